From an optimization exercise on the open Yosys and OpenROAD flow, aimed at small area; shortcuts taken in it are not production practice. Where RTL was checked, it was by simulation tests only, not by an equivalence proof against the original. The runs stand in the order in which they began. Some may have run side by side, so a run need not build on the results above it, and the first need not be the original design. Some runs may be left out. An edit can pass the tests and still lose a function that they never use. Only the layout flow was run in run 11; the RTL was not checked for function there. In runs 7 to 14 the design's own scripts or RTL, not TritonCTS, make the clock network. The clock input has no modelled driver; a real chip could not lean on it and would need a root buffer or a full tree.

==> design/flow/design.v <==
module  debounce (   
    input    wire    clk          ,
        input    wire    rst_n        ,
        input    wire    key_i        ,
    output   wire    key_o     
);
parameter CLK_MAX = 6'd49;  
reg [5:0] cnt;
reg clk_en;
reg key_o_r;
always @(posedge clk or negedge rst_n) begin  
    if (~rst_n) begin
        cnt <= 0;
    end  
    else begin
        cnt <= (cnt == CLK_MAX) ? 6'd0 : cnt + 1'b1;    
    end  
end  
always @(posedge clk or negedge rst_n) begin  
    if (~rst_n) begin
        clk_en <= 1'b0;
    end  
    else begin
        clk_en <= (cnt == CLK_MAX) ? 1'b1 : 1'b0;    
    end  
end  
reg [7:0] shift_val;
always @(posedge clk or negedge rst_n) begin  
    if (~rst_n) begin
        shift_val <= 8'hff;
    end  
    else begin
        shift_val <= (clk_en) ? {shift_val[6:0],key_i} : shift_val;    
    end  
end  
always @(posedge clk or negedge rst_n) begin
    if (~rst_n) begin
        key_o_r <= 1'b0;
    end  
    else begin
        if (shift_val == 8'b1000_0000 && clk_en) begin   
        	key_o_r <= 1'b1;
        end    
        else begin
        	key_o_r <= 1'b0;
        end
    end  
end  
assign key_o = key_o_r;
endmodule
module  sco (
    input    wire              clk                 ,
        input    wire              rst_n               ,
        input    wire              key_bs              ,  
        input    wire              key_rec             ,  
        input    wire              key_dis             ,  
    output   wire    [23:0]    dout        
);
parameter CNT_10MS = 6'd49;  
reg en_bs; 
reg en_rec;  
reg en_dis;  
always @(posedge clk or negedge rst_n) begin  
    if (~rst_n) begin
        en_bs <= 0;
    end  
    else begin
        en_bs <= (key_bs) ? ~en_bs : en_bs;    
    end  
end  
always @(posedge clk or negedge rst_n) begin  
    if (~rst_n) begin
        en_rec <= 0;
    end  
    else begin
        en_rec <= (en_bs && key_rec) ? 1'b1 : 1'b0;    
    end  
end  
always @(posedge clk or negedge rst_n) begin  
    if (~rst_n) begin
        en_dis <= 0;
    end  
    else begin
        en_dis <= (~en_bs && key_dis) ? 1'b1 : 1'b0;    
    end  
end  
reg [5:0] cnt_10ms;
reg flag_10ms;  
always @(posedge clk or negedge rst_n) begin   
    if (~rst_n) begin
        cnt_10ms <= 0;
    end  
    else begin
        cnt_10ms <= (cnt_10ms == CNT_10MS) ? 6'd0 : cnt_10ms + 1'b1;    
    end  
end  
always @(posedge clk or negedge rst_n) begin  
    if (~rst_n) begin
        flag_10ms <= 1'b0;
    end  
    else begin
        flag_10ms <= (cnt_10ms == CNT_10MS) ? 1'b1 : 1'b0;    
    end  
end  
reg [3:0] cnt_0;  
reg [3:0] cnt_1;
reg [3:0] cnt_2;
reg [3:0] cnt_3;
reg [3:0] cnt_4;
reg [3:0] cnt_5;
always @(posedge clk or negedge rst_n) begin
    if (~rst_n) begin
        cnt_0 <= 0;
    end  
    else begin
        cnt_0 <= (cnt_0 == 4'd9 && flag_10ms) ? 4'd0 : (en_bs && flag_10ms) ? cnt_0 + 1'b1 : cnt_0;    
    end  
end  
always @(posedge clk or negedge rst_n) begin
    if (~rst_n) begin
        cnt_1 <= 0;
    end  
    else begin
        cnt_1 <= (cnt_1 == 4'd9 && cnt_0 == 4'd9 && flag_10ms) ? 4'd0 : (cnt_0 == 4'd9 && flag_10ms) ? cnt_1 + 1'b1 : cnt_1;    
    end  
end  
always @(posedge clk or negedge rst_n) begin
    if (~rst_n) begin
        cnt_2 <= 0;
    end  
    else begin
        cnt_2 <= (cnt_2 == 4'd9 && cnt_1 == 4'd9 && cnt_0 == 4'd9 && flag_10ms) ? 4'd0 : (cnt_1 == 4'd9 && cnt_0 == 4'd9 && flag_10ms) ? cnt_2 + 1'b1 : cnt_2;    
    end  
end  
always @(posedge clk or negedge rst_n) begin
    if (~rst_n) begin
        cnt_3 <= 0;
    end  
    else begin
        cnt_3 <= (cnt_3 == 4'd5 && cnt_2 == 4'd9 && cnt_1 == 4'd9 && cnt_0 == 4'd9 && flag_10ms) ? 4'd0 : (cnt_2 == 4'd9 && cnt_1 == 4'd9 && cnt_0 == 4'd9 && flag_10ms) ? cnt_3 + 1'b1 : cnt_3;    
    end  
end  
always @(posedge clk or negedge rst_n) begin
    if (~rst_n) begin
        cnt_4 <= 0;
    end  
    else begin
        cnt_4 <= (cnt_4 == 4'd9 && cnt_3 == 4'd5 && cnt_2 == 4'd9 && cnt_1 == 4'd9 && cnt_0 == 4'd9 && flag_10ms) ? 4'd0 : (cnt_3 == 4'd5 && cnt_2 == 4'd9 && cnt_1 == 4'd9 && cnt_0 == 4'd9 && flag_10ms) ? cnt_4 + 1'b1 : cnt_4;    
    end  
end  
always @(posedge clk or negedge rst_n) begin
    if (~rst_n) begin
        cnt_5 <= 0;
    end  
    else begin
        cnt_5 <= (cnt_5 == 4'd5 && cnt_4 == 4'd9 && cnt_3 == 4'd5 && cnt_2 == 4'd9 && cnt_1 == 4'd9 && cnt_0 == 4'd9 && flag_10ms) ? 4'd0 : (cnt_4 == 4'd9 && cnt_3 == 4'd5 && cnt_2 == 4'd9 && cnt_1 == 4'd9 && cnt_0 == 4'd9 && flag_10ms) ? cnt_5 + 1'b1 : cnt_5;    
    end  
end  
reg [23:0] data_rec0;  
reg [23:0] data_rec1;
reg [23:0] data_rec2;
reg [1:0]  cnt_rec;
always @(posedge clk or negedge rst_n) begin
    if (~rst_n) begin
        cnt_rec <= 0;
    end  
    else begin
        cnt_rec <= (cnt_rec == 2'd2 && en_rec ) ? 2'd0 : (en_rec) ? cnt_rec + 1'b1 : cnt_rec;      
    end  
end  
always @(posedge clk or negedge rst_n) begin
    if (~rst_n) begin
        data_rec0 <= 24'hffffff;
        data_rec1 <= 24'hffffff;
        data_rec2 <= 24'hffffff;
    end  
    else begin
        case (cnt_rec)
                2'd0: begin data_rec0 <= (en_rec) ? {cnt_5,cnt_4,cnt_3,cnt_2,cnt_1,cnt_0} : data_rec0; end
                2'd1: begin data_rec1 <= (en_rec) ? {cnt_5,cnt_4,cnt_3,cnt_2,cnt_1,cnt_0} : data_rec1; end
                2'd2: begin data_rec2 <= (en_rec) ? {cnt_5,cnt_4,cnt_3,cnt_2,cnt_1,cnt_0} : data_rec2; end
                default: ;
            endcase  
    end  
end  
reg [23:0] data_r;
reg [1:0]  cnt_dis;
always @(posedge clk or negedge rst_n) begin
    if (~rst_n) begin
        cnt_dis <= 0;
    end  
    else begin
        cnt_dis <= (en_bs) ? 2'd0 : (en_dis) ? cnt_dis + 1'b1 : cnt_dis;    
    end  
end  
always @(posedge clk or negedge rst_n) begin
    if (~rst_n) begin
        data_r <= 24'hffffff;
    end  
    else begin
        if (en_bs) begin
           data_r <= {cnt_5,cnt_4,cnt_3,cnt_2,cnt_1,cnt_0};  
        end 
        else begin
           case (cnt_dis)
                   2'd0: begin data_r <= {cnt_5,cnt_4,cnt_3,cnt_2,cnt_1,cnt_0}; end
                   2'd1: begin data_r <= data_rec0; end     
                   2'd2: begin data_r <= data_rec1; end     
                   2'd3: begin data_r <= data_rec2; end     
                   default:;
               endcase  
        end   
    end  
end  
assign dout = data_r;
endmodule
module  led_display (
    input    wire              clk              ,
        input    wire              rst_n            ,
        input    wire    [23:0]    din              ,   
    output   wire    [2:0]     sel              ,   
        output   wire    [7:0]     seg                  
);
parameter MS_MAX = 3'd4;  
reg          flag_1ms;
reg  [2:0]   cnt_1ms;
reg  [2:0]   sel_r;
reg  [6:0]   seg_r;
reg  [3:0]   seg_sel;
reg  [2:0]   cnt_sel;
wire         dp;  
always @(posedge clk or negedge rst_n) begin    
    if (~rst_n) begin
        cnt_1ms <= 0;
    end  
    else begin
        cnt_1ms <= (cnt_1ms == MS_MAX) ? 3'd0 : cnt_1ms + 1'b1;    
    end  
end  
always @(posedge clk or negedge rst_n) begin  
    if (~rst_n) begin
        flag_1ms <= 1'b0;
    end  
    else begin
        flag_1ms <= (cnt_1ms == MS_MAX) ? 1'b1 : 1'b0;    
    end  
end  
always @(posedge clk or negedge rst_n) begin  
    if (~rst_n) begin
        cnt_sel <= 0;
    end  
    else begin
        cnt_sel <= (cnt_sel == 3'd5 && flag_1ms) ? 3'd0 : (flag_1ms) ? cnt_sel + 1'b1 : cnt_sel;   
    end  
end  
always @(*) begin           
        case (cnt_sel)
            3'd0: begin sel_r = 3'b101;seg_sel = din[3:0];   end
            3'd1: begin sel_r = 3'b100;seg_sel = din[7:4];   end
            3'd2: begin sel_r = 3'b011;seg_sel = din[11:8];  end
            3'd3: begin sel_r = 3'b010;seg_sel = din[15:12]; end
            3'd4: begin sel_r = 3'b001;seg_sel = din[19:16]; end
            3'd5: begin sel_r = 3'b000;seg_sel = din[23:20]; end
            default: begin sel_r = 3'b111;seg_sel = 4'd10;   end 
        endcase  
end  
always @(*) begin          
        case (seg_sel)
            4'd0: begin seg_r = 7'b100_0000;    end  
            4'd1: begin seg_r = 7'b111_1001;    end  
            4'd2: begin seg_r = 7'b010_0100;    end  
            4'd3: begin seg_r = 7'b011_0000;    end  
            4'd4: begin seg_r = 7'b001_1001;    end  
            4'd5: begin seg_r = 7'b001_0010;    end  
            4'd6: begin seg_r = 7'b000_0010;    end  
            4'd7: begin seg_r = 7'b111_1000;    end  
            4'd8: begin seg_r = 7'b000_0000;    end  
            4'd9: begin seg_r = 7'b001_0000;    end  
            default: begin seg_r = 7'b100_0000; end  
            endcase  
end  
assign dp = !(cnt_sel == 3'd2 || cnt_sel == 3'd4);   
assign seg = {dp,seg_r};
assign sel = sel_r;
endmodule
module  second_counter_top (
    input    wire             clk                 ,
        input    wire             rst_n               ,
        input    wire             key_bs              ,  
        input    wire             key_rec             ,  
        input    wire             key_dis             ,  
    output   wire    [2:0]    sel                 ,                   
    output   wire    [7:0]    seg                  
);
wire        key_bs_o;
wire        key_rec_o;
wire        key_dis_o;
wire [23:0] dout;
debounce  debounce_u1( 
    .clk                 (clk),
    .rst_n               (rst_n),
    .key_i               (key_bs),
    .key_o               (key_bs_o)
);
debounce  debounce_u2( 
    .clk                 (clk),
    .rst_n               (rst_n),
    .key_i               (key_rec),
    .key_o               (key_rec_o)
); 
debounce  debounce_u3( 
    .clk                 (clk),
    .rst_n               (rst_n),
    .key_i               (key_dis),
    .key_o               (key_dis_o)
);
sco  sco_u1( 
    .clk                 (clk),
    .rst_n               (rst_n),
    .key_bs              (key_bs_o),
    .key_rec             (key_rec_o),
    .key_dis             (key_dis_o),
    .dout                (dout)
);
led_display  led_display_u1( 
    .clk                 (clk),
    .rst_n               (rst_n),
    .din                 (dout),
    .sel                 (sel),
    .seg                 (seg)
);
endmodule
==> design/flow/run.sh <==
#!/bin/bash
# synth_recipe.tcl (not shown) runs the flow's synth.tcl, then flattens the netlist and writes it again
# the make line also repeats each setting of config.mk as NAME=value (left out here)
make -C /OpenROAD-flow-scripts/flow DESIGN_CONFIG=/design/flow/config.mk WORK_HOME=/design/flow/orfs CLKGATE_MAP_FILE= SYNTH_SCRIPT=/design/flow/synth_recipe.tcl finish
==> design/flow/config.mk <==
export PLATFORM = sky130hd
export DESIGN_NAME = second_counter_top
export DESIGN_NICKNAME = second_counter_top
export VERILOG_FILES = /design/flow/design.v
export SDC_FILE = /design/flow/constraint.sdc
export NUM_CORES = 4
export LEC_CHECK = 0
export CAP_MARGIN = 20
export CORE_MARGIN = 2
export CORE_UTILIZATION = 40
export SLEW_MARGIN = 20
==> design/flow/constraint.sdc <==
create_clock -name core_clock -period 10.0 [get_ports {clk}]
set_input_delay 2.0000 -clock core_clock [delete_from_list [all_inputs] [get_ports {clk}]]
set_output_delay 2.0000 -clock core_clock [all_outputs]
set_load 0.01 [all_outputs]
==> qor.txt, run 1 <==
status -> timing/DRC/antenna clean
wire length per cell -> 16.4 µm
clock sinks -> 189
CTS root buf -> clkbuf_16
setup total negative slack -> 0 ps
via count -> 5295
Final Util -> 45.3%
initial antenna violation count -> 0
synthesized instance count -> 697
MaxCap Viol Count -> 0
Worst-Margin Slew -> 879 ps
startpoint types -> flop
Min-Delay Path Class -> flop to flop
largest net degree at the start of global routing -> 100
Max-slew headroom -> 41.3%
CTS tree -> done
port bufs -> 15
mapped cell area -> 0.00853 mm²
CP delay by family, top -> simple AND/OR/NAND/NOR gates
xor/xnor cell area share of the yosys netlist -> 2.05%
GPL Wtd Cong -> 0.817
cts hold-fix bufs -> 0
# Post-CTS Setup Buffers -> 0
Worst-path clk slew -> 70 ps
Starting DRT DRC Count -> 411
CP Max Fanout -> 16
cell mode on critical path -> ha_1
initial core utilization -> 40.7%
nets -> 741
Post-Synthesis Net Count -> 737
Yosys cell types -> 53
area grow syn2layout -> 11.2%
largest family of logic cells by synthesized area -> multiplexers
mux share of post-synthesis cell area -> 12.2%
skew final -> 11.6 ps
Worst Setup End Kind -> primary output
final wirelength -> 16.2 mm
core box area -> 0.0210 mm²
Max clock buf depth -> 2
Synth warnings -> 3
post-CTS sizing -> 0
register area share after synthesis -> 57.2%
vias per cell -> 5.35
TritonCTS buffer count -> 17
Compound-Gate Fraction of Synth Area -> 9.66%
final setup fails -> 0
fin crit share -> 55.1%
DIE HEIGHT -> 150 µm
Max stage delay cell, worst path -> dfrtp_1
GRT overflow -> 0
GRT Total Usage -> 15.4%
RSZ-0062 raised after global routing -> no
htree depth -> 4
first-pass GRT wire length -> 27.3 mm
HPWL Detailed -> 10.4 mm
Initial DRT Pass Iterations -> 5
crit-path max cell delay -> 660 ps
Async SR Flop Fraction -> 100%
CP Cell Sequence -> inv_1 -> ha_1 -> or3_1 -> or2_2 -> and3_1 -> ha_1 -> nand2_1 -> nor3b_1 -> clkdlybuf4s50_1
type of the worst setup path -> flop to primary output
IO Pins -> 16
layout cells sized above 1 -> 36.0%
Mean Syn Cell Area -> 12.2 µm²
min cycle time layout -> 5510 ps
num rows -> 53
CP arrival -> 3510 ps
ANT cells -> 0
Routed Antenna Nets -> 0
vias in the first global route -> 5457
die area -> 0.0225 mm²
WP buf/inv -> 2
fillers -> 1924
Crit path required time -> 8000 ps
Highest Clock Rate -> 181 MHz
synthesized flop and latch total -> 189
Synth Area in Simple Gates -> 10.6%
hold_ws -> 435 ps
most used flip-flop cell after synthesis -> dfstp_2
adder-cell area share of the yosys netlist -> 5.13%
latest clock arrival within the worst-skew pair -> 420 ps
Fin. Hold Viols -> 0
EDFF count, synth -> 0
DRC -> 0
Die Width -> 150 µm
max-slew violation count -> 0
[metrics by stage]
stage	instances	area, µm²	setup WS, ps
CTS	989	9490	4450
global placement	957	8900	5020
detailed placement	957	8910	4910
floorplan	697	8530	5570
finish	989	9490	4490
global route	989	9490	4250
[worst register-to-register path: cells and delay by family, from the launching register on]
kind | cells | cell delay [ps]
adders and majority gates | 1 | 180
and+or+nand+nor | 4 | 1250
buffers and inverters | 1 | 140
DFF | 1 | 440
[layout by cell type, fill, tap and decap left out, drive strengths merged, types with 4 or more instances in the layout]
cell type | Yosys | routed
nor3 | 6 | 6
xor2 | 9 | 9
mux2 | 89 | 89
xnor2 | 11 | 11
clkbuf | 22 | 22
inv | 26 | 27
dfrtp | 69 | 69
a22o | 4 | 4
nor2b | 5 | 5
nor4 | 7 | 7
nand4 | 4 | 4
clkdlybuf4s50 | 0 | 14
ha | 35 | 35
o31ai | 4 | 4
clkinv | 0 | 4
a21oi | 11 | 11
or3 | 5 | 5
and3b | 4 | 4
dfstp | 120 | 120
a222oi | 25 | 25
a21o | 4 | 4
nor2 | 41 | 41
a22oi | 5 | 5
o21ai | 58 | 58
nand3 | 25 | 25
mux2i | 4 | 4
or2 | 4 | 4
nand2 | 56 | 56
buf | 13 | 6
nand2b | 4 | 4
[Yosys cell counts, types with 2 or more instances]
| library cell | instances | area (µm²) |
|---|---|---|
| xnor2_1 | 11 | 96.3 |
| nand3_1 | 24 | 120 |
| nand2b_1 | 4 | 25.0 |
| mux2_2 | 89 | 1000 |
| and2_1 | 2 | 12.5 |
| buf_4 | 3 | 22.5 |
| a22oi_1 | 5 | 37.5 |
| xor2_1 | 9 | 78.8 |
| nand2_1 | 56 | 210 |
| and3_1 | 2 | 12.5 |
| and3b_1 | 3 | 26.3 |
| ha_1 | 35 | 438 |
| a32oi_1 | 2 | 17.5 |
| mux2i_1 | 4 | 40.0 |
| a21o_1 | 4 | 30.0 |
| nand4b_1 | 3 | 26.3 |
| buf_6 | 3 | 33.8 |
| o22ai_1 | 2 | 12.5 |
| buf_2 | 7 | 35.0 |
| or3_1 | 5 | 31.3 |
| nor3_1 | 5 | 25.0 |
| nor2_1 | 41 | 154 |
| dfrtp_1 | 69 | 1730 |
| nor2b_1 | 5 | 31.3 |
| nor4_1 | 7 | 43.8 |
| inv_1 | 26 | 97.6 |
| clkbuf_1 | 22 | 82.6 |
| a21oi_1 | 11 | 55.1 |
| o21ai_0 | 58 | 290 |
| o31ai_1 | 4 | 30.0 |
| a211oi_1 | 2 | 15.0 |
| or2_2 | 3 | 18.8 |
| a22o_1 | 4 | 35.0 |
| dfstp_2 | 120 | 3150 |
| nand3b_1 | 3 | 22.5 |
| a222oi_1 | 25 | 250 |
| nand4_1 | 3 | 18.8 |
[final cells by class]
| class | count | area [µm²] | share of cell area (%) |
|---|---|---|---|
| Sequential cell | 189 | 4880 | 51.4 |
| Multi-Input combinational cell | 447 | 3400 | 35.8 |
| Clock buffer | 22 | 464 | 4.89 |
| Tap cell | 275 | 344 | 3.63 |
| Timing Repair Buffer | 20 | 193 | 2.03 |
| Clock inverter | 10 | 115 | 1.21 |
| Inverter | 26 | 97.6 | 1.03 |
[metal layers]
metal	GRT usage [%]	vias to the layer above	part of all wire [%]
li1	-	2501	-
met3	3.57	13	3.9
met4	3.63	0	0.77
met1	20.3	2692	46
met2	25.8	89	49
met5	0	-	0
[kinds of logic after synthesis]
logic type / count (synthesis)
flops: 189
simple gates: 177
xor+xnor: 20
compound gates: 122
mux: 93
fa+ha+maj: 35
buf+inv: 61
[final timing paths]
kind / to / slack [ps] / from / depth (start not counted)
max: seg[3] / 4490 / led_display_u1.cnt_sel[2]$_DFFE_PN0P_ / 9
min: sco_u1.en_bs$_DFFE_PN0P_ / 440 / debounce_u1.key_o_r$_DFF_PN0_ / 1
max reg2reg: sco_u1.cnt_4[3]$_DFFE_PN0P_ / 7940 / sco_u1.cnt_1[1]$_DFFE_PN0P_ / 6
min reg2reg: sco_u1.en_bs$_DFFE_PN0P_ / 440 / debounce_u1.key_o_r$_DFF_PN0_ / 1
max in group asynchronous: sco_u1.cnt_0[0]$_DFFE_PN0P_ / 7040 / rst_n / 2
min in group asynchronous: debounce_u2.cnt[0]$_DFF_PN0_ / 1680 / rst_n / 1
[flip-flops by register name, summed over array words and instances (netlist names), 6 cells and up]
register	cells
sco_u1.data_rec0	24
debounce_u3.shift_val	8
sco_u1.data_rec1	24
sco_u1.data_r	24
debounce_u1.shift_val	8
debounce_u1.cnt	6
sco_u1.cnt_10ms	6
debounce_u3.cnt	6
debounce_u2.cnt	6
debounce_u2.shift_val	8
sco_u1.data_rec2	24
Power of run 1 is not shown: the default activity estimate is doubtful for this run.
==> run 2: changes to the inputs <==
==> design/flow/design.v (replaced) <==
module  debounce (
        input    wire    clk          ,
        input    wire    rst_n        ,
        input    wire    smp          ,
        input    wire    key_i        ,
        output   wire    fire
);
reg [3:0] st;
always @(posedge clk or negedge rst_n) begin
    if (~rst_n)
        st <= 4'b0000;
    else if (smp) begin
        if (key_i)
            st <= (st == 4'b0111) ? 4'b1000 : 4'b0000;
        else if (st[3])
            st <= (st[1] | st[0]) ? 4'b1111 : 4'b0001;
        else
            st <= (st[2:0] == 3'd7) ? 4'b1001 : {1'b0, st[2:0] + 3'd1};
    end
end
assign fire = st[3] & ~st[1];
endmodule
module  sco (
        input    wire              clk                 ,
        input    wire              rst_n               ,
        input    wire              p1                  ,
        input    wire              p2                  ,
        input    wire              p3                  ,
        input    wire              fire_bs             ,
        input    wire              fire_rec            ,
        input    wire              fire_dis            ,
        input    wire    [2:0]     sel                 ,
        output   wire    [3:0]     dig
);
reg        en;         
reg [1:0]  cd;         
reg [1:0]  cr;         
reg [3:0]  d0, d1, d2, d4;
reg [2:0]  d3, d5;
wire d0_9 = d0[3] & d0[0];
wire d1_9 = d1[3] & d1[0];
wire d2_9 = d2[3] & d2[0];
wire d3_5 = d3[2] & d3[0];
wire d4_9 = d4[3] & d4[0];
wire d5_5 = d5[2] & d5[0];
wire c1 = p1 & d0_9;
wire c2 = c1 & d1_9;
wire c3 = c2 & d2_9;
wire c4 = c3 & d3_5;
wire c5 = c4 & d4_9;
function [3:0] inc10;
    input [3:0] d;
    inc10 = (d[3] & d[0]) ? 4'd0 : d + 4'd1;
endfunction
function [2:0] inc6;
    input [2:0] d;
    inc6 = (d[2] & d[0]) ? 3'd0 : d + 3'd1;
endfunction
always @(posedge clk or negedge rst_n) begin
    if (~rst_n) begin
        d0 <= 4'd0; d1 <= 4'd0; d2 <= 4'd0; d3 <= 3'd0; d4 <= 4'd0; d5 <= 3'd0;
    end
    else begin
        if (p1 & (en | d0_9)) d0 <= inc10(d0);
        if (c1) d1 <= inc10(d1);
        if (c2) d2 <= inc10(d2);
        if (c3) d3 <= inc6(d3);
        if (c4) d4 <= inc10(d4);
        if (c5) d5 <= inc6(d5);
    end
end
always @(posedge clk or negedge rst_n) begin
    if (~rst_n) begin
        en <= 1'b0;
        cd <= 2'd0;
    end
    else begin
        if (p2 & fire_bs) begin
            en <= ~en;
            cd <= 2'd0;
        end
        else if (p3 & fire_dis & ~fire_bs & ~en)
            cd <= cd + 2'd1;
    end
end
wire [21:0] now = {d5, d4, d3, d2, d1, d0};
wire wr = p2 & fire_rec & en;
reg        full;       
always @(posedge clk or negedge rst_n) begin
    if (~rst_n) begin
        cr <= 2'd0;
        full <= 1'b0;
    end
    else if (wr) begin
        cr <= cr[1] ? 2'd0 : cr + 2'd1;
        if (cr[1]) full <= 1'b1;
    end
end
reg [21:0] lap0, lap1, lap2;
always @(posedge clk) begin
    if (wr & (cr == 2'd0)) lap0 <= now;
    if (wr & (cr == 2'd1)) lap1 <= now;
    if (wr & cr[1])        lap2 <= now;
end
wire blank = ~full & ((cd == 2'd3) | (cd == 2'd2 & ~cr[1]) | (cd == 2'd1 & cr == 2'd0));
reg [21:0] v;
always @(*) begin
    case (cd)
        2'd0: v = now;
        2'd1: v = lap0;
        2'd2: v = lap1;
        default: v = lap2;
    endcase
end
reg [3:0] dv;
always @(*) begin
    case (sel)
        3'd5: dv = v[3:0];
        3'd4: dv = v[7:4];
        3'd3: dv = v[11:8];
        3'd2: dv = {1'b0, v[14:12]};
        3'd1: dv = v[18:15];
        default: dv = {1'b0, v[21:19]};
    endcase
end
assign dig = blank ? 4'd0 : dv;
endmodule
module  led_display (
        input    wire              clk              ,
        input    wire              rst_n            ,
        input    wire    [3:0]     dig              ,   
        output   wire              p0               ,
        output   wire              p1               ,
        output   wire              p2               ,
        output   wire              p3               ,
        output   wire    [2:0]     sel              ,
        output   wire    [7:0]     seg
);
reg [2:0] b;
reg [2:0] c;
reg [2:0] sel_q;
wire f1 = b[2] & b[0];
always @(posedge clk or negedge rst_n) begin
    if (~rst_n) begin
        b     <= 3'd0;
        c     <= 3'd0;
        sel_q <= 3'd5;
    end
    else begin
        b <= f1 ? 3'd1 : b + 3'd1;
        if (f1) begin
            c     <= c[2] ? 3'd0 : c + 3'd1;
            sel_q <= (sel_q == 3'd0) ? 3'd5 : sel_q - 3'd1;
        end
    end
end
wire after = (c == 3'd0) & sel_q[0];
assign p0 = f1 & c[2] & ~sel_q[0];
assign p1 = after & b[0] & ~b[1] & ~b[2];
assign p2 = after & b[1] & ~b[0];
assign p3 = after & b[1] & b[0];
assign sel = sel_q;
reg [6:0] seg_r;
always @(*) begin
    case (dig)
        4'd0: seg_r = 7'b100_0000;
        4'd1: seg_r = 7'b111_1001;
        4'd2: seg_r = 7'b010_0100;
        4'd3: seg_r = 7'b011_0000;
        4'd4: seg_r = 7'b001_1001;
        4'd5: seg_r = 7'b001_0010;
        4'd6: seg_r = 7'b000_0010;
        4'd7: seg_r = 7'b111_1000;
        4'd8: seg_r = 7'b000_0000;
        4'd9: seg_r = 7'b001_0000;
        default: seg_r = 7'b100_0000;
    endcase
end
assign seg = {~(sel_q[0] & ~sel_q[2]), seg_r};
endmodule
module  second_counter_top (
        input    wire             clk                 ,
        input    wire             rst_n               ,
        input    wire             key_bs              ,
        input    wire             key_rec             ,
        input    wire             key_dis             ,
        output   wire    [2:0]    sel                 ,
        output   wire    [7:0]    seg
);
wire p0, p1, p2, p3;
wire fire_bs, fire_rec, fire_dis;
wire [3:0] dig;
debounce debounce_u1 (.clk(clk), .rst_n(rst_n), .smp(p0), .key_i(key_bs),  .fire(fire_bs));
debounce debounce_u2 (.clk(clk), .rst_n(rst_n), .smp(p0), .key_i(key_rec), .fire(fire_rec));
debounce debounce_u3 (.clk(clk), .rst_n(rst_n), .smp(p0), .key_i(key_dis), .fire(fire_dis));
sco sco_u1 (
    .clk(clk), .rst_n(rst_n), .p1(p1), .p2(p2), .p3(p3),
    .fire_bs(fire_bs), .fire_rec(fire_rec), .fire_dis(fire_dis),
    .sel(sel), .dig(dig));
led_display led_display_u1 (
    .clk(clk), .rst_n(rst_n), .dig(dig),
    .p0(p0), .p1(p1), .p2(p2), .p3(p3), .sel(sel), .seg(seg));
endmodule
==> qor.txt, run 2 <==
IO Pins -> 16
EDFF count, synth -> 66
post-CTS sizing -> 0
mapped cell area -> 0.00555 mm²
wire length per cell -> 16.3 µm
final setup fails -> 0
HPWL Detailed -> 7.49 mm
CP Max Fanout -> 23
CP Cell Sequence -> inv_1 -> ha_1 -> nor2b_1 -> o21ai_0 -> a21oi_1 -> a311o_1 -> inv_2 -> ha_1 -> nor3b_2 -> a221o_1 -> clkdlybuf4s50_1
vias per cell -> 5.45
fin crit share -> 61.0%
Starting DRT DRC Count -> 254
most common cell in the netlist -> edfxtp_1
initial antenna violation count -> 0
setup total negative slack -> 0 ps
max-slew violation count -> 0
latest clock arrival within the worst-skew pair -> 410 ps
synthesized instance count -> 474
r2r startpoint -> led_display_u1.sel_q[0]$_DFFE_PN1P_
clock sinks -> 115
CTS tree -> done
register area share after synthesis -> 57.9%
startpoint types -> flop
Worst Hold Path EP -> sco_u1.full$_DFFE_PN0P_
Die Width -> 122 µm
Post-Synthesis Net Count -> 506
most area-consuming cells after synthesis -> edfxtp_1, dfrtp_1, ha_1
die area -> 0.0148 mm²
Crit path required time -> 8000 ps
Worst-path clk slew -> 50 ps
Min-Delay Path Class -> flop to flop
CTS root buf -> clkbuf_16
num rows -> 43
GRT Total Usage -> 16.8%
min cycle time layout -> 6100 ps
status -> timing/DRC/antenna clean
Fin. Hold Viols -> 0
# Post-CTS Setup Buffers -> 0
synth cell count leaders -> edfxtp_1, dfrtp_1, nand2_1, inv_1, nor2_1
Initial DRT Pass Iterations -> 5
Max stage delay cell, worst path -> ha_1
DIE HEIGHT -> 122 µm
GRT overflow -> 0
Yosys top cell by area -> edfxtp_1
Reg2Reg Depth -> 6
min-delay src -> sco_u1.full$_DFFE_PN0P_
Synth warnings -> 3
ANT cells -> 0
skew final -> 10.3 ps
first-pass GRT wire length -> 18.8 mm
crit-path max cell delay -> 750 ps
area grow syn2layout -> 15.1%
core box area -> 0.0137 mm²
nets -> 527
CP arrival -> 4100 ps
GPL Wtd Cong -> 0.821
Mean Syn Cell Area -> 11.7 µm²
synthesized flop and latch total -> 115
RSZ-0062 raised after global routing -> no
Yosys cell types -> 55
hold path depth -> 1
Max-slew headroom -> 39.0%
layout cells sized above 1 -> 10.0%
most used flip-flop cell after synthesis -> edfxtp_1
Highest Clock Rate -> 164 MHz
vias in the first global route -> 3606
Regs by FF count -> sco_u1.lap0 x22, sco_u1.lap1 x22, sco_u1.lap2 x22
cts hold-fix bufs -> 0
TritonCTS buffer count -> 17
commonest cells after routing, fill and taps aside -> edfxtp_1, dfrtp_1, nand2_1
type of the worst setup path -> flop to primary output
port bufs -> 15
Worst Setup End Kind -> primary output
via count -> 3750
reg2reg setup slack -> 7550 ps
Worst-Margin Slew -> 915 ps
cell mode on critical path -> ha_1
Worst R2R End -> sco_u1.d5[2]$_DFFE_PN0P_
Max clock buf depth -> 2
MaxCap Viol Count -> 0
htree depth -> 4
largest net degree at the start of global routing -> 50
commonest non-fill, non-tap cell in the layout -> edfxtp_1
initial core utilization -> 40.4%
Routed Antenna Nets -> 0
area fraction of the dominant cell type after synthesis -> 35.7%
final wirelength -> 11.2 mm
Async SR Flop Fraction -> 42.6%
DRC -> 0
## run 2: cell count changes in the layout (fill, tap and decap cells not counted), sizes merged, moves of 9 or more
cell    delta
xnor2      -9
dfstp    -118
nand2     -12
o21ai     -38
a221oi    +14
a21oi     +20
a222oi    -21
inv       +12
edfxtp    +66
mux2      -85
dfrtp     -22
a22oi     +13
nand3     -17
## run 2: layer usage
layer | share of wire [%] | routed length [µm] | global-route usage [%]
met5 | 0 | 0 | 0
met1 | 46 | 5160 | 22.1
met3 | 5.2 | 587 | 4.68
met4 | 2.3 | 260 | 7.83
met2 | 46 | 5200 | 25.9
## run 2: worst max path at each step
stage | from | slack, ps | endpoint | cells past startpoint
floorplan | sco_u1.cd[0]$_DFFE_PN0P_ | 5570 | seg[6] | 12
global placement | sco_u1.cd[1]$_DFFE_PN0P_ | 4480 | seg[4] | 11
detailed placement | sco_u1.cd[1]$_DFFE_PN0P_ | 4340 | seg[4] | 11
CTS | sco_u1.cd[1]$_DFFE_PN0P_ | 3870 | seg[4] | 11
global route | sco_u1.cd[1]$_DFFE_PN0P_ | 3620 | seg[4] | 11
finish | sco_u1.cd[1]$_DFFE_PN0P_ | 3900 | seg[4] | 11
## run 2: final cells by class
cell class	instances	area [µm²]
multi-input cells	302	2100
clock buffers	25	485
flip-flops and latches	115	3210
inverters	39	146
fillers	1245	7330
well taps	180	225
clock inverters	7	31.3
repair buffers	20	183
## run 2: through the flow
step	worst slack, ps	instance area (µm²)	hold slack, ps	util (%)	instances
2_1_floorplan	5570	5550	440	-	474
3_3_place_gp	4480	5870	481	42.8	656
3_5_place_dp	4340	5870	480	42.8	656
4_1_cts	3870	6380	502	46.5	688
5_1_grt	3620	6380	525	46.5	688
6_report	3900	6380	502	46.5	688
## run 2: critical path, delay by kind of cell, from the launching register on
| kind | cells | cell delay (ps) |
|---|---|---|
| compound gates | 4 | 1180 |
| buf+inv | 3 | 710 |
| fa+ha+maj | 2 | 970 |
| simple gates | 2 | 390 |
| flops | 1 | 420 |
## run 2: cell families (layout without fill, tap and decap cells)
group | after synthesis | in the layout | synth area share (%)
mux | 12 | 12 | 2.25
flops | 115 | 115 | 57.9
fa+ha+maj | 27 | 27 | 6.09
buf+inv | 57 | 91 | 4.46
xor+xnor | 10 | 10 | 1.58
simple gates | 134 | 134 | 12.4
compound gates | 119 | 119 | 15.3
Power of run 2 is not shown: the default activity estimate is doubtful for this run.
==> run 3: changes to the inputs <==
--- a/design/flow/config.mk
+++ b/design/flow/config.mk
@@ -9,3 +9,6 @@
 export CORE_MARGIN = 2
-export CORE_UTILIZATION = 40
+export CORE_UTILIZATION = 70
+export CTS_BUF_LIST = sky130_fd_sc_hd__clkbuf_4
+export CTS_CLUSTER_SIZE = 20
+export PLACE_DENSITY = 0.8
 export SLEW_MARGIN = 20
==> qor.txt, run 3 <==
status -> timing/DRC/antenna clean
post-CTS sizing -> 0
mux share of post-synthesis cell area -> 2.25%
skew final -> 15.5 ps
htree depth -> 4
final setup fails -> 0
CP Max Fanout -> 23
mapped cell area -> 0.00555 mm²
Yosys cell types -> 55
layout cells sized above 1 -> 11.0%
synthesized instance count -> 474
TritonCTS buffer count -> 17
clock sinks -> 115
Max clock buf depth -> 2
final cell count without fillers -> 609
final wirelength -> 11.6 mm
Crit path required time -> 8000 ps
Yosys top cell by area -> edfxtp_1
Die Width -> 93.0 µm
GR Util met1 -> 34.8%
commonest non-fill, non-tap cell in the layout -> edfxtp_1
setup total negative slack -> 0 ps
HPWL Detailed -> 7.41 mm
Synth warnings -> 3
Min-Delay Path Class -> flop to flop
synthesized flop and latch total -> 115
MaxCap Viol Count -> 0
CTS root buf -> clkbuf_4
Async SR Flop Fraction -> 42.6%
Mean Syn Cell Area -> 11.7 µm²
die area -> 0.00866 mm²
ANT cells -> 0
DIE HEIGHT -> 93.0 µm
Fin. Hold Viols -> 0
# Post-CTS Setup Buffers -> 0
DRC -> 0
IO Pins -> 16
Final Util -> 78.9%
EDFF count, synth -> 66
Max-slew headroom -> 38.2%
most used flip-flop cell after synthesis -> edfxtp_1
Initial DRT Pass Iterations -> 6
Synth Area in Simple Gates -> 12.4%
Starting DRT DRC Count -> 349
grt peak-use layer -> met2
Compound-Gate Fraction of Synth Area -> 15.3%
area grow syn2layout -> 9.24%
CP arrival -> 4250 ps
CTS tree -> done
routing usage on met2 -> 49.6%
nets -> 526
xor/xnor cell area share of the yosys netlist -> 1.58%
via count -> 3910
largest family of logic cells by synthesized area -> compound AO/OA/AOI/OAI gates
M3 GR Usage -> 6.37%
vias per cell -> 6.42
area fraction of the dominant cell type after synthesis -> 35.7%
initial antenna violation count -> 0
commonest cells after routing, fill and taps aside -> edfxtp_1, dfrtp_1, nand2_1
Regs by FF count -> sco_u1.lap0 x22, sco_u1.lap1 x22, sco_u1.lap2 x22
Highest Clock Rate -> 160 MHz
post-layout instance area -> 0.00606 mm²
Worst Setup End Kind -> primary output
most area-consuming cells after synthesis -> edfxtp_1, dfrtp_1, ha_1
cts hold-fix bufs -> 0
latest clock arrival within the worst-skew pair -> 510 ps
GRT Total Usage -> 28.4%
GPL Wtd Cong -> 0.867
Worst-Margin Slew -> 927 ps
fin crit share -> 62.5%
largest net degree at the start of global routing -> 50
initial core utilization -> 72.2%
register area share after synthesis -> 57.9%
RSZ-0062 raised after global routing -> no
wire length per cell -> 19.0 µm
type of the worst setup path -> flop to primary output
adder-cell area share of the yosys netlist -> 6.09%
max-slew violation count -> 0
fillers -> 482
num rows -> 32
port bufs -> 15
startpoint types -> flop
most common cell in the netlist -> edfxtp_1
core box area -> 0.00769 mm²
min cycle time layout -> 6250 ps
vias in the first global route -> 3740
Post-Synthesis Net Count -> 506
Cell Count Post-Placement -> 577
first-pass GRT wire length -> 18.5 mm
placed inst area -> 0.00576 mm²
Worst-path clk slew -> 100 ps
synth cell count leaders -> edfxtp_1, dfrtp_1, nand2_1, inv_1, nor2_1
GRT overflow -> 0
Routed Antenna Nets -> 0
==> run 3: cell types whose count changed in the layout (fill, tap and decap cells not counted), sizes merged <==
| cell | change |
|---|---|
| inv | +2 |
| clkinv | -1 |
| bufinv | +3 |
| clkinvlp | +3 |
| clkbuf | -7 |
| buf | -1 |
==> run 3: through the flow <==
stage | hold slack, ps | setup slack, ps
3_3_place_gp | 452 | 4560
3_5_place_dp | 454 | 4410
6_report | 477 | 3750
5_1_grt | 497 | 3550
2_1_floorplan | 440 | 5570
4_1_cts | 478 | 3740
==> run 3: routing by layer <==
metal	routed length, µm	vias to the layer above
met5	0	-
met4	261	0
met3	740	34
met2	6000	189
met1	4590	1895
li1	-	1792
==> run 3: worst max-delay path, stage by stage, from the launching register on <==
cell             delay [ps]
dfrtp_1                 440
inv_1                   100
ha_1                    770
a22oi_1                 230
a221oi_1                500
nor4_1                  120
a311o_1                 360
inv_2                   110
ha_1                    170
inv_1                    70
a311oi_1                290
clkdlybuf4s50_1         610
==> run 3: cells by family after synthesis <==
| kind of cell | after synthesis |
|---|---|
| AND/OR/NAND/NOR | 134 |
| AO/OA/AOI/OAI | 119 |
| flip-flops | 115 |
| buffers and inverters | 57 |
| adder cells (fa/ha/maj) | 27 |
| multiplexers | 12 |
| XOR/XNOR | 10 |
==> run 3: layout make-up <==
class / instances / area (µm²) / area share, %
inverters: 39 / 146 / 2.41
clock inverters: 14 / 161 / 2.66
clock buffers: 18 / 135 / 2.23
flip-flops and latches: 115 / 3210 / 53.0
multi-input cells: 302 / 2100 / 34.7
repair buffers: 19 / 178 / 2.93
well taps: 102 / 128 / 2.11
==> run 3: final timing paths <==
kind / startpoint / endpoint / slack [ps] / depth (start not counted)
min in group asynchronous: rst_n / debounce_u2.st[2]$_DFFE_PN0P_ / 1500 / 1
worst max register to register: led_display_u1.sel_q[0]$_DFFE_PN1P_ / sco_u1.d5[2]$_DFFE_PN0P_ / 7540 / 6
worst min register to register: sco_u1.full$_DFFE_PN0P_ / sco_u1.full$_DFFE_PN0P_ / 480 / 1
worst min-delay path: sco_u1.full$_DFFE_PN0P_ / sco_u1.full$_DFFE_PN0P_ / 480 / 1
worst max-delay path: sco_u1.cd[1]$_DFFE_PN0P_ / seg[6] / 3750 / 11
max in group asynchronous: rst_n / led_display_u1.b[1]$_DFF_PN0_ / 8040 / 1
Power of run 3 is not shown: the default activity estimate is doubtful for this run.
==> run 4: changes to the inputs <==
--- a/design/flow/design.v
+++ b/design/flow/design.v
@@ -1,22 +1,45 @@
-module  debounce (
-        input    wire    clk          ,
-        input    wire    rst_n        ,
-        input    wire    smp          ,
-        input    wire    key_i        ,
-        output   wire    fire
-);
-reg [3:0] st;
-always @(posedge clk or negedge rst_n) begin
-    if (~rst_n)
-        st <= 4'b0000;
-    else if (smp) begin
-        if (key_i)
-            st <= (st == 4'b0111) ? 4'b1000 : 4'b0000;
-        else if (st[3])
-            st <= (st[1] | st[0]) ? 4'b1111 : 4'b0001;
-        else
-            st <= (st[2:0] == 3'd7) ? 4'b1001 : {1'b0, st[2:0] + 3'd1};
-    end
-end
-assign fire = st[3] & ~st[1];
+module debounce(input wire clk, input wire rst_n, input wire smp, input wire key_i, output reg fire);
+reg [3:0] st; reg [3:0] nx;
+always @(*) begin
+  case ({st, key_i})
+    5'd0: nx = 4'd9;
+    5'd1: nx = 4'd0;
+    5'd2: nx = 4'd7;
+    5'd3: nx = 4'd0;
+    5'd4: nx = 4'd9;
+    5'd5: nx = 4'd0;
+    5'd6: nx = 4'd5;
+    5'd7: nx = 4'd0;
+    5'd10: nx = 4'd5;
+    5'd11: nx = 4'd0;
+    5'd14: nx = 4'd3;
+    5'd15: nx = 4'd2;
+    5'd18: nx = 4'd10;
+    5'd19: nx = 4'd0;
+    5'd20: nx = 4'd11;
+    5'd21: nx = 4'd0;
+    5'd22: nx = 4'd13;
+    5'd23: nx = 4'd0;
+    5'd26: nx = 4'd14;
+    5'd27: nx = 4'd0;
+    5'd28: nx = 4'd1;
+    5'd29: nx = 4'd0;
+    default: nx = 4'bxxxx;
+  endcase
+  case (st)
+    4'd0: fire = 1'b0;
+    4'd1: fire = 1'b0;
+    4'd2: fire = 1'b1;
+    4'd3: fire = 1'b1;
+    4'd5: fire = 1'b0;
+    4'd7: fire = 1'b0;
+    4'd9: fire = 1'b0;
+    4'd10: fire = 1'b0;
+    4'd11: fire = 1'b0;
+    4'd13: fire = 1'b0;
+    4'd14: fire = 1'b0;
+    default: fire = 1'bx;
+  endcase
+end
+always @(posedge clk or negedge rst_n) if (~rst_n) st <= 4'd0; else if (smp) st <= nx;
 endmodule
@@ -52,3 +75,7 @@
     input [3:0] d;
-    inc10 = (d[3] & d[0]) ? 4'd0 : d + 4'd1;
+    input       e;
+    inc10 = {d[3] ^ (e & d[0] & (d[3] | (d[2] & d[1]))),
+             d[2] ^ (e & d[0] & d[1]),
+             d[1] ^ (e & d[0] & ~d[3]),
+             d[0] ^ e};
 endfunction
@@ -56,3 +83,6 @@
     input [2:0] d;
-    inc6 = (d[2] & d[0]) ? 3'd0 : d + 3'd1;
+    input       e;
+    inc6 = {d[2] ^ (e & d[0] & (d[2] | d[1])),
+            d[1] ^ (e & d[0] & ~d[2]),
+            d[0] ^ e};
 endfunction
@@ -63,8 +93,8 @@
     else begin
-        if (p1 & (en | d0_9)) d0 <= inc10(d0);
-        if (c1) d1 <= inc10(d1);
-        if (c2) d2 <= inc10(d2);
-        if (c3) d3 <= inc6(d3);
-        if (c4) d4 <= inc10(d4);
-        if (c5) d5 <= inc6(d5);
+        d0 <= inc10(d0, p1 & (en | d0_9));
+        d1 <= inc10(d1, c1);
+        d2 <= inc10(d2, c2);
+        d3 <= inc6(d3, c3);
+        d4 <= inc10(d4, c4);
+        d5 <= inc6(d5, c5);
     end
@@ -82,3 +112,3 @@
         else if (p3 & fire_dis & ~fire_bs & ~en)
-            cd <= cd + 2'd1;
+            cd <= {cd[1] ^ cd[0], ~cd[0]};
     end
@@ -94,3 +124,3 @@
     else if (wr) begin
-        cr <= cr[1] ? 2'd0 : cr + 2'd1;
+        cr <= {cr[0], ~(cr[1] | cr[0])};
         if (cr[1]) full <= 1'b1;
@@ -114,13 +144,6 @@
 end
-reg [3:0] dv;
-always @(*) begin
-    case (sel)
-        3'd5: dv = v[3:0];
-        3'd4: dv = v[7:4];
-        3'd3: dv = v[11:8];
-        3'd2: dv = {1'b0, v[14:12]};
-        3'd1: dv = v[18:15];
-        default: dv = {1'b0, v[21:19]};
-    endcase
-end
+wire [3:0] hi = sel[0] ? v[3:0]   : v[7:4];
+wire [3:0] mi = sel[0] ? v[11:8]  : {1'b0, v[14:12]};
+wire [3:0] lo = sel[0] ? v[18:15] : {1'b0, v[21:19]};
+wire [3:0] dv = sel[2] ? hi : sel[1] ? mi : lo;
 assign dig = blank ? 4'd0 : dv;
@@ -140,24 +163,24 @@
 reg [2:0] c;
-reg [2:0] sel_q;
-wire f1 = b[2] & b[0];
-always @(posedge clk or negedge rst_n) begin
-    if (~rst_n) begin
-        b     <= 3'd0;
-        c     <= 3'd0;
-        sel_q <= 3'd5;
+reg [2:0] s;
+wire f1 = b[2] & ~b[1];
+always @(posedge clk or negedge rst_n) begin
+    if (~rst_n) begin
+        b <= 3'b000;
+        c <= 3'b000;
+        s <= 3'd5;
     end
     else begin
-        b <= f1 ? 3'd1 : b + 3'd1;
-        if (f1) begin
-            c     <= c[2] ? 3'd0 : c + 3'd1;
-            sel_q <= (sel_q == 3'd0) ? 3'd5 : sel_q - 3'd1;
-        end
-    end
-end
-wire after = (c == 3'd0) & sel_q[0];
-assign p0 = f1 & c[2] & ~sel_q[0];
-assign p1 = after & b[0] & ~b[1] & ~b[2];
-assign p2 = after & b[1] & ~b[0];
-assign p3 = after & b[1] & b[0];
-assign sel = sel_q;
+        b <= {b[1], b[0], ~(b[2] & b[1])};
+        if (f1) c <= {c[1], c[0], ~(c[2] | c[1])};
+        s <= {s[2] ^ (f1 & ~s[0] & ~s[1]),
+              s[1] ^ (f1 & ~s[0] & (s[2] | s[1])),
+              s[0] ^ f1};
+    end
+end
+wire after = (c == 3'b000) & s[0];
+assign p0 = f1 & c[2] & ~c[1] & ~s[0];
+assign p1 = after & b[0] & ~b[1];
+assign p2 = after & b[1] & ~b[2];
+assign p3 = after & b[2] & b[0];
+assign sel = s;
 reg [6:0] seg_r;
@@ -175,6 +198,6 @@
         4'd9: seg_r = 7'b001_0000;
-        default: seg_r = 7'b100_0000;
+        default: seg_r = 7'bxxx_xxxx;
     endcase
 end
-assign seg = {~(sel_q[0] & ~sel_q[2]), seg_r};
+assign seg = {~(s[0] & ~s[2]), seg_r};
 endmodule
==> qor.txt, run 4 <==
status -> timing/DRC/antenna clean
Setup crit start -> sco_u1.cd[0]$_DFFE_PN0P_
r2r startpoint -> led_display_u1.s[0]$_DFF_PN1_
commonest non-fill, non-tap cell in the layout -> edfxtp_1
ANT cells -> 0
Worst R2R End -> sco_u1.lap2[21]$_DFFE_PP_
synth cell count leaders -> edfxtp_1, dfrtp_1, nand2_1, o21ai_0, inv_1
initial core utilization -> 71.2%
Initial DRT Pass Iterations -> 5
area fraction of the dominant cell type after synthesis -> 38.8%
via count -> 3371
Mean Syn Cell Area -> 12.7 µm²
Worst-path clk slew -> 100 ps
largest net degree at the start of global routing -> 50
CTS root buf -> clkbuf_4
placed inst area -> 0.00535 mm²
final wirelength -> 10.4 mm
GRT Total Usage -> 28.1%
post-CTS sizing -> 0
CP Max Fanout -> 22
MaxCap Viol Count -> 0
# Post-CTS Setup Buffers -> 0
cts hold-fix bufs -> 0
fin crit share -> 64.3%
Yosys cell types -> 50
die area -> 0.00799 mm²
mapped cell area -> 0.00511 mm²
Yosys top cell by area -> edfxtp_1
CTS tree -> done
nets -> 449
IO Pins -> 16
type of the worst setup path -> flop to primary output
Async SR Flop Fraction -> 42.6%
setup total negative slack -> 0 ps
Starting DRT DRC Count -> 338
GPL Wtd Cong -> 0.834
num rows -> 31
Crit path required time -> 8000 ps
Synth warnings -> 3
commonest cells after routing, fill and taps aside -> edfxtp_1, dfrtp_1, nand2_1
Max clock buf depth -> 2
Post-Synthesis Net Count -> 424
HPWL Detailed -> 6.75 mm
most common cell in the netlist -> edfxtp_1
most area-consuming cells after synthesis -> edfxtp_1, dfrtp_1, ha_1
startpoint types -> flop
Min-Delay Path Class -> flop to flop
Die Width -> 89.4 µm
port bufs -> 15
GRT overflow -> 0
first-pass GRT wire length -> 16.2 mm
Regs by FF count -> sco_u1.lap0 x22, sco_u1.lap1 x22, sco_u1.lap2 x22
core box area -> 0.00718 mm²
final setup fails -> 0
Fin. Hold Viols -> 0
vias per cell -> 6.25
min-delay src -> led_display_u1.b[0]$_DFF_PN0_
htree depth -> 4
Highest Clock Rate -> 155 MHz
vias in the first global route -> 3194
DRC -> 0
wire length per cell -> 19.3 µm
Setup crit end -> seg[3]
DIE HEIGHT -> 89.4 µm
latest clock arrival within the worst-skew pair -> 520 ps
area grow syn2layout -> 10.8%
initial antenna violation count -> 0
TritonCTS buffer count -> 17
skew final -> 13.8 ps
Worst Setup End Kind -> primary output
Reg2Reg Depth -> 5
layout cells sized above 1 -> 11.8%
Routed Antenna Nets -> 0
RSZ-0062 raised after global routing -> no
Worst-Margin Slew -> 907 ps
CP arrival -> 4430 ps
register area share after synthesis -> 62.9%
Max-slew headroom -> 39.6%
min cycle time layout -> 6430 ps
post-layout instance area -> 0.00566 mm²
reg2reg setup slack -> 6740 ps
synthesized flop and latch total -> 115
max-slew violation count -> 0
EDFF count, synth -> 66
clock sinks -> 115
most used flip-flop cell after synthesis -> edfxtp_1
synthesized instance count -> 402
-- run 4: cell count changes after synthesis, moves of 6 or more --
cell	delta
a21oi_1	-15
nand2b_1	+15
nand2_1	-13
inv_1	-12
a221oi_1	-10
ha_1	-10
nor2_1	-10
xnor2_1	+10
o21ai_0	+9
xor2_1	-8
o31ai_1	-6
-- run 4: area by class of cell --
cell class | instances | area [µm²]
inverter | 26 | 97.6
fill | 442 | 1520
multi-input combinational | 249 | 1750
clock inverter | 15 | 174
clock buffer | 17 | 128
timing repair buffer | 18 | 170
sequential | 115 | 3210
tap | 99 | 124
-- run 4: kinds of logic after synthesis --
family                   after synthesis  share of synthesized area [%]
XOR/XNOR                              12                           2.06
AND/OR/NAND/NOR                      102                           10.1
adder cells (fa/ha/maj)               17                           4.17
flip-flops                           115                           62.9
multiplexers                          19                           4.39
AO/OA/AOI/OAI                         99                           13.4
buffers and inverters                 38                           3.04
-- run 4: worst min-delay path by stage --
stage                                               end  slack [ps]  cells after the start
final                     led_display_u1.b[1]$_DFF_PN0_         410                      0
after global routing      led_display_u1.b[1]$_DFF_PN0_         440                      0
after CTS                 led_display_u1.b[1]$_DFF_PN0_         410                      0
after detailed placement  led_display_u1.b[1]$_DFF_PN0_         390                      0
after global placement    led_display_u1.b[1]$_DFF_PN0_         380                      0
after floorplan           led_display_u1.b[1]$_DFF_PN0_         370                      0
-- run 4: stage by stage --
step	util (%)	instances	setup WS [ps]	hold WS [ps]
finish	78.8	539	3570	413
global route	78.8	539	3280	444
CTS	78.8	539	3570	414
detailed placement	74.6	507	4160	390
global placement	74.6	507	4350	384
floorplan	-	402	5260	375
-- run 4: per-layer routing --
layer  up-vias  global-route usage [%]  share of wire (%)
met2       155                    44.6                 49
met5         -                       0                  0
met1      1636                    37.8                 42
met3        22                    7.66                6.3
met4         0                    10.2                1.9
li1       1558                       -                  -
-- run 4: worst max-delay path, stage by stage (launching register included) --
cell	delay, ps
dfrtp_1	450
inv_1	110
ha_1	760
a22oi_1	240
a32oi_1	270
o21ai_0	130
a221oi_1	610
inv_1	190
ha_1	360
inv_1	80
mux2i_1	70
nor2_1	110
clkdlybuf4s50_1	550
Power of run 4 is not shown: the default activity estimate is doubtful for this run.
==> run 5: changes to the inputs <==
==> design/flow/flow/run.sh (new file) <==
#!/bin/bash
# Own layout flow: the standard ORFS flow with three changes.
#  1. Synthesis is the standard synthesis script, except that ABC maps the
#     logic with an area-oriented script (flow/abc_area.script). Everything
#     before ABC (and so every register, its name and its cell) is unchanged.
#  2. Port buffers are the smallest buffer (buf_1) instead of a delay buffer.
#  3. CTS uses small clock buffers and no dummy loads.
# Each tool's output is in orfs/logs/...; make's own output in flow_make.log.
set -euo pipefail
W=$PWD
F=$W/flow

# synthesis script: synth_recipe.tcl sourcing a copy of ORFS's synth.tcl whose
# ABC call uses our script
sed "s|^source \$::env(SCRIPTS_DIR)/synth_preamble.tcl|source \$::env(SCRIPTS_DIR)/synth_preamble.tcl\nset abc_args [lreplace \$abc_args 1 1 $F/abc_area.script]|" \
    "$FLOW_HOME/scripts/synth.tcl" > "$W/synth_area.tcl"
grep -q "abc_area.script" "$W/synth_area.tcl"
sed "s|^source \$::env(SCRIPTS_DIR)/synth.tcl|source $W/synth_area.tcl|" synth_recipe.tcl > "$W/own_synth.tcl"
grep -q "synth_area.tcl" "$W/own_synth.tcl"
sed "s|SYNTH_SCRIPT=[^ ]*|SYNTH_SCRIPT=$W/own_synth.tcl|" standard.sh > "$W/own_standard.sh"
grep -q "own_synth.tcl" "$W/own_standard.sh"

CTS="-sink_clustering_enable -repair_clock_nets -dont_use_dummy_load"
CTS="$CTS -buf_list sky130_fd_sc_hd__clkbuf_4 -root_buf sky130_fd_sc_hd__clkbuf_8"
CTS="$CTS -sink_clustering_size 30 -sink_clustering_max_diameter 60"

bash "$W/own_standard.sh" \
    "BUFFER_PORTS_ARGS=-buffer_cell sky130_fd_sc_hd__buf_1" \
    "CTS_ARGS=$CTS" \
    finish > "$W/flow_make.log" 2>&1
test -s "$W/out/final.def"
==> design/flow/flow/abc_area.script (new file) <==
&get -n
&st
&syn3
&dch -f
&nf -R 1000 -p
&put
==> design/flow/standard.sh (new file) <==
#!/bin/bash
# synth_recipe.tcl (not shown) runs the flow's synth.tcl, then flattens the netlist and writes it again
# the make line also repeats each setting of config.mk as NAME=value (left out here)
make -C /OpenROAD-flow-scripts/flow DESIGN_CONFIG=/design/flow/config.mk WORK_HOME=/design/flow/orfs CLKGATE_MAP_FILE= SYNTH_SCRIPT=/design/flow/synth_recipe.tcl "${@:-finish}"
removed: design/flow/run.sh
==> qor.txt, run 5 <==
WP buf/inv -> 3
DRC -> 0
startpoint types -> flop
most used flip-flop cell after synthesis -> edfxtp_1
DIE HEIGHT -> 87.5 µm
r2r startpoint -> led_display_u1.s[0]$_DFF_PN1_
Cell Count Post-Placement -> 452
final cell count without fillers -> 469
hold path depth -> 0
layout cells sized above 1 -> 8.48%
Starting DRT DRC Count -> 426
first-pass GRT wire length -> 14.8 mm
HPWL Detailed -> 5.88 mm
Worst-path clk slew -> 80 ps
GPL Wtd Cong -> 0.779
fin crit share -> 57.8%
htree depth -> 4
most common cell in the netlist -> edfxtp_1
Max-slew headroom -> 40.2%
final setup fails -> 0
MaxCap Viol Count -> 0
CTS root buf -> clkbuf_8
type of the worst setup path -> flop to primary output
Reg2Reg Depth -> 7
area fraction of the dominant cell type after synthesis -> 40.6%
ANT cells -> 0
skew final -> 38.2 ps
port bufs -> 15
# Post-CTS Setup Buffers -> 0
area grow syn2layout -> 6.79%
Mean Syn Cell Area -> 13.8 µm²
Async SR Flop Fraction -> 42.6%
CTS tree -> done
Die Width -> 87.5 µm
Highest Clock Rate -> 173 MHz
post-CTS sizing -> 0
nets -> 413
mapped cell area -> 0.00488 mm²
num rows -> 30
Post-Synthesis Net Count -> 376
largest net degree at the start of global routing -> 50
most area-consuming cells after synthesis -> edfxtp_1, dfrtp_1, a222oi_1
setup total negative slack -> 0 ps
RSZ-0062 raised after global routing -> no
commonest non-fill, non-tap cell in the layout -> edfxtp_1
TritonCTS buffer count -> 17
Post-Place Worst Slack -> 4690 ps
min cycle time layout -> 5780 ps
Routed Antenna Nets -> 0
Max stage delay cell, worst path -> ha_1
Worst-Margin Slew -> 897 ps
IO Pins -> 16
latest clock arrival within the worst-skew pair -> 400 ps
GRT overflow -> 0
final worst slack -> 4220 ps
Fin. Hold Viols -> 0
clock sinks -> 115
wire length per cell -> 19.3 µm
initial core utilization -> 72.2%
vias per cell -> 6.45
Yosys top cell by area -> edfxtp_1
via count -> 3027
synth cell count leaders -> edfxtp_1, dfrtp_1, a21oi_1, nor2_1, nand2_1
register area share after synthesis -> 65.8%
min-delay src -> led_display_u1.b[0]$_DFF_PN0_
Worst R2R End -> sco_u1.lap1[8]$_DFFE_PP_
GRT Total Usage -> 26.5%
Regs by FF count -> sco_u1.lap0 x22, sco_u1.lap1 x22, sco_u1.lap2 x22
Crit path required time -> 8000 ps
crit-path max cell delay -> 530 ps
die area -> 0.00765 mm²
CP Max Fanout -> 23
CP delay by family, top -> compound AO/OA/AOI/OAI gates
synthesized flop and latch total -> 115
vias in the first global route -> 2933
Worst Setup End Kind -> primary output
reg2reg setup slack -> 6280 ps
cts hold-fix bufs -> 0
Synth warnings -> 3
Yosys cell types -> 34
EDFF count, synth -> 66
Max clock buf depth -> 2
max-slew violation count -> 0
CP arrival -> 3780 ps
synthesized instance count -> 354
core box area -> 0.00676 mm²
commonest cells after routing, fill and taps aside -> edfxtp_1, dfrtp_1, a21oi_1, nor2_1, nand2_1
Worst Hold Path EP -> led_display_u1.b[1]$_DFF_PN0_
status -> timing/DRC/antenna clean
final wirelength -> 9.08 mm
initial antenna violation count -> 0
Min-Delay Path Class -> flop to flop
CP Cell Sequence -> clkinv_1 -> ha_1 -> a222oi_1 -> mux4_2 -> a21oi_1 -> o21ai_0 -> clkinv_1 -> ha_1 -> o21ai_0 -> a21oi_1 -> buf_1
Initial DRT Pass Iterations -> 7
[run 5: how the worst max path moves through the flow]
stage / from / to / slack [ps] / depth (start not counted)
after floorplan: sco_u1.cd[0]$_DFFE_PN0P_ / seg[5] / 5300 / 9
after CTS: sco_u1.cd[0]$_DFFE_PN0P_ / seg[3] / 4280 / 11
after detailed placement: sco_u1.cd[0]$_DFFE_PN0P_ / seg[6] / 4690 / 10
after global routing: sco_u1.cd[0]$_DFFE_PN0P_ / seg[3] / 3870 / 11
after global placement: sco_u1.cd[0]$_DFFE_PN0P_ / seg[5] / 4890 / 10
final: sco_u1.cd[0]$_DFFE_PN0P_ / seg[3] / 4220 / 11
[run 5: kinds of logic (layout without fill, tap and decap cells)]
group | Yosys count | in the layout | synth area share [%]
DFF | 115 | 115 | 65.8
and+or+nand+nor | 90 | 90 | 8.92
AOI/OAI and AO/OA | 88 | 88 | 12.5
adders and majority gates | 17 | 17 | 4.36
buffers and inverters | 17 | 52 | 1.31
muxes | 15 | 15 | 4.95
xor gates and xnor gates | 12 | 12 | 2.15
[run 5: routing by layer]
metal,vias to the layer above,GRT usage (%),wire [µm]
li1,1425,-,-
met1,1457,39.5,4010
met2,129,38.0,4350
met3,16,7.77,594
met4,0,9.09,112
met5,-,0,0
[run 5: area by class of cell]
class / instances / area, µm²
flip-flops and latches: 115 / 3210
fillers: 428 / 1550
multi-input cells: 222 / 1620
repair buffers: 18 / 80.1
inverters: 17 / 63.8
well taps: 80 / 100
clock buffers: 17 / 134
[run 5: stage by stage]
step / util [%] / hold slack [ps] / cell area, µm²
3_5_place_dp: 75.1 / 369 / 5070
3_3_place_gp: 75.1 / 354 / 5070
4_1_cts: 77.1 / 407 / 5210
2_1_floorplan: - / 354 / 4880
5_1_grt: 77.1 / 430 / 5210
6_report: 77.1 / 409 / 5210
Power of run 5 is not shown: the default activity estimate is doubtful for this run.
==> run 6: changes to the inputs <==
--- a/design/flow/design.v
+++ b/design/flow/design.v
@@ -135,16 +135,9 @@
 wire blank = ~full & ((cd == 2'd3) | (cd == 2'd2 & ~cr[1]) | (cd == 2'd1 & cr == 2'd0));
-reg [21:0] v;
-always @(*) begin
-    case (cd)
-        2'd0: v = now;
-        2'd1: v = lap0;
-        2'd2: v = lap1;
-        default: v = lap2;
-    endcase
-end
-wire [3:0] hi = sel[0] ? v[3:0]   : v[7:4];
-wire [3:0] mi = sel[0] ? v[11:8]  : {1'b0, v[14:12]};
-wire [3:0] lo = sel[0] ? v[18:15] : {1'b0, v[21:19]};
-wire [3:0] dv = sel[2] ? hi : sel[1] ? mi : lo;
-assign dig = blank ? 4'd0 : dv;
+wire [3:0] src = blank ? 4'b0000 : {cd == 2'd3, cd == 2'd2, cd == 2'd1, cd == 2'd0};
+wire [21:0] v = ({22{src[0]}} & now)  | ({22{src[1]}} & lap0) |
+                ({22{src[2]}} & lap1) | ({22{src[3]}} & lap2);
+wire [5:0] pos = {sel == 3'd0, sel == 3'd1, sel == 3'd2, sel == 3'd3, sel == 3'd4, sel == 3'd5};
+assign dig = ({4{pos[0]}} & v[3:0])           | ({4{pos[1]}} & v[7:4])  |
+             ({4{pos[2]}} & v[11:8])          | ({4{pos[3]}} & {1'b0, v[14:12]}) |
+             ({4{pos[4]}} & v[18:15])         | ({4{pos[5]}} & {1'b0, v[21:19]});
 endmodule
--- a/design/flow/flow/run.sh
+++ b/design/flow/flow/run.sh
@@ -5,2 +5,4 @@
 #     before ABC (and so every register, its name and its cell) is unchanged.
+#     Yosys's full/half-adder extraction is skipped (ADDER_MAP_FILE empty), so
+#     ABC sees and optimises all of the logic.
 #  2. Port buffers are the smallest buffer (buf_1) instead of a delay buffer.
@@ -27,2 +29,3 @@
 bash "$W/own_standard.sh" \
+    "ADDER_MAP_FILE=" \
     "BUFFER_PORTS_ARGS=-buffer_cell sky130_fd_sc_hd__buf_1" \
--- a/design/flow/config.mk
+++ b/design/flow/config.mk
@@ -9,6 +9,3 @@
 export CORE_MARGIN = 2
-export CORE_UTILIZATION = 70
-export CTS_BUF_LIST = sky130_fd_sc_hd__clkbuf_4
-export CTS_CLUSTER_SIZE = 20
-export PLACE_DENSITY = 0.8
+export CORE_UTILIZATION = 45
 export SLEW_MARGIN = 20
==> qor.txt, run 6 <==
most area-consuming cells after synthesis -> edfxtp_1, dfrtp_1, a222oi_1
Worst-Margin Slew -> 965 ps
cts hold-fix bufs -> 0
status -> timing/DRC/antenna clean
CP Max Fanout -> 22
max-slew violation count -> 0
Worst-path clk slew -> 90 ps
area grow syn2layout -> 9.21%
DRC -> 0
multi-input logic area -> 0.00148 mm²
Mean Syn Cell Area -> 12.6 µm²
fin crit share -> 51.0%
initial antenna violation count -> 0
CP arrival -> 3100 ps
final cell count without fillers -> 548
Yosys top cell by area -> edfxtp_1
core box area -> 0.0102 mm²
Highest Clock Rate -> 196 MHz
GRT Total Usage -> 18.5%
commonest non-fill, non-tap cell in the layout -> edfxtp_1
via count -> 3152
GRT overflow -> 0
HPWL Detailed -> 5.96 mm
initial core utilization -> 45.8%
Yosys cell types -> 36
Initial DRT Pass Iterations -> 6
type of the worst setup path -> flop to primary output
ANT cells -> 0
Post-Synthesis Net Count -> 378
register area share after synthesis -> 68.5%
Regs by FF count -> sco_u1.lap0 x22, sco_u1.lap1 x22, sco_u1.lap2 x22
most common cell in the netlist -> edfxtp_1
fillers -> 907
synthesized instance count -> 373
Max-slew headroom -> 34.7%
final wirelength -> 9.53 mm
final setup fails -> 0
Die Width -> 106 µm
most used flip-flop cell after synthesis -> edfxtp_1
Fin. Hold Viols -> 0
startpoint types -> flop
min cycle time layout -> 5100 ps
vias per cell -> 5.75
Routed Antenna Nets -> 0
latest clock arrival within the worst-skew pair -> 390 ps
num rows -> 37
setup total negative slack -> 0 ps
skew final -> 30.2 ps
post-CTS sizing -> 0
Cell Count Post-Placement -> 531
Async SR Flop Fraction -> 42.6%
largest net degree at the start of global routing -> 50
Worst Setup End Kind -> primary output
Starting DRT DRC Count -> 261
register area -> 0.00321 mm²
mapped cell area -> 0.00468 mm²
TritonCTS buffer count -> 17
vias in the first global route -> 3016
# Post-CTS Setup Buffers -> 0
layout cells sized above 1 -> 7.52%
die area -> 0.0112 mm²
Min-Delay Path Class -> flop to flop
synthesized flop and latch total -> 115
MaxCap Viol Count -> 0
DIE HEIGHT -> 106 µm
commonest cells after routing, fill and taps aside -> edfxtp_1, nand2_1, dfrtp_1
CTS root buf -> clkbuf_8
clock sinks -> 115
RSZ-0062 raised after global routing -> no
nets -> 419
wire length per cell -> 17.4 µm
reg2reg setup slack -> 6360 ps
synth cell count leaders -> edfxtp_1, nand2_1, dfrtp_1, nor2_1, a21oi_1
Max clock buf depth -> 2
IO Pins -> 16
EDFF count, synth -> 66
Synth warnings -> 3
htree depth -> 4
GPL Wtd Cong -> 0.764
port bufs -> 15
first-pass GRT wire length -> 15.9 mm
Crit path required time -> 8000 ps
CTS tree -> done
area fraction of the dominant cell type after synthesis -> 42.3%
## run 6: metrics by stage
step | instance area, µm² | hold WS [ps] | worst slack, ps | utilization, %
2_1_floorplan | 4680 | 354 | 4880 | -
4_1_cts | 5120 | 388 | 4880 | 50.0
6_report | 5120 | 386 | 4900 | 50.0
3_5_place_dp | 4980 | 361 | 5310 | 48.7
3_3_place_gp | 4980 | 357 | 5430 | 48.7
5_1_grt | 5120 | 397 | 4590 | 50.0
## run 6: worst max-delay path: stages (launching register included)
cell      delay [ps]
dfrtp_1          430
and3_1           800
a222oi_1         190
nand3_1          130
o21ai_0           90
o21ai_0          560
nor2_1           140
nand3_1          130
o21ai_0           90
buf_1            160
## run 6: path summary, 6_finish.rpt
path	start	to	depth (start not counted)
setup reg to reg	led_display_u1.s[0]$_DFF_PN1_	sco_u1.d5[1]$_DFF_PN0_	11
max in group asynchronous	rst_n	sco_u1.d2[0]$_DFF_PN0_	2
hold / removal	led_display_u1.b[0]$_DFF_PN0_	led_display_u1.b[1]$_DFF_PN0_	0
hold reg to reg	led_display_u1.b[0]$_DFF_PN0_	led_display_u1.b[1]$_DFF_PN0_	0
setup / recovery	sco_u1.cd[0]$_DFFE_PN0P_	seg[3]	9
min in group asynchronous	rst_n	debounce_u3.st[0]$_DFFE_PN0P_	2
## run 6: layer usage
layer | wire length [µm] | vias up | part of all wire (%) | track usage (%)
met2 | 4360 | 77 | 46 | 27.2
met1 | 4670 | 1566 | 49 | 26.8
li1 | - | 1501 | - | -
met4 | 78 | 0 | 0.82 | 5.92
met3 | 417 | 8 | 4.4 | 5.33
met5 | 0 | - | 0 | 0
## run 6: area by class of cell
cell class / count / area share (%)
flip-flops and latches: 115 / 62.8
multi-input cells: 256 / 29.0
clock buffers: 17 / 2.62
inverters: 2 / 0.147
repair buffers: 22 / 2.15
well taps: 136 / 3.33
## run 6: logic make-up (layout without fill, tap and decap cells)
family / Yosys count / in the layout / synth area share (%)
AOI/OAI and AO/OA: 96 / 96 / 13.7
xor gates and xnor gates: 14 / 14 / 2.62
buffers and inverters: 2 / 41 / 0.160
DFF: 115 / 115 / 68.5
muxes: 3 / 3 / 0.721
and+or+nand+nor: 143 / 143 / 14.2
Power of run 6 is not shown: the default activity estimate is doubtful for this run.
==> run 7: changes to the inputs <==
--- a/design/flow/flow/run.sh
+++ b/design/flow/flow/run.sh
@@ -8,3 +8,4 @@
 #  2. Port buffers are the smallest buffer (buf_1) instead of a delay buffer.
-#  3. CTS uses small clock buffers and no dummy loads.
+#  3. The clock tree is built by flow/cts.tcl (a root buffer and 12 leaf
+#     buffers over position-based groups of registers) instead of TritonCTS.
 # Each tool's output is in orfs/logs/...; make's own output in flow_make.log.
@@ -24,6 +25,2 @@
 
-CTS="-sink_clustering_enable -repair_clock_nets -dont_use_dummy_load"
-CTS="$CTS -buf_list sky130_fd_sc_hd__clkbuf_4 -root_buf sky130_fd_sc_hd__clkbuf_8"
-CTS="$CTS -sink_clustering_size 30 -sink_clustering_max_diameter 60"
-
 bash "$W/own_standard.sh" \
@@ -31,3 +28,3 @@
     "BUFFER_PORTS_ARGS=-buffer_cell sky130_fd_sc_hd__buf_1" \
-    "CTS_ARGS=$CTS" \
+    "PRE_CTS_TCL=$F/cts.tcl" \
     finish > "$W/flow_make.log" 2>&1
==> design/flow/flow/cts.tcl (new file) <==
proc my_cts_build { nleaf ncol bufname {rootname sky130_fd_sc_hd__clkbuf_8} } {
  set db [ord::get_db]
  set block [ord::get_db_block]
  set clk [$block findNet clk]
  $clk setSigType CLOCK
  set sinks {}
  foreach it [$clk getITerms] {
    set bb [[$it getInst] getBBox]
    lappend sinks [list $it [expr {([$bb xMin] + [$bb xMax]) / 2}] [expr {([$bb yMin] + [$bb yMax]) / 2}]]
  }
  # split into ncol columns by x, each into nrow groups by y
  set nrow [expr {($nleaf + $ncol - 1) / $ncol}]
  set groups {}
  set s [lsort -integer -index 1 $sinks]
  set n [llength $s]
  for {set c 0} {$c < $ncol} {incr c} {
    set col [lsort -integer -index 2 [lrange $s [expr {$c * $n / $ncol}] [expr {($c + 1) * $n / $ncol - 1}]]]
    set m [llength $col]
    for {set r 0} {$r < $nrow} {incr r} {
      lappend groups [lrange $col [expr {$r * $m / $nrow}] [expr {($r + 1) * $m / $nrow - 1}]]
    }
  }
  set master [$db findMaster $bufname]
  set drv $clk
  if {$nleaf > 4} {
    set sx 0; set sy 0
    foreach e $sinks { incr sx [lindex $e 1]; incr sy [lindex $e 2] }
    set n [llength $sinks]
    set root [odb::dbInst_create $block [$db findMaster $rootname] "clkbuf_root"]
    set drv [odb::dbNet_create $block "clknet_root"]
    $drv setSigType CLOCK
    [$root findITerm A] connect $clk
    [$root findITerm X] connect $drv
    $root setLocation [expr {$sx / $n}] [expr {$sy / $n}]
    $root setPlacementStatus PLACED
  }
  set k 0
  foreach g $groups {
    set sx 0; set sy 0
    foreach e $g { incr sx [lindex $e 1]; incr sy [lindex $e 2] }
    set n [llength $g]
    set inst [odb::dbInst_create $block $master "clkbuf_leaf_$k"]
    set net [odb::dbNet_create $block "clknet_leaf_$k"]
    $net setSigType CLOCK
    [$inst findITerm A] connect $drv
    [$inst findITerm X] connect $net
    foreach e $g { set it [lindex $e 0]; $it disconnect; $it connect $net }
    $inst setLocation [expr {$sx / $n}] [expr {$sy / $n}]
    $inst setPlacementStatus PLACED
    incr k
  }
  puts "my_cts: [llength $sinks] sinks, $k buffers $bufname"
}

# Replace TritonCTS: the clock port drives one root clock buffer, which
# drives 12 leaf clock buffers, each driving about 10 registers.
rename clock_tree_synthesis triton_clock_tree_synthesis
proc clock_tree_synthesis { args } {
  my_cts_build 12 3 sky130_fd_sc_hd__clkbuf_4 sky130_fd_sc_hd__clkbuf_4
  set_propagated_clock [all_clocks]
}
--- a/design/flow/config.mk
+++ b/design/flow/config.mk
@@ -7,5 +7,6 @@
 export LEC_CHECK = 0
-export CAP_MARGIN = 20
+export CAP_MARGIN = 0
 export CORE_MARGIN = 2
 export CORE_UTILIZATION = 45
-export SLEW_MARGIN = 20
+export GPL_TIMING_DRIVEN = 0
+export SLEW_MARGIN = 0
==> qor.txt, run 7 <==
status -> timing/DRC/antenna clean
post-CTS sizing -> 0
Starting DRT DRC Count -> 347
GR Util met1 -> 27.1%
Max-slew headroom -> 29.7%
HPWL Detailed -> 6.47 mm
Max stage delay cell, worst path -> and3_1
die area -> 0.0112 mm²
Regs by FF count -> sco_u1.lap0 x22, sco_u1.lap1 x22, sco_u1.lap2 x22
type of the worst setup path -> flop to primary output
nets -> 417
vias in the first global route -> 3186
setup total negative slack -> 0 ps
wire length per cell -> 18.1 µm
CP arrival -> 3400 ps
vias per cell -> 5.78
Post-Synthesis Net Count -> 378
MaxCap Viol Count -> 0
skew final -> 11.7 ps
synth cell count leaders -> edfxtp_1, nand2_1, dfrtp_1, nor2_1, a21oi_1
port bufs -> 15
Async SR Flop Fraction -> 42.6%
num rows -> 37
crit-path max cell delay -> 900 ps
grt peak-use layer -> met2
routing usage on met2 -> 29.9%
layout cells sized above 1 -> 7.56%
Highest Clock Rate -> 185 MHz
Worst-Margin Slew -> 1050 ps
DRC -> 0
Mean Syn Cell Area -> 12.6 µm²
RSZ-0062 raised after global routing -> no
max-slew violation count -> 0
fillers -> 951
GRT overflow -> 0
# Post-CTS Setup Buffers -> 0
synthesized flop and latch total -> 115
Yosys top cell by area -> edfxtp_1
final wirelength -> 9.88 mm
Worst-path clk slew -> 100 ps
IO Pins -> 16
EDFF count, synth -> 66
final setup fails -> 0
most area-consuming cells after synthesis -> edfxtp_1, dfrtp_1, a222oi_1
CP Max Fanout -> 22
area fraction of the dominant cell type after synthesis -> 42.3%
DIE HEIGHT -> 106 µm
via count -> 3163
cell mode on critical path -> nand2_1
GRT Total Usage -> 18.3%
min cycle time layout -> 5400 ps
M3 GR Usage -> 2.15%
Synth warnings -> 3
largest net degree at the start of global routing -> 30
latest clock arrival within the worst-skew pair -> 490 ps
mapped cell area -> 0.00468 mm²
area grow syn2layout -> 10.4%
fin crit share -> 54.0%
Fin. Hold Viols -> 0
Min-Delay Path Class -> flop to flop
most used flip-flop cell after synthesis -> edfxtp_1
startpoint types -> flop
first-pass GRT wire length -> 16.7 mm
Crit path required time -> 8000 ps
commonest cells after routing, fill and taps aside -> edfxtp_1, nand2_1, dfrtp_1
Routed Antenna Nets -> 0
initial antenna violation count -> 0
Die Width -> 106 µm
core box area -> 0.0102 mm²
CP Cell Sequence -> and3_1 -> a221o_1 -> a221oi_1 -> a31oi_1 -> nand2_1 -> nand2_1 -> clkinv_1 -> nor2_1 -> nand3_1 -> o31ai_1 -> buf_1
register area share after synthesis -> 68.5%
Initial DRT Pass Iterations -> 8
synthesized instance count -> 373
Worst Setup End Kind -> primary output
GPL Wtd Cong -> 0.717
commonest non-fill, non-tap cell in the layout -> edfxtp_1
Yosys cell types -> 36
most common cell in the netlist -> edfxtp_1
cts hold-fix bufs -> 0
initial core utilization -> 45.8%
## run 7: cell counts after synthesis
No cell type changed its count.
## run 7: cell families after synthesis
family	count (synthesis)	share of synthesized area, %
AND/OR/NAND/NOR	143	14.2
flip-flops	115	68.5
AO/OA/AOI/OAI	96	13.7
XOR/XNOR	14	2.62
multiplexers	3	0.721
buffers and inverters	2	0.160
## run 7: area by class of cell
type	instances	area (µm²)	area share [%]
Buffer	13	97.6	1.89
Multi-Input combinational cell	256	1490	28.8
Tap cell	136	170	3.29
Sequential cell	115	3210	62.1
Antenna cell	1	2.50	0.0484
Inverter	2	7.51	0.145
Timing Repair Buffer	24	194	3.75
## run 7: metrics by stage
stage	hold WS, ps	cell area (µm²)	worst slack [ps]	util, %	cells
final	388	5170	4600	50.5	547
after global routing	398	5170	4270	50.5	546
after CTS	389	5170	4560	50.5	546
after detailed placement	368	5070	5140	49.6	533
after global placement	358	4910	3450	48.0	524
after floorplan	354	4680	4880	-	373
## run 7: worst max-delay path: cells and delay by family (launching register included)
| kind | cells | cell delay (ps) |
|---|---|---|
| AOI/OAI and AO/OA | 4 | 640 |
| buffers and inverters | 2 | 320 |
| and+or+nand+nor | 5 | 1460 |
| DFF | 1 | 480 |
## run 7: final timing paths
kind / from / endpoint / slack, ps / depth (start not counted)
setup / recovery: sco_u1.cd[0]$_DFFE_PN0P_ / seg[6] / 4600 / 11
setup reg to reg: led_display_u1.s[0]$_DFF_PN1_ / sco_u1.d5[1]$_DFF_PN0_ / 6450 / 11
min in group asynchronous: rst_n / debounce_u3.st[0]$_DFFE_PN0P_ / 1560 / 1
max in group asynchronous: rst_n / sco_u1.d2[0]$_DFF_PN0_ / 7870 / 2
hold / removal: led_display_u1.b[0]$_DFF_PN0_ / led_display_u1.b[1]$_DFF_PN0_ / 390 / 0
hold reg to reg: led_display_u1.b[0]$_DFF_PN0_ / led_display_u1.b[1]$_DFF_PN0_ / 390 / 0
## run 7: routing by layer
layer,up-vias,wire length (µm)
li1,1499,-
met1,1564,4480
met2,83,4650
met3,17,570
met4,0,186
met5,-,0
Power of run 7 is not shown: the default activity estimate is doubtful for this run.
==> run 8: changes to the inputs <==
--- a/design/flow/flow/cts.tcl
+++ b/design/flow/flow/cts.tcl
@@ -58,3 +58,3 @@
 proc clock_tree_synthesis { args } {
-  my_cts_build 12 3 sky130_fd_sc_hd__clkbuf_4 sky130_fd_sc_hd__clkbuf_4
+  my_cts_build 12 6 sky130_fd_sc_hd__clkbuf_4 sky130_fd_sc_hd__clkbuf_4
   set_propagated_clock [all_clocks]
--- a/design/flow/config.mk
+++ b/design/flow/config.mk
@@ -7,3 +7,3 @@
 export LEC_CHECK = 0
-export CAP_MARGIN = 0
+export CAP_MARGIN = 20
 export CORE_MARGIN = 2
@@ -11,2 +11,2 @@
 export GPL_TIMING_DRIVEN = 0
-export SLEW_MARGIN = 0
+export SLEW_MARGIN = 20
==> qor.txt, run 8 <==
status -> timing/DRC/antenna clean
Max stage delay cell, worst path -> and3_1
Worst-Margin Slew -> 1020 ps
setup total negative slack -> 0 ps
final setup fails -> 0
area grow syn2layout -> 10.4%
wire length per cell -> 17.9 µm
die area -> 0.0112 mm²
GRT Total Usage -> 18.1%
latest clock arrival within the worst-skew pair -> 470 ps
vias in the first global route -> 3148
nets -> 419
Worst-path clk slew -> 90 ps
commonest cells after routing, fill and taps aside -> edfxtp_1, nand2_1, dfrtp_1
Setup crit start -> sco_u1.cd[0]$_DFFE_PN0P_
initial core utilization -> 45.8%
post-CTS sizing -> 0
Initial DRT Pass Iterations -> 5
Starting DRT DRC Count -> 307
WP buf/inv -> 2
most used flip-flop cell after synthesis -> edfxtp_1
min cycle time layout -> 5360 ps
area fraction of the dominant cell type after synthesis -> 42.3%
Mean Syn Cell Area -> 12.6 µm²
num rows -> 37
HPWL Detailed -> 6.55 mm
Die Width -> 106 µm
Routed Antenna Nets -> 0
min-delay src -> led_display_u1.b[0]$_DFF_PN0_
fin crit share -> 53.6%
Cell Count Post-Placement -> 535
Fin. Hold Viols -> 0
mapped cell area -> 0.00468 mm²
via count -> 3160
Min-Delay Path Class -> flop to flop
fillers -> 941
initial antenna violation count -> 0
# Post-CTS Setup Buffers -> 0
crit-path max cell delay -> 870 ps
DIE HEIGHT -> 106 µm
core box area -> 0.0102 mm²
synthesized flop and latch total -> 115
Max-slew headroom -> 32.0%
synth cell count leaders -> edfxtp_1, nand2_1, dfrtp_1, nor2_1, a21oi_1
CP Max Fanout -> 22
multi-input logic area -> 0.00149 mm²
GPL Wtd Cong -> 0.717
CP Cell Sequence -> and3_1 -> a221o_1 -> a221oi_1 -> a31oi_1 -> nand2_1 -> nand2_1 -> clkinv_1 -> nor2_1 -> nand3_1 -> o31ai_1 -> buf_1
first-pass GRT wire length -> 16.5 mm
Yosys top cell by area -> edfxtp_1
Worst Setup End Kind -> primary output
Regs by FF count -> sco_u1.lap0 x22, sco_u1.lap1 x22, sco_u1.lap2 x22
IO Pins -> 16
register area -> 0.00321 mm²
register area share after synthesis -> 68.5%
most area-consuming cells after synthesis -> edfxtp_1, dfrtp_1, a222oi_1
GRT overflow -> 0
Yosys cell types -> 36
synthesized instance count -> 373
largest net degree at the start of global routing -> 24
Crit path required time -> 8000 ps
commonest non-fill, non-tap cell in the layout -> edfxtp_1
RSZ-0062 raised after global routing -> no
skew final -> 13.1 ps
EDFF count, synth -> 66
startpoint types -> flop
cts hold-fix bufs -> 0
type of the worst setup path -> flop to primary output
CP delay by family, top -> simple AND/OR/NAND/NOR gates
port bufs -> 15
MaxCap Viol Count -> 0
vias per cell -> 5.76
layout cells sized above 1 -> 8.01%
max-slew violation count -> 0
Synth warnings -> 3
r2r startpoint -> led_display_u1.s[0]$_DFF_PN1_
cell mode on critical path -> nand2_1
final wirelength -> 9.81 mm
most common cell in the netlist -> edfxtp_1
CP arrival -> 3360 ps
DRC -> 0
Post-Synthesis Net Count -> 378
final cell count without fillers -> 549
Async SR Flop Fraction -> 42.6%
Highest Clock Rate -> 187 MHz
-- run 8: cell counts after synthesis --
Identical to the previous run, type by type.
-- run 8: layout make-up --
class	count	share of cell area [%]
Inverter	2	0.145
Sequential cell	115	62.1
Antenna cell	1	0.0484
Buffer	13	1.89
Timing Repair Buffer	26	3.70
Tap cell	136	3.29
Multi-Input combinational cell	256	28.9
-- run 8: worst paths after layout --
| path | endpoint | slack, ps | depth (start not counted) |
|---|---|---|---|
| max in group asynchronous | sco_u1.d4[1]$_DFF_PN0_ | 8060 | 3 |
| hold / removal | led_display_u1.b[1]$_DFF_PN0_ | 390 | 0 |
| setup reg to reg | sco_u1.d5[1]$_DFF_PN0_ | 6420 | 11 |
| hold reg to reg | led_display_u1.b[1]$_DFF_PN0_ | 390 | 0 |
| setup / recovery | seg[6] | 4640 | 11 |
| min in group asynchronous | debounce_u3.st[3]$_DFFE_PN0P_ | 1370 | 1 |
-- run 8: per-layer routing --
| metal | up-vias | part of all wire, % | track usage, % |
|---|---|---|---|
| li1 | 1505 | - | - |
| met5 | - | 0 | 0 |
| met3 | 10 | 5.0 | 2.39 |
| met1 | 1577 | 46 | 26.0 |
| met2 | 68 | 48 | 30.9 |
| met4 | 0 | 1.1 | 1.88 |
-- run 8: metrics by stage --
stage	utilization, %	hold slack, ps	worst slack, ps	cell area, µm²
CTS	50.5	393	4620	5170
detailed placement	49.6	371	5150	5070
floorplan	-	354	4880	4680
global route	50.5	400	4310	5170
finish	50.6	391	4640	5170
global placement	48.0	358	3450	4910
-- run 8: cell families (layout without fill, tap and decap cells) --
kind of cell           count (synthesis)  after routing  synth area share, %
AO/OA/AOI/OAI                         96             96                 13.7
flip-flops                           115            115                 68.5
other                                  0              1                    0
buffers and inverters                  2             41                0.160
multiplexers                           3              3                0.721
AND/OR/NAND/NOR                      143            143                 14.2
XOR/XNOR                              14             14                 2.62
Power of run 8 is not shown: the default activity estimate is doubtful for this run.
==> run 9: changes to the inputs <==
==> design/flow/flow/abc_area.script (replaced) <==
&get -n
&st
&syn3
&dch -f
&nf -R 1000 -p
&put
topo
buffer -c -N 16
dnsize -c
--- a/design/flow/config.mk
+++ b/design/flow/config.mk
@@ -10,3 +10,2 @@
 export CORE_UTILIZATION = 45
-export GPL_TIMING_DRIVEN = 0
 export SLEW_MARGIN = 20
==> qor.txt, run 9 <==
via count -> 3089
hold_ws -> 387 ps
synth cell count leaders -> edfxtp_1, nand2_1, dfrtp_1, nor2_1, a21oi_1
Die Width -> 107 µm
fillers -> 940
ANT cells -> 0
startpoint types -> flop
Worst Setup End Kind -> primary output
EDFF count, synth -> 66
most area-consuming cells after synthesis -> edfxtp_1, dfrtp_1, a222oi_1
Setup crit start -> sco_u1.cd[0]$_DFFE_PN0P_
Synth warnings -> 3
Async SR Flop Fraction -> 42.6%
r2r startpoint -> led_display_u1.s[0]$_DFF_PN1_
Worst-Margin Slew -> 1070 ps
Fin. Hold Viols -> 0
num rows -> 37
IO Pins -> 16
HPWL Detailed -> 5.98 mm
initial antenna violation count -> 0
Initial DRT Pass Iterations -> 8
final wirelength -> 9.50 mm
most common cell in the netlist -> edfxtp_1
CP arrival -> 3110 ps
Final Util -> 49.4%
Max-slew headroom -> 27.6%
Highest Clock Rate -> 196 MHz
mapped cell area -> 0.00473 mm²
fin crit share -> 51.1%
final setup fails -> 0
Mean Syn Cell Area -> 12.3 µm²
commonest cells after routing, fill and taps aside -> edfxtp_1, nand2_1, dfrtp_1
die area -> 0.0114 mm²
Crit path required time -> 8000 ps
Routed Antenna Nets -> 0
port bufs -> 15
DRC -> 0
vias in the first global route -> 3035
GRT overflow -> 0
Post-Synthesis Net Count -> 390
Yosys cell types -> 40
area fraction of the dominant cell type after synthesis -> 41.9%
CP Max Fanout -> 22
nets -> 415
Post-Place Worst Slack -> 5380 ps
type of the worst setup path -> flop to primary output
Regs by FF count -> sco_u1.lap0 x22, sco_u1.lap1 x22, sco_u1.lap2 x22
register area share after synthesis -> 67.8%
largest net degree at the start of global routing -> 50
setup total negative slack -> 0 ps
wire length per cell -> 17.5 µm
DIE HEIGHT -> 107 µm
GPL Wtd Cong -> 0.760
Yosys top cell by area -> edfxtp_1
min cycle time layout -> 5110 ps
GRT Total Usage -> 17.0%
final worst slack -> 4890 ps
layout cells sized above 1 -> 8.09%
initial core utilization -> 46.1%
core box area -> 0.0103 mm²
post-CTS sizing -> 0
synthesized instance count -> 385
MaxCap Viol Count -> 0
Min-Delay Path Class -> flop to flop
max-slew violation count -> 0
min-delay src -> led_display_u1.b[0]$_DFF_PN0_
status -> timing/DRC/antenna clean
# Post-CTS Setup Buffers -> 0
area grow syn2layout -> 7.32%
latest clock arrival within the worst-skew pair -> 480 ps
Worst-path clk slew -> 90 ps
commonest non-fill, non-tap cell in the layout -> edfxtp_1
skew final -> 17.4 ps
first-pass GRT wire length -> 15.7 mm
cts hold-fix bufs -> 0
Starting DRT DRC Count -> 277
most used flip-flop cell after synthesis -> edfxtp_1
synthesized flop and latch total -> 115
RSZ-0062 raised after global routing -> no
vias per cell -> 5.68
[run 9: cell types whose count changed after synthesis, sizes merged]
cell / before / now
inv: 0 / 2
clkinv: 2 / 0
clkbuf: 0 / 9
buf: 0 / 3
[run 9: critical path, stage by stage, from the launching register on]
cell	delay (ps)
dfrtp_1	430
and3_1	820
a222oi_1	190
nand3_1	140
o21ai_0	120
o21ai_1	460
nor2_1	110
nand3_1	120
o21ai_0	90
buf_1	150
[run 9: layout make-up]
| cell class | instances | area (µm²) | area share [%] |
|---|---|---|---|
| flip-flops and latches | 115 | 3210 | 63.2 |
| multi-input cells | 256 | 1480 | 29.2 |
| well taps | 136 | 170 | 3.35 |
| repair buffers | 22 | 110 | 2.17 |
| plain buffers | 13 | 97.6 | 1.92 |
| inverters | 2 | 7.51 | 0.148 |
[run 9: stage by stage]
| step | instances | cell area [µm²] |
|---|---|---|
| global placement | 531 | 4980 |
| global route | 544 | 5080 |
| finish | 544 | 5080 |
| floorplan | 385 | 4730 |
| CTS | 544 | 5080 |
| detailed placement | 531 | 4980 |
[run 9: path summary, 6_finish.rpt]
kind                                                  to  slack [ps]  depth (start not counted)
min in group asynchronous  led_display_u1.s[1]$_DFF_PN0_        1630                          2
min                        led_display_u1.b[1]$_DFF_PN0_         390                          0
max                                               seg[3]        4890                          9
max reg2reg                       sco_u1.d5[1]$_DFF_PN0_        6320                         11
min reg2reg                led_display_u1.b[1]$_DFF_PN0_         390                          0
max in group asynchronous         sco_u1.d4[1]$_DFF_PN0_        7940                          2
[run 9: logic make-up after synthesis]
| logic type | count (synthesis) | share of synthesized area, % |
|---|---|---|
| simple gates | 143 | 14.1 |
| buf+inv | 14 | 1.19 |
| flops | 115 | 67.8 |
| xor+xnor | 14 | 2.59 |
| mux | 3 | 0.714 |
| compound gates | 96 | 13.6 |
[run 9: per-layer routing]
| layer | up-vias | routed length, µm | GRT usage (%) |
|---|---|---|---|
| met5 | - | 0 | 0 |
| li1 | 1489 | - | - |
| met1 | 1517 | 4290 | 24.2 |
| met4 | 0 | 109 | 2.41 |
| met3 | 10 | 474 | 1.90 |
| met2 | 73 | 4620 | 29.0 |
Power of run 9 is not shown: the default activity estimate is doubtful for this run.
==> run 10: changes to the inputs <==
==> design/flow/flow/abc_area.script (replaced) <==
&get -n
&st
&syn3
&dch -f
&nf -R 1000 -p
&put
--- a/design/flow/flow/cts.tcl
+++ b/design/flow/flow/cts.tcl
@@ -58,3 +58,3 @@
 proc clock_tree_synthesis { args } {
-  my_cts_build 12 6 sky130_fd_sc_hd__clkbuf_4 sky130_fd_sc_hd__clkbuf_4
+  my_cts_build 12 3 sky130_fd_sc_hd__clkbuf_4 sky130_fd_sc_hd__clkbuf_4
   set_propagated_clock [all_clocks]
==> qor.txt, run 10 <==
hold path depth -> 0
EDFF count, synth -> 66
# Post-CTS Setup Buffers -> 0
CP arrival -> 3240 ps
Post-Synthesis Net Count -> 378
multi-input logic area -> 0.00148 mm²
Max-slew headroom -> 33.9%
Worst Setup End Kind -> primary output
nets -> 415
Crit path required time -> 8000 ps
layout cells sized above 1 -> 6.62%
initial antenna violation count -> 0
crit-path max cell delay -> 810 ps
Min-Delay Path Class -> flop to flop
mux share of post-synthesis cell area -> 0.721%
Worst path depth -> 9
Worst-Margin Slew -> 978 ps
vias per cell -> 5.68
HPWL Detailed -> 5.96 mm
DRC -> 0
Fin. Hold Viols -> 0
Initial DRT Pass Iterations -> 5
Compound-Gate Fraction of Synth Area -> 13.7%
fin crit share -> 52.4%
Starting DRT DRC Count -> 272
GRT overflow -> 0
Die Width -> 106 µm
adder-cell area share of the yosys netlist -> 0%
first-pass GRT wire length -> 15.8 mm
wire length per cell -> 17.4 µm
Post-Place Worst Slack -> 5310 ps
CP delay by family, top -> simple AND/OR/NAND/NOR gates
most common cell in the netlist -> edfxtp_1
cts hold-fix bufs -> 0
cell mode on critical path -> o21ai_0
via count -> 3097
MaxCap Viol Count -> 0
setup total negative slack -> 0 ps
Yosys cell types -> 36
register area share after synthesis -> 68.5%
skew final -> 18.9 ps
largest family of logic cells by synthesized area -> simple AND/OR/NAND/NOR gates
port bufs -> 15
final worst slack -> 4760 ps
num rows -> 37
synthesized flop and latch total -> 115
most used flip-flop cell after synthesis -> edfxtp_1
Mean Syn Cell Area -> 12.6 µm²
final setup fails -> 0
latest clock arrival within the worst-skew pair -> 490 ps
Synth warnings -> 3
fillers -> 913
register area -> 0.00321 mm²
vias in the first global route -> 2968
area fraction of the dominant cell type after synthesis -> 42.3%
Routed Antenna Nets -> 0
post-CTS sizing -> 0
final wirelength -> 9.50 mm
min cycle time layout -> 5240 ps
mapped cell area -> 0.00468 mm²
core box area -> 0.0102 mm²
xor/xnor cell area share of the yosys netlist -> 2.62%
CP Cell Sequence -> and3_1 -> a222oi_1 -> nand3_1 -> o21ai_0 -> o21ai_0 -> nor2_1 -> nand3_1 -> o21ai_0 -> buf_1
startpoint types -> flop
most area-consuming cells after synthesis -> edfxtp_1, dfrtp_1, a222oi_1
CP Max Fanout -> 22
area grow syn2layout -> 8.49%
type of the worst setup path -> flop to primary output
Regs by FF count -> sco_u1.lap0 x22, sco_u1.lap1 x22, sco_u1.lap2 x22
IO Pins -> 16
GRT Total Usage -> 17.3%
RSZ-0062 raised after global routing -> no
synthesized instance count -> 373
DIE HEIGHT -> 106 µm
GPL Wtd Cong -> 0.764
largest net degree at the start of global routing -> 50
commonest cells after routing, fill and taps aside -> edfxtp_1, nand2_1, dfrtp_1
initial core utilization -> 45.8%
Async SR Flop Fraction -> 42.6%
Yosys top cell by area -> edfxtp_1
synth cell count leaders -> edfxtp_1, nand2_1, dfrtp_1, nor2_1, a21oi_1
hold_ws -> 381 ps
WP buf/inv -> 1
Reg2Reg Depth -> 11
Synth Area in Simple Gates -> 14.2%
Highest Clock Rate -> 191 MHz
status -> timing/DRC/antenna clean
Max stage delay cell, worst path -> and3_1
max-slew violation count -> 0
commonest non-fill, non-tap cell in the layout -> edfxtp_1
die area -> 0.0112 mm²
Worst-path clk slew -> 110 ps
run 10: layout make-up:
| cell class | instances | share of cell area (%) |
|---|---|---|
| diodes | 1 | 0.0492 |
| repair buffers | 22 | 2.17 |
| plain buffers | 13 | 1.92 |
| flip-flops and latches | 115 | 63.2 |
| multi-input cells | 256 | 29.2 |
| inverters | 2 | 0.148 |
| well taps | 136 | 3.35 |
run 10: routing by layer:
metal  GRT usage (%)  wire length, µm  up-vias
met3            1.96              381        6
met1            27.3             4760     1532
met5               0                0        -
met4            1.97               65        0
met2            26.6             4290       60
li1                -                -     1499
run 10: metrics by stage:
stage	util, %	std cells	cell area, µm²
after detailed placement	48.7	531	4980
after CTS	49.7	544	5080
final	49.7	545	5080
after global placement	48.7	531	4980
after floorplan	-	373	4680
after global routing	49.7	544	5080
run 10: path summary, 6_finish.rpt:
path	start	to	slack, ps
hold reg to reg	led_display_u1.b[0]$_DFF_PN0_	led_display_u1.b[1]$_DFF_PN0_	380
hold / removal	led_display_u1.b[0]$_DFF_PN0_	led_display_u1.b[1]$_DFF_PN0_	380
setup / recovery	sco_u1.cd[1]$_DFFE_PN0P_	seg[3]	4760
min in group asynchronous	rst_n	led_display_u1.s[1]$_DFF_PN0_	1620
max in group asynchronous	rst_n	sco_u1.d2[3]$_DFF_PN0_	7950
setup reg to reg	led_display_u1.s[0]$_DFF_PN1_	sco_u1.d5[1]$_DFF_PN0_	6370
run 10: cell families after synthesis:
kind of cell / Yosys count
multiplexers: 3
flip-flops: 115
buffers and inverters: 2
AO/OA/AOI/OAI: 96
XOR/XNOR: 14
AND/OR/NAND/NOR: 143
run 10: worst register-to-register path: stages (launching register included):
cell,delay (ps)
dfstp_2,770
nor4b_1,400
nand2_1,160
nor2_1,200
and3_1,210
and2_0,340
and3_1,420
and3_1,250
and3_1,320
nand3_1,170
nor2_1,170
xor2_1,170
Power of run 10 is not shown: the default activity estimate is doubtful for this run.
==> run 11: changes to the inputs <==
--- a/design/flow/design.v
+++ b/design/flow/design.v
@@ -136,8 +136,12 @@
 wire [3:0] src = blank ? 4'b0000 : {cd == 2'd3, cd == 2'd2, cd == 2'd1, cd == 2'd0};
-wire [21:0] v = ({22{src[0]}} & now)  | ({22{src[1]}} & lap0) |
-                ({22{src[2]}} & lap1) | ({22{src[3]}} & lap2);
 wire [5:0] pos = {sel == 3'd0, sel == 3'd1, sel == 3'd2, sel == 3'd3, sel == 3'd4, sel == 3'd5};
-assign dig = ({4{pos[0]}} & v[3:0])           | ({4{pos[1]}} & v[7:4])  |
-             ({4{pos[2]}} & v[11:8])          | ({4{pos[3]}} & {1'b0, v[14:12]}) |
-             ({4{pos[4]}} & v[18:15])         | ({4{pos[5]}} & {1'b0, v[21:19]});
+function [3:0] pick;
+    input [21:0] v;
+    input [5:0]  p;
+    pick = ({4{p[0]}} & v[3:0])           | ({4{p[1]}} & v[7:4])  |
+           ({4{p[2]}} & v[11:8])          | ({4{p[3]}} & {1'b0, v[14:12]}) |
+           ({4{p[4]}} & v[18:15])         | ({4{p[5]}} & {1'b0, v[21:19]});
+endfunction
+assign dig = pick(now,  pos & {6{src[0]}}) | pick(lap0, pos & {6{src[1]}}) |
+             pick(lap1, pos & {6{src[2]}}) | pick(lap2, pos & {6{src[3]}});
 endmodule
==> qor.txt, run 11 <==
core box area -> 0.0103 mm²
Synth warnings -> 3
max-slew violation count -> 0
final wirelength -> 10.8 mm
area grow syn2layout -> 7.73%
skew final -> 12.3 ps
most common cell in the netlist -> edfxtp_1
GRT Total Usage -> 19.5%
Highest Clock Rate -> 174 MHz
xor/xnor cell area share of the yosys netlist -> 2.76%
Worst Setup End Kind -> primary output
Crit path required time -> 8000 ps
Starting DRT DRC Count -> 275
first-pass GRT wire length -> 17.3 mm
crit-path max cell delay -> 870 ps
Worst-Margin Slew -> 960 ps
num rows -> 37
commonest cells after routing, fill and taps aside -> edfxtp_1, nor2_1, dfrtp_1
initial antenna violation count -> 1
Yosys top cell by area -> edfxtp_1
GRT overflow -> 0
# Post-CTS Setup Buffers -> 0
Routed Antenna Nets -> 0
Setup crit end -> seg[3]
Max-slew headroom -> 35.2%
latest clock arrival within the worst-skew pair -> 500 ps
WP buf/inv -> 1
DRC -> 0
min cycle time layout -> 5750 ps
synth cell count leaders -> edfxtp_1, nor2_1, dfrtp_1, nand2_1, a21oi_1
port bufs -> 15
WL met3 -> 637 µm
CP Cell Sequence -> o311ai_0 -> nor2_1 -> a32o_1 -> a221oi_1 -> and3_1 -> nand4_1 -> xnor2_1 -> nor3_1 -> o21bai_1 -> buf_1
fin crit share -> 57.5%
type of the worst setup path -> flop to primary output
Initial DRT Pass Iterations -> 5
Worst path depth -> 10
status -> timing/DRC/antenna clean
mapped cell area -> 0.00476 mm²
setup total negative slack -> 0 ps
most area-consuming cells after synthesis -> edfxtp_1, dfrtp_1, nor2_1
Fin. Hold Viols -> 0
IO Pins -> 16
Setup crit start -> sco_u1.cr[1]$_DFFE_PN0P_
GPL Wtd Cong -> 0.975
Post-Synthesis Net Count -> 387
via count -> 3206
vias in the first global route -> 3053
area fraction of the dominant cell type after synthesis -> 41.6%
DIE HEIGHT -> 107 µm
post-CTS sizing -> 0
layout cells sized above 1 -> 5.33%
final worst slack -> 4250 ps
initial core utilization -> 46.3%
wire length per cell -> 19.7 µm
RSZ-0062 raised after global routing -> no
register area share after synthesis -> 67.5%
Async SR Flop Fraction -> 42.6%
Post-Place Worst Slack -> 4850 ps
max layer used -> met4
fillers -> 936
Mean Syn Cell Area -> 12.5 µm²
Min-Delay Path Class -> flop to flop
vias per cell -> 5.83
Synth Area in Simple Gates -> 15.3%
Yosys cell types -> 39
synthesized flop and latch total -> 115
EDFF count, synth -> 66
M1 WL -> 4.89 mm
Die Width -> 107 µm
adder-cell area share of the yosys netlist -> 0%
Worst-path clk slew -> 100 ps
min-delay src -> led_display_u1.b[0]$_DFF_PN0_
commonest non-fill, non-tap cell in the layout -> edfxtp_1
die area -> 0.0114 mm²
Max stage delay cell, worst path -> o311ai_0
register area -> 0.00321 mm²
Compound-Gate Fraction of Synth Area -> 13.6%
Regs by FF count -> sco_u1.lap0 x22, sco_u1.lap1 x22, sco_u1.lap2 x22
CP Max Fanout -> 7
Reg2Reg Depth -> 11
met2 wire length -> 5.02 mm
CP arrival -> 3750 ps
HPWL Detailed -> 7.66 mm
r2r startpoint -> led_display_u1.s[0]$_DFF_PN1_
startpoint types -> flop
final setup fails -> 0
reg2reg setup slack -> 6510 ps
largest family of logic cells by synthesized area -> simple AND/OR/NAND/NOR gates
most used flip-flop cell after synthesis -> edfxtp_1
mux share of post-synthesis cell area -> 0.473%
multi-input logic area -> 0.00155 mm²
Worst R2R End -> sco_u1.d5[1]$_DFF_PN0_
MaxCap Viol Count -> 0
nets -> 420
largest net degree at the start of global routing -> 50
synthesized instance count -> 382
cts hold-fix bufs -> 0
CP delay by family, top -> compound AO/OA/AOI/OAI gates
-- run 11: changes by cell type after synthesis, sizes merged, moves of 4 or more --
cell,before,now
nor3,6,11
a21oi,37,27
a22o,0,4
a22oi,0,10
nand2b,6,12
nor2,42,59
a221oi,3,12
a222oi,20,8
o21ai,16,7
a32o,0,5
nand2,49,30
-- run 11: logic make-up after synthesis --
family	after synthesis
flops	115
simple gates	155
buf+inv	5
compound gates	90
xor+xnor	15
mux	2
-- run 11: layout make-up --
cell class / instances / area share [%]
antenna: 1 / 0.0488
buffer: 13 / 1.90
inverter: 5 / 0.366
multi-input combinational: 262 / 30.2
sequential: 115 / 62.6
tap: 136 / 3.32
timing repair buffer: 18 / 1.56
-- run 11: per-stage QoR --
step	util (%)	std cells	cell area, µm²	hold slack (ps)
6_report	49.9	550	5130	384
5_1_grt	49.9	549	5120	403
4_1_cts	49.9	549	5120	387
3_5_place_dp	48.9	536	5030	362
3_3_place_gp	48.9	536	5020	358
2_1_floorplan	-	382	4760	354
-- run 11: worst min-delay path by stage --
stage	end	slack, ps	cells past startpoint
3_3_place_gp	led_display_u1.b[1]$_DFF_PN0_	360	0
2_1_floorplan	led_display_u1.b[1]$_DFF_PN0_	350	0
5_1_grt	led_display_u1.b[1]$_DFF_PN0_	400	0
4_1_cts	led_display_u1.b[1]$_DFF_PN0_	390	0
6_report	led_display_u1.b[1]$_DFF_PN0_	380	0
3_5_place_dp	led_display_u1.b[1]$_DFF_PN0_	360	0
-- run 11: worst reg2reg max path: cells and delay by family, from the launching register on --
| kind | cells | cell delay (ps) |
|---|---|---|
| xor+xnor | 1 | 160 |
| simple gates | 10 | 2640 |
| flops | 1 | 640 |
-- run 11: per-layer routing --
layer	vias to the layer above	GRT usage, %
met5	-	0
met4	0	4.55
met3	22	2.25
met2	116	31.8
met1	1554	28.4
li1	1514	-
Power of run 11 is not shown: the default activity estimate is doubtful for this run.
==> run 12: changes to the inputs <==
--- a/design/flow/design.v
+++ b/design/flow/design.v
@@ -117,31 +117,48 @@
 wire wr = p2 & fire_rec & en;
+reg [1:0]  ph;
+reg        pend;       
 reg        full;       
-always @(posedge clk or negedge rst_n) begin
-    if (~rst_n) begin
-        cr <= 2'd0;
+wire [1:0] ph_n = {ph[0], ~(ph[1] | ph[0])};     
+wire       ins  = pend & (ph_n == cr);
+always @(posedge clk or negedge rst_n) begin
+    if (~rst_n) begin
+        ph   <= 2'd0;
+        pend <= 1'b0;
+        cr   <= 2'd0;
         full <= 1'b0;
     end
-    else if (wr) begin
-        cr <= {cr[0], ~(cr[1] | cr[0])};
-        if (cr[1]) full <= 1'b1;
-    end
-end
-reg [21:0] lap0, lap1, lap2;
+    else begin
+        ph <= ph_n;
+        if (wr) pend <= 1'b1;
+        else if (ins) begin
+            pend <= 1'b0;
+            cr   <= {cr[0], ~(cr[1] | cr[0])};
+            if (cr[1]) full <= 1'b1;
+        end
+    end
+end
+reg [21:0] r0, r1, r2;
 always @(posedge clk) begin
-    if (wr & (cr == 2'd0)) lap0 <= now;
-    if (wr & (cr == 2'd1)) lap1 <= now;
-    if (wr & cr[1])        lap2 <= now;
+    r0 <= ins ? now : r2;
+    r1 <= r0;
+    r2 <= r1;
 end
 wire blank = ~full & ((cd == 2'd3) | (cd == 2'd2 & ~cr[1]) | (cd == 2'd1 & cr == 2'd0));
-wire [3:0] src = blank ? 4'b0000 : {cd == 2'd3, cd == 2'd2, cd == 2'd1, cd == 2'd0};
+reg [3:0] src;
+always @(*) begin
+    case ({cd, ph})
+        4'b00_00, 4'b00_01, 4'b00_10: src = 4'b0001;                  
+        4'b01_00: src = 4'b0010;  4'b01_01: src = 4'b0100;  4'b01_10: src = 4'b1000;   
+        4'b10_00: src = 4'b1000;  4'b10_01: src = 4'b0010;  4'b10_10: src = 4'b0100;   
+        4'b11_00: src = 4'b0100;  4'b11_01: src = 4'b1000;  4'b11_10: src = 4'b0010;   
+        default: src = 4'bxxxx;
+    endcase
+    if (blank) src = 4'b0000;
+end
+wire [21:0] v = ({22{src[0]}} & now) | ({22{src[1]}} & r0) |
+                ({22{src[2]}} & r1)  | ({22{src[3]}} & r2);
 wire [5:0] pos = {sel == 3'd0, sel == 3'd1, sel == 3'd2, sel == 3'd3, sel == 3'd4, sel == 3'd5};
-function [3:0] pick;
-    input [21:0] v;
-    input [5:0]  p;
-    pick = ({4{p[0]}} & v[3:0])           | ({4{p[1]}} & v[7:4])  |
-           ({4{p[2]}} & v[11:8])          | ({4{p[3]}} & {1'b0, v[14:12]}) |
-           ({4{p[4]}} & v[18:15])         | ({4{p[5]}} & {1'b0, v[21:19]});
-endfunction
-assign dig = pick(now,  pos & {6{src[0]}}) | pick(lap0, pos & {6{src[1]}}) |
-             pick(lap1, pos & {6{src[2]}}) | pick(lap2, pos & {6{src[3]}});
+assign dig = ({4{pos[0]}} & v[3:0])           | ({4{pos[1]}} & v[7:4])  |
+             ({4{pos[2]}} & v[11:8])          | ({4{pos[3]}} & {1'b0, v[14:12]}) |
+             ({4{pos[4]}} & v[18:15])         | ({4{pos[5]}} & {1'b0, v[21:19]});
 endmodule
==> qor.txt, run 12 <==
EDFF count, synth -> 0
GRT Total Usage -> 16.8%
CP Cell Sequence -> a21o_1 -> or3_1 -> a21oi_2 -> a22oi_1 -> nand3_1 -> nand3_1 -> nand3_1 -> clkinv_1 -> maj3_1 -> nor2b_1 -> buf_1
wire length per cell -> 15.9 µm
vias per cell -> 5.41
Crit path required time -> 8000 ps
Mean Syn Cell Area -> 10.7 µm²
fin crit share -> 57.6%
max-slew violation count -> 0
synth cell count leaders -> dfxtp_1, nor2_1, dfrtp_1, a22oi_1, nand2_1
nets -> 456
layout cells sized above 1 -> 4.90%
Async SR Flop Fraction -> 44.1%
Post-Synthesis Net Count -> 422
DRC -> 0
commonest cells after routing, fill and taps aside -> dfxtp_1, nor2_1, dfrtp_1
Regs by FF count -> sco_u1.r0 x22, sco_u1.r1 x22, sco_u1.r2 x22
final wirelength -> 9.25 mm
Initial DRT Pass Iterations -> 5
final worst slack -> 4240 ps
RSZ-0062 raised after global routing -> no
Routed Antenna Nets -> 0
core box area -> 0.00968 mm²
DIE HEIGHT -> 104 µm
synthesized instance count -> 417
Fin. Hold Viols -> 0
setup total negative slack -> 0 ps
port bufs -> 15
GRT overflow -> 0
Max stage delay cell, worst path -> a21oi_2
most common cell in the netlist -> dfxtp_1
type of the worst setup path -> flop to primary output
Highest Clock Rate -> 174 MHz
CP Max Fanout -> 22
die area -> 0.0107 mm²
latest clock arrival within the worst-skew pair -> 500 ps
area fraction of the dominant cell type after synthesis -> 29.6%
most used flip-flop cell after synthesis -> dfxtp_1
IO Pins -> 16
num rows -> 36
Worst-Margin Slew -> 1100 ps
initial core utilization -> 46.1%
crit-path max cell delay -> 840 ps
Yosys top cell by area -> dfxtp_1
fillers -> 900
MaxCap Viol Count -> 0
mapped cell area -> 0.00447 mm²
Min-Delay Path Class -> flop to flop
post-CTS sizing -> 0
first-pass GRT wire length -> 15.5 mm
largest net degree at the start of global routing -> 53
cell mode on critical path -> nand3_1
Worst Setup End Kind -> primary output
Post-Place Worst Slack -> 4700 ps
Yosys cell types -> 35
skew final -> 15.3 ps
CP arrival -> 3760 ps
HPWL Detailed -> 6.05 mm
# Post-CTS Setup Buffers -> 0
area grow syn2layout -> 8.12%
register area share after synthesis -> 58.8%
final setup fails -> 0
Die Width -> 104 µm
most area-consuming cells after synthesis -> dfxtp_1, dfrtp_1, mux2_1
cts hold-fix bufs -> 0
vias in the first global route -> 3051
commonest non-fill, non-tap cell in the layout -> dfxtp_1
initial antenna violation count -> 0
status -> timing/DRC/antenna clean
min cycle time layout -> 5760 ps
startpoint types -> flop
Starting DRT DRC Count -> 155
Max-slew headroom -> 26.4%
synthesized flop and latch total -> 118
Worst-path clk slew -> 100 ps
Synth warnings -> 3
GPL Wtd Cong -> 0.871
via count -> 3154
[run 12: cell types whose count changed in the layout (fill, tap and decap cells not counted), moves of 8 or more]
| cell | previous run | this run |
|---|---|---|
| nand3_1 | 9 | 24 |
| dfxtp_1 | 0 | 66 |
| edfxtp_1 | 66 | 0 |
| mux2_1 | 2 | 26 |
| a22oi_1 | 10 | 33 |
| a222oi_1 | 8 | 0 |
[run 12: kinds of logic (layout without fill, tap and decap cells)]
group	after synthesis	count (layout)	synth area share, %
multiplexers	26	26	6.55
AND/OR/NAND/NOR	150	150	15.7
buffers and inverters	3	35	0.252
adder cells (fa/ha/maj)	1	1	0.224
AO/OA/AOI/OAI	102	102	15.2
other	0	1	0
XOR/XNOR	17	17	3.33
flip-flops	118	118	58.8
[run 12: metrics by stage]
step / instance area, µm² / hold WS [ps] / utilization, % / cells
after floorplan: 4470 / 332 / - / 417
after global placement: 4730 / 333 / 48.8 / 569
after detailed placement: 4730 / 337 / 48.8 / 569
after CTS: 4830 / 350 / 49.8 / 582
after global routing: 4830 / 356 / 49.8 / 582
final: 4830 / 350 / 49.9 / 583
[run 12: layout make-up]
cell class / instances / area, µm² / area share (%)
Inverter: 3 / 11.3 / 0.233
Multi-Input combinational cell: 296 / 1840 / 38.1
Antenna cell: 1 / 2.50 / 0.0518
Tap cell: 133 / 166 / 3.45
Buffer: 13 / 97.6 / 2.02
Sequential cell: 118 / 2630 / 54.4
Timing Repair Buffer: 19 / 87.6 / 1.81
[run 12: metal layers]
| layer | global-route usage (%) | part of all wire [%] | vias to the layer above |
|---|---|---|---|
| met5 | 0 | 0 | - |
| met4 | 2.99 | 2.4 | 0 |
| met3 | 1.70 | 3.2 | 19 |
| met2 | 27.6 | 45 | 47 |
| met1 | 24.6 | 49 | 1512 |
| li1 | - | - | 1576 |
[run 12: critical path: cells and delay by family (launching register included)]
| family | cells | cell delay, ps |
|---|---|---|
| DFF | 1 | 480 |
| and+or+nand+nor | 5 | 1020 |
| adders and majority gates | 1 | 330 |
| AOI/OAI and AO/OA | 3 | 1200 |
| buffers and inverters | 2 | 220 |
[run 12: worst paths after layout]
path	start	end	slack (ps)	cells past startpoint
min	sco_u1.r1[1]$_DFF_P_	sco_u1.r2[1]$_DFF_P_	350	0
min in group asynchronous	rst_n	debounce_u2.st[2]$_DFFE_PN0P_	1600	2
max in group asynchronous	rst_n	sco_u1.d2[1]$_DFF_PN0_	7920	2
max	sco_u1.cd[1]$_DFFE_PN0P_	seg[5]	4240	11
max reg2reg	led_display_u1.s[0]$_DFF_PN1_	sco_u1.d5[1]$_DFF_PN0_	6190	11
min reg2reg	sco_u1.r1[1]$_DFF_P_	sco_u1.r2[1]$_DFF_P_	350	0
Power of run 12 is not shown: the default activity estimate is doubtful for this run.
==> run 13: changes to the inputs <==
--- a/design/flow/design.v
+++ b/design/flow/design.v
@@ -119,5 +119,5 @@
 reg        pend;       
-reg        full;       
+reg        init;       
 wire [1:0] ph_n = {ph[0], ~(ph[1] | ph[0])};     
-wire       ins  = pend & (ph_n == cr);
+wire       wins = pend & (ph_n == cr);
 always @(posedge clk or negedge rst_n) begin
@@ -127,3 +127,3 @@
         cr   <= 2'd0;
-        full <= 1'b0;
+        init <= 1'b1;
     end
@@ -131,7 +131,7 @@
         ph <= ph_n;
+        if (ph[1]) init <= 1'b0;
         if (wr) pend <= 1'b1;
-        else if (ins) begin
+        else if (wins) begin
             pend <= 1'b0;
             cr   <= {cr[0], ~(cr[1] | cr[0])};
-            if (cr[1]) full <= 1'b1;
         end
@@ -141,3 +141,3 @@
 always @(posedge clk) begin
-    r0 <= ins ? now : r2;
+    r0 <= (wins | init) ? now : r2;
     r1 <= r0;
@@ -145,3 +145,2 @@
 end
-wire blank = ~full & ((cd == 2'd3) | (cd == 2'd2 & ~cr[1]) | (cd == 2'd1 & cr == 2'd0));
 reg [3:0] src;
@@ -155,3 +154,2 @@
     endcase
-    if (blank) src = 4'b0000;
 end
==> qor.txt, run 13 <==
GRT overflow -> 0
min cycle time layout -> 5890 ps
die area -> 0.0107 mm²
Max stage delay cell, worst path -> a31o_1
Yosys cell types -> 36
final wirelength -> 8.91 mm
initial antenna violation count -> 0
mapped cell area -> 0.00444 mm²
crit-path max cell delay -> 700 ps
CP Max Fanout -> 22
Post-Synthesis Net Count -> 410
Max-slew headroom -> 34.9%
Yosys top cell by area -> dfxtp_1
layout cells sized above 1 -> 5.71%
commonest cells after routing, fill and taps aside -> dfxtp_1, dfrtp_1, nor2_1
Crit path required time -> 8000 ps
# Post-CTS Setup Buffers -> 0
max-slew violation count -> 0
most used flip-flop cell after synthesis -> dfxtp_1
synthesized instance count -> 405
vias per cell -> 5.50
CP arrival -> 3890 ps
num rows -> 36
Routed Antenna Nets -> 0
multi-input logic area -> 0.00182 mm²
mux share of post-synthesis cell area -> 6.09%
skew final -> 18.9 ps
ANT cells -> 0
type of the worst setup path -> flop to primary output
Worst-path clk slew -> 110 ps
EDFF count, synth -> 0
setup total negative slack -> 0 ps
Synth warnings -> 3
final setup fails -> 0
first-pass GRT wire length -> 14.9 mm
RSZ-0062 raised after global routing -> no
CP Cell Sequence -> nand2b_1 -> a21oi_1 -> a31o_1 -> a221o_1 -> a21oi_1 -> a221oi_1 -> a21oi_1 -> o21ai_0 -> xnor2_1 -> nor3_1 -> o21bai_1 -> buf_1
Die Width -> 103 µm
largest family of logic cells by synthesized area -> compound AO/OA/AOI/OAI gates
DIE HEIGHT -> 103 µm
via count -> 3139
final cell count without fillers -> 571
most area-consuming cells after synthesis -> dfxtp_1, dfrtp_1, mux2_1
wire length per cell -> 15.6 µm
vias in the first global route -> 3033
core box area -> 0.00968 mm²
nets -> 445
port bufs -> 15
GRT Total Usage -> 17.2%
IO Pins -> 16
Starting DRT DRC Count -> 130
xor/xnor cell area share of the yosys netlist -> 3.35%
Mean Syn Cell Area -> 11.0 µm²
commonest non-fill, non-tap cell in the layout -> dfxtp_1
startpoint types -> flop
post-CTS sizing -> 0
HPWL Detailed -> 5.87 mm
MaxCap Viol Count -> 0
most common cell in the netlist -> dfxtp_1
adder-cell area share of the yosys netlist -> 0%
largest net degree at the start of global routing -> 53
latest clock arrival within the worst-skew pair -> 480 ps
Compound-Gate Fraction of Synth Area -> 17.9%
fillers -> 895
synth cell count leaders -> dfxtp_1, dfrtp_1, nor2_1, nand2_1, a21oi_1
initial core utilization -> 45.8%
Synth Area in Simple Gates -> 13.2%
GPL Wtd Cong -> 0.820
Worst-Margin Slew -> 977 ps
Initial DRT Pass Iterations -> 4
cell mode on critical path -> a21oi_1
area fraction of the dominant cell type after synthesis -> 29.8%
Regs by FF count -> sco_u1.r0 x22, sco_u1.r1 x22, sco_u1.r2 x22
synthesized flop and latch total -> 118
Highest Clock Rate -> 170 MHz
register area share after synthesis -> 59.2%
register area -> 0.00263 mm²
fin crit share -> 58.9%
Worst Setup End Kind -> primary output
DRC -> 0
Async SR Flop Fraction -> 44.1%
Cell Count Post-Placement -> 558
Fin. Hold Viols -> 0
area grow syn2layout -> 8.48%
status -> timing/DRC/antenna clean
Min-Delay Path Class -> flop to flop
cts hold-fix bufs -> 0
==> run 13: changes by cell type after synthesis, sizes merged, moves of 2 or more <==
| cell | change |
|---|---|
| nand3 | -14 |
| nor2 | -12 |
| a22oi | -11 |
| a221o | +8 |
| a31oi | +8 |
| o21ai | +4 |
| a21oi | +3 |
| a21o | -2 |
| mux2 | -2 |
==> run 13: worst max-delay path, delay by kind of cell (launching register included) <==
kind | cells | cell delay [ps]
xor+xnor | 1 | 140
compound gates | 8 | 2210
buf+inv | 1 | 170
flops | 1 | 450
simple gates | 2 | 450
==> run 13: layout make-up <==
cell class / count / share of cell area (%)
Tap cell: 133 / 3.46
Sequential cell: 118 / 54.5
Inverter: 4 / 0.312
Timing Repair Buffer: 20 / 1.97
Buffer: 13 / 2.03
Multi-Input combinational cell: 283 / 37.7
==> run 13: worst paths after layout <==
path / start / endpoint / slack [ps] / cells past startpoint
max reg2reg: led_display_u1.s[0]$_DFF_PN1_ / sco_u1.d5[1]$_DFF_PN0_ / 6290 / 11
max in group asynchronous: rst_n / sco_u1.d0[1]$_DFF_PN0_ / 7900 / 2
min in group asynchronous: rst_n / sco_u1.d5[0]$_DFF_PN0_ / 1640 / 2
max: sco_u1.ph[1]$_DFF_PN0_ / seg[3] / 4110 / 12
min: sco_u1.r1[3]$_DFF_P_ / sco_u1.r2[3]$_DFF_P_ / 330 / 0
min reg2reg: sco_u1.r1[3]$_DFF_P_ / sco_u1.r2[3]$_DFF_P_ / 330 / 0
==> run 13: per-layer routing <==
layer | part of all wire [%] | wire (µm) | GRT usage, % | up-vias
met3 | 3.8 | 335 | 2.02 | 12
li1 | - | - | - | 1566
met2 | 47 | 4210 | 28.7 | 38
met5 | 0 | 0 | 0 | -
met4 | 1.5 | 133 | 2.83 | 0
met1 | 47 | 4230 | 24.8 | 1523
==> run 13: logic make-up after synthesis <==
family / Yosys count
flops: 118
xor+xnor: 17
simple gates: 124
mux: 24
compound gates: 118
buf+inv: 4
==> run 13: through the flow <==
step           utilization (%)  setup slack, ps  cell area [µm²]  hold slack, ps
6_report                  49.7             4110             4820             334
3_5_place_dp              48.7             4630             4720             336
5_1_grt                   49.7             3660             4820             354
2_1_floorplan                -             4390             4440             331
4_1_cts                   49.7             4060             4820             340
3_3_place_gp              48.7             4790             4720             334
Power of run 13 is not shown: the default activity estimate is doubtful for this run.
==> run 14: changes to the inputs <==
==> design/flow/flow/abc_area.script (replaced) <==
&get -n
&st
&dc2
&syn3
&dch -f
&nf -R 1000 -p
&put
==> qor.txt, run 14 <==
initial core utilization -> 45.9%
GPL Wtd Cong -> 0.762
status -> timing/DRC/antenna clean
synthesized instance count -> 422
DIE HEIGHT -> 103 µm
fillers -> 930
# Post-CTS Setup Buffers -> 0
Initial DRT Pass Iterations -> 6
port bufs -> 15
vias in the first global route -> 2940
most area-consuming cells after synthesis -> dfxtp_1, dfrtp_1, mux2_1
RSZ-0062 raised after global routing -> no
Synth warnings -> 3
Starting DRT DRC Count -> 228
WP buf/inv -> 1
placed inst area -> 0.00469 mm²
final wirelength -> 8.72 mm
cts hold-fix bufs -> 0
Fin. Hold Viols -> 0
first-pass GRT wire length -> 14.6 mm
area fraction of the dominant cell type after synthesis -> 29.9%
vias per cell -> 5.32
Yosys top cell by area -> dfxtp_1
ANT cells -> 0
area grow syn2layout -> 8.26%
Cell Count Post-Placement -> 575
setup total negative slack -> 0 ps
most used flip-flop cell after synthesis -> dfxtp_1
CP delay by family, top -> simple AND/OR/NAND/NOR gates
Yosys cell types -> 35
final cell count without fillers -> 588
Max stage delay cell, worst path -> o21a_1
DRC -> 0
Die Width -> 103 µm
met2 wire length -> 3.80 mm
skew final -> 8.87 ps
Async SR Flop Fraction -> 44.1%
initial antenna violation count -> 0
via count -> 3130
num rows -> 36
nets -> 462
CP arrival -> 3480 ps
CP Cell Sequence -> nor2b_1 -> and2_0 -> o21a_1 -> a222oi_1 -> a21oi_1 -> a21oi_1 -> nand2_1 -> nor3_1 -> and2_0 -> nor2_1 -> nor2_1 -> buf_1
multi-input logic area -> 0.00180 mm²
type of the worst setup path -> flop to primary output
post-layout instance area -> 0.00479 mm²
synth cell count leaders -> dfxtp_1, nand2_1, nor2_1, dfrtp_1, a21oi_1
MaxCap Viol Count -> 0
Post-Synthesis Net Count -> 427
Max-slew headroom -> 37.4%
Worst-path clk slew -> 100 ps
IO Pins -> 16
fin crit share -> 54.8%
synthesized flop and latch total -> 118
commonest non-fill, non-tap cell in the layout -> dfxtp_1
min cycle time layout -> 5480 ps
die area -> 0.0106 mm²
HPWL Detailed -> 5.71 mm
register area -> 0.00263 mm²
Routed Antenna Nets -> 0
Mean Syn Cell Area -> 10.5 µm²
commonest cells after routing, fill and taps aside -> dfxtp_1, nand2_1, nor2_1
register area share after synthesis -> 59.4%
latest clock arrival within the worst-skew pair -> 480 ps
max-slew violation count -> 0
largest net degree at the start of global routing -> 53
startpoint types -> flop
EDFF count, synth -> 0
most common cell in the netlist -> dfxtp_1
Crit path required time -> 8000 ps
CP Max Fanout -> 22
mapped cell area -> 0.00442 mm²
final setup fails -> 0
layout cells sized above 1 -> 5.05%
wire length per cell -> 14.8 µm
Highest Clock Rate -> 183 MHz
M1 WL -> 4.50 mm
GRT Total Usage -> 16.9%
GRT overflow -> 0
WL met3 -> 286 µm
max layer used -> met4
Worst Setup End Kind -> primary output
post-CTS sizing -> 0
Worst-Margin Slew -> 939 ps
core box area -> 0.00964 mm²
crit-path max cell delay -> 470 ps
Min-Delay Path Class -> flop to flop
Regs by FF count -> sco_u1.r0 x22, sco_u1.r1 x22, sco_u1.r2 x22
==> run 14: cell count changes in the layout (fill, tap and decap cells not counted), sizes merged, moves of 8 or more <==
cell    delta
a21oi     +10
a221o      -8
a221oi    -13
a222oi    +22
a22oi     -20
a31oi      -8
nand2     +28
nor2      +14
==> run 14: logic make-up after synthesis <==
kind of cell / after synthesis / share of synthesized area (%)
buffers and inverters: 1 / 0.0848
multiplexers: 22 / 5.60
XOR/XNOR: 18 / 3.57
AND/OR/NAND/NOR: 168 / 17.2
flip-flops: 118 / 59.4
AO/OA/AOI/OAI: 95 / 14.2
==> run 14: worst paths after layout <==
kind                                                to                           from  slack (ps)  depth (start not counted)
min in group asynchronous       sco_u1.d5[1]$_DFF_PN0_                          rst_n        1630                          2
worst min register to register    sco_u1.r1[9]$_DFF_P_           sco_u1.r0[9]$_DFF_P_         350                          0
max in group asynchronous       sco_u1.d1[3]$_DFF_PN0_                          rst_n        7910                          2
worst max register to register  sco_u1.d5[1]$_DFF_PN0_  led_display_u1.s[0]$_DFF_PN1_        6380                         11
worst min-delay path              sco_u1.r1[9]$_DFF_P_           sco_u1.r0[9]$_DFF_P_         350                          0
worst max-delay path                            seg[3]         sco_u1.ph[0]$_DFF_PN0_        4520                         12
==> run 14: cell type report <==
class / instances / share of cell area (%)
plain buffers: 13 / 2.04
inverters: 1 / 0.0784
multi-input cells: 303 / 37.5
flip-flops and latches: 118 / 54.9
well taps: 133 / 3.48
repair buffers: 20 / 1.99
==> run 14: per-stage QoR <==
step	hold WS, ps	utilization (%)	setup WS, ps
2_1_floorplan	330	-	5350
3_3_place_gp	333	48.6	5140
3_5_place_dp	339	48.6	5030
4_1_cts	354	49.6	4440
5_1_grt	361	49.6	4170
6_report	350	49.6	4520
==> run 14: metal layers <==
layer | track usage, % | up-vias
met1 | 26.5 | 1502
met3 | 1.90 | 10
met5 | 0 | -
met4 | 2.63 | 0
li1 | - | 1581
met2 | 25.8 | 37
Power of run 14 is not shown: the default activity estimate is doubtful for this run.

==> separate check: timing with driven ports <==
The results above use ideal ports. As a check the final layouts listed here were re-extracted and re-timed, cells and wires unchanged.
Step 1 assumes that a clkbuf_16 drives the clock port and a buf_2 every other input.
Step 2, shift: input delay + t, output delay - t, t = (earliest + latest rising clock arrival at the registers) / 2. This alone moves slack from input paths to output paths.
Three values: ideal, step 1, step 2; two values: the first two.
run	shift t [ns]	setup slack, ns	hold WS [ns]
run 1	0.456	4.489 / 4.449 / 4.904	0.435 / 0.435 / 0.435
run 2	0.449	3.901 / 3.862 / 4.310	0.502 / 0.502 / 0.502
run 3	0.528	3.750 / 3.720 / 4.248	0.477 / 0.477 / 0.477
run 4	0.547	3.566 / 3.533 / 4.080	0.413 / 0.413 / 0.413
run 5	0.410	4.219 / 4.187 / 4.598	0.409 / 0.409 / 0.409
run 6	0.406	4.899 / 4.865 / 5.271	0.386 / 0.386 / 0.386
run 7	0.516	4.604 / 4.574 / 5.090	0.388 / 0.388 / 0.388
run 8	0.495	4.644 / 4.612 / 5.108	0.391 / 0.391 / 0.391
run 9	0.499	4.894 / 4.864 / 5.363	0.387 / 0.387 / 0.387
run 10	0.512	4.761 / 4.732 / 5.244	0.381 / 0.381 / 0.381
run 11	0.530	4.247 / 4.216 / 4.746	0.384 / 0.384 / 0.384
run 12	0.529	4.241 / 4.209 / 4.738	0.350 / 0.350 / 0.350
run 13	0.497	4.107 / 4.077 / 4.574	0.334 / 0.334 / 0.334
run 14	0.500	4.525 / 4.497 / 4.997	0.350 / 0.350 / 0.350
After both steps every run listed still meets setup and hold.
